Context: an optimization exercise on an open-source flow, tuned for small area, a short achievable clock period and few clock cycles per item. The choices shown serve that exercise and are no tape-out recipe.
At most, simulation tests tie the RTL to the original design; equivalence was not proved.
Runs are listed by start time; runs that overlapped did not see each other's results, and the first one shown may already differ from the original design.
The series may have gaps, and a smaller design here may also do less where the tests do not look.
The RTL of run 2 was laid out without a check of its function.

### flow/design.v
module softmax_4 (
    input wire clk,
    input wire reset,
    input wire start,
    input wire [15:0] in0, in1, in2, in3,     
    output reg [7:0] out0, out1, out2, out3, 
    output reg done
);
    parameter IDLE = 2'd0, EXP = 2'd1, DIVIDE = 2'd2, DONE = 2'd3;
    reg [1:0] state;
    reg [15:0] exp0, exp1, exp2, exp3;
    wire [17:0] sum_exp;
    reg [7:0] result0, result1, result2, result3;
    always @(posedge clk or posedge reset) begin
        if (reset)
            state <= IDLE;
        else begin
            case (state)
                IDLE:    state <= (start) ? EXP : IDLE;
                EXP:     state <= DIVIDE;
                DIVIDE:  state <= DONE;
                DONE:    state <= IDLE;
                default: state <= IDLE;
            endcase
        end
    end
    wire [31:0] x_sq0, x_sq1, x_sq2, x_sq3;
    assign x_sq0 = in0 * in0;
    assign x_sq1 = in1 * in1;
    assign x_sq2 = in2 * in2;
    assign x_sq3 = in3 * in3;
    assign sum_exp = exp0 + exp1 + exp2 + exp3;
    always @(posedge clk) begin
        if (reset) begin
            exp0 <= 0; exp1 <= 0; exp2 <= 0; exp3 <= 0;
            done <= 0;
        end else begin
            case (state)
                EXP: begin
                    exp0 <= 16'd256 + in0 + (x_sq0 >> 9);
                    exp1 <= 16'd256 + in1 + (x_sq1 >> 9);
                    exp2 <= 16'd256 + in2 + (x_sq2 >> 9);
                    exp3 <= 16'd256 + in3 + (x_sq3 >> 9);
                end
                DIVIDE: begin
                    if (sum_exp != 0) begin
                        result0 <= ({8'd0, exp0} * 24'd255) / sum_exp;
                        result1 <= ({8'd0, exp1} * 24'd255) / sum_exp;
                        result2 <= ({8'd0, exp2} * 24'd255) / sum_exp;
                        result3 <= ({8'd0, exp3} * 24'd255) / sum_exp;
                    end else begin
                        result0 <= 0;
                        result1 <= 0;
                        result2 <= 0;
                        result3 <= 0;
                    end
                end
                DONE: begin
                    out0 <= result0;
                    out1 <= result1;
                    out2 <= result2;
                    out3 <= result3;
                    done <= 1;
                end
                default: begin
                    done <= 0;
                end
            endcase
        end
    end
endmodule
### flow/run.sh
#!/bin/bash
# synth_recipe.tcl (not shown) runs the flow's synth.tcl, then flattens the netlist and writes it again
# the make line also repeats each setting of config.mk as NAME=value (left out here)
make -C /OpenROAD-flow-scripts/flow DESIGN_CONFIG=/design/flow/config.mk WORK_HOME=/design/flow/orfs CLKGATE_MAP_FILE= SYNTH_SCRIPT=/design/flow/synth_recipe.tcl finish
### flow/config.mk
export PLATFORM = sky130hd
export DESIGN_NAME = softmax_4
export DESIGN_NICKNAME = softmax_4
export VERILOG_FILES = /design/flow/design.v
export SDC_FILE = /design/flow/constraint.sdc
export NUM_CORES = 4
export LEC_CHECK = 0
export CAP_MARGIN = 20
export CORE_MARGIN = 2
export CORE_UTILIZATION = 40
export SLEW_MARGIN = 20
### flow/constraint.sdc
create_clock -name core_clock -period 60.0 [get_ports {clk}]
set_input_delay 12.0000 -clock core_clock [delete_from_list [all_inputs] [get_ports {clk}]]
set_output_delay 12.0000 -clock core_clock [all_outputs]
set_load 0.01 [all_outputs]
==> results of run 1 <==
cells by family after synthesis:
logic type	count (synthesis)
and+or+nand+nor	3675
AOI/OAI and AO/OA	2880
adders and majority gates	2639
buffers and inverters	1800
xor gates and xnor gates	783
muxes	484
DFF	131
registers in the layout, indices dropped and copies added, names as in the netlist, 16 cells and up:
register	cells
exp0	16
exp1	16
exp2	16
exp3	16
worst max-delay path: cells and delay by family (launching register included):
kind                     cells  cell delay [ns]
multiplexers                12             4.08
adder cells (fa/ha/maj)     28             8.62
AND/OR/NAND/NOR             72            12.18
XOR/XNOR                     1             0.17
AO/OA/AOI/OAI              134            29.01
buffers and inverters       14             1.86
flip-flops                   1             0.57
area by class of cell:
class,count,area [µm²],share of cell area
sequential,131,3310,0.0303
tap,3220,4030,0.0370
timing repair buffer,602,4910,0.0450
inverter,1503,5660,0.0520
antenna,4,10.0,0.0000919
clock inverter,14,163,0.00149
multi-input combinational,10464,90500,0.830
clock buffer,18,429,0.00394
synthesized netlist by cell type, drive strengths merged, types with 18 or more instances:
cell        n
xor2      269
mux2i     122
nor4       62
buf        72
or4        24
nor2b     142
or2        82
and3       76
o31ai     132
dfxtp      65
o21bai    101
mux2      362
nand3     217
a2111oi    21
nand2b    102
a21o      298
nor3      452
ha       1721
a21boi     54
and2      265
a21oi     711
fa        916
o31a       32
edfxtp     64
a211oi     98
or3        98
o21a      372
clkbuf    225
inv      1502
o2111ai    18
nand2     867
a31oi      72
nand4     100
xnor2     514
nor2     1124
o211ai     89
o21ai     544
o22ai      23
a211o      28
per-layer routing:
metal | track usage | vias up | share of wire
li1 | - | 44151 | -
met1 | 0.330 | 42097 | 0.48
met2 | 0.388 | 2015 | 0.45
met3 | 0.0192 | 346 | 0.046
met4 | 0.0538 | 4 | 0.026
met5 | 0 | - | 0.000090
how the worst max path moves through the flow:
stage	from	to	slack (ns)
after floorplan	exp1[1]	result2[0]	0.006
after global placement	exp2[4]	result2[0]	-1.26
after detailed placement	exp2[4]	result2[0]	-1.95
after CTS	exp2[4]	result2[0]	0.04
after global routing	exp2[9]	result2[0]	-0.27
final	exp2[0]	result2[0]	3.19
timing repair:
action                     CTS  global route
hold endpoints to repair     0             0
cloned                       0             5
setup endpoints to repair    3             8
pin swaps                    2            59
gates resized for setup     26           405
setup buffers                3            63
through the flow:
step | hold WS [ns] | TNS (ns) | std cells | util
2_1_floorplan | 0.400 | 0 | 12392 | -
3_3_place_gp | 0.403 | -1.35 | 15849 | 0.432
3_5_place_dp | 0.405 | -1.98 | 15849 | 0.432
4_1_cts | 0.421 | 0 | 15884 | 0.435
5_1_grt | 0.426 | -0.561 | 15952 | 0.443
6_report | 0.419 | 0 | 15956 | 0.443
==> results.yml, run 1 <==
outcome:
  status: "complete, no violations"
critical_path:
  critical_path.max_fanout: 14
  slowest_delay_ns: 0.57
  startpoint_type: "register"
  r2r_cells: 261
  rrSetupSlack_ns: 3.19
  path_class: "register to register"
  timing.rr.start: "exp2[0]"
  cp-end-kind: "register"
  slowest_stage: "dfxtp_1"
  crit_required_ns: 60.26
  cpMostUsedCell: "ha_1"
  worstReg2RegEnd: "result2[0]"
  timing.critical_path.arrival_ns: 57.07
timing:
  finalSetupViolations: 0
  fin_crit_sh: 0.947
  fin_crit_ns: 56.81
  finalHoldViolCount: 0
  layout_setup_ws_ns: 3.19
  finalMaxSlewViolations: 0
  worst_pin_slew_ns: 1.16
  finClkSkew_ns: 0.0131
  max_freq_mhz: 17.6
  max_slew_margin: 0.223
clock_network:
  cts_buffer_depth: 2
  clockRootBuffer: "clkbuf_16"
  hold_buffers: 0
  cts_tree: "built"
  cts_buffers: 17
  clk_pin_slew_worst_paths_ns: 0.07
  clk_latency_ns: 0.54
  cts_num_sinks: 131
  htree_levels: 4
synth:
  synth_top_family_by_area: "adder cells"
  ys_ff_latch: 131
  synth_warnings: 1
  yosysTopAreaCell: "ha_1"
  synth_xor_area_frac: 0.0694
  syn_inst: 12392
  avgSynthCellArea_um2: 7.98
  seq_area_frac_synth: 0.0331
  synth_flop_cell: "dfxtp_1"
  synth_nets: 15096
  synth_edf_count: 64
  synthAdderAreaFrac: 0.403
  synth_cell_types: 119
  async_flop_share: 0.0153
  synth_area_um2: 98900
  post_synth_and_or_nand_nor_area_fraction: 0.177
  synthMuxAreaShare: 0.0539
  synth.top_cell.area_share: 0.218
  synth_area_leaders: "ha_1, fa_1, inv_1, xnor2_1, nor2_1"
  synth_compound_area_frac: 0.194
die:
  die_x_um: 501
  row_count: 182
  io_pins: 100
  core-area_um2: 246000
  start_util: 0.402
  dieArea_um2: 251000
  die_h_um: 501
finish:
  drive_gt1_frac: 0.107
  area_growth_pct: 10.2
  most-common-layout-cells: "ha_1, inv_1, nor2_1, fa_1, nand2_1"
  nNetsFinal: 15423
  design_area_um2: 109000
  layout_commonest_cell: "ha_1"
  fillers: 24854
global_routing:
  grt_pass1_wl_mm: 475
  grt_start_max_net_pins: 90
  grt_overflow: 0
  gr-usage-all-layers: 0.234
  antenna_found_initial: 11
  grt_pass1_vias: 86300
routing:
  vias: 88613
  drtPass1Iterations: 6
  wl_per_cell_um: 18.7
  vias_per_cell: 5.55
  drt_iter0_drc: 5524
  ant_nets: 0
  drc: 0
  wirelength_mm: 299
place:
  io_buffers: 99
  post-place-ws_ns: -1.95
  place_area_um2: 106000
  hpwlAfterDp_mm: 240
  gp_congestion: 0.946
job:
  cap_violations: 0
worst_hold_path:
  worstHoldStart: "result3[7]"
  hold_class: "register to register"
  hold_end: "out3[7]"
  whs_path_depth: 0
Testbench counts, summed over its fixed seeds: cycles 96,000, items 24,000.
Power of run 1 is not shown: default switching activity piles up to over one toggle a cycle in this logic, so the estimate is an artifact.
==> inputs of run 2 (changes only) <==
==> flow/design.v (replaced) <==
module softmax_4 (
    input wire clk,
    input wire reset,
    input wire start,
    input wire [15:0] in0, in1, in2, in3,
    output reg [7:0] out0, out1, out2, out3,
    output reg done
);
    function [15:0] fexp(input [15:0] x);
        reg [31:0] sq;
        begin
            sq = x * x;
            fexp = 16'd256 + x + sq[24:9];
        end
    endfunction
    function [7:0] fdiv(input [15:0] e, input [17:0] s);
        reg [23:0] n;
        reg [18:0] r;
        reg [18:0] d;
        integer b;
        begin
            n = {e, 8'd0} - {8'd0, e};
            r = {2'd0, n[23:7]};
            for (b = 7; b >= 0; b = b - 1) begin
                d = r - {1'b0, s};
                fdiv[b] = ~d[18] && (s != 0);
                if (!d[18]) r = d;
                if (b > 0) r = {r[17:0], n[b-1]};
            end
        end
    endfunction
    wire [15:0] e0 = fexp(in0);
    wire [15:0] e1 = fexp(in1);
    wire [15:0] e2 = fexp(in2);
    wire [15:0] e3 = fexp(in3);
    wire [17:0] s = e0 + e1 + e2 + e3;
    always @(posedge clk) begin
        out0 <= fdiv(e0, s);
        out1 <= fdiv(e1, s);
        out2 <= fdiv(e2, s);
        out3 <= fdiv(e3, s);
    end
    always @(posedge clk or posedge reset) begin
        if (reset)
            done <= 1'b0;
        else
            done <= start;
    end
endmodule
==> results.yml, run 2 <==
routing:
  ant_nets: 0
  drtPass1Iterations: 6
  wirelength_mm: 168
  routed.top_layer: "met4"
  wl_met2_mm: 81.4
  drt_iter0_drc: 2780
  routed-wl-met3_mm: 5.93
  drt-met1-wl_mm: 76.4
  vias_per_cell: 5.42
  vias: 52456
  drc: 0
  wl_per_cell_um: 17.4
die:
  die_x_um: 392
  io_pins: 100
  dieArea_um2: 154000
  start_util: 0.403
  core-area_um2: 150000
  die_h_um: 392
  row_count: 142
clock_network:
  cts_resized: 0
  clockRootBuffer: "clkbuf_16"
  htree_levels: 2
  cts_buffers: 5
  cts_buffer_depth: 2
  cts_tree: "built"
  post_cts_buffers: 0
  clk_pin_slew_worst_paths_ns: 0.09
  cts_num_sinks: 33
  hold_buffers: 0
timing:
  worst_pin_slew_ns: 1.07
  max_slew_margin: 0.281
  tns_ns: 0
  rsz0062_at_grt: "no"
  finalMaxSlewViolations: 0
  hold_ws_ns: 11.81
  finalSetupViolations: 0
  max_freq_mhz: 19.2
  fin_crit_ns: 52.00
  finalHoldViolCount: 0
  fin_crit_sh: 0.867
synth:
  synth.top_cell.area_share: 0.219
  seq_area_frac_synth: 0.0110
  async_flop_share: 0.0303
  synth_flop_cell: "dfxtp_1"
  ys_ff_latch: 33
  avgSynthCellArea_um2: 7.88
  syn_inst: 7652
  yosysTopAreaCell: "fa_1"
  synth_area_um2: 60300
  synth_most_common_cell: "inv_1"
  synth_area_leaders: "fa_1, ha_1, inv_1, xnor2_1, a21oi_1"
  synth_common_cells: "inv_1, ha_1, fa_1"
  synth_edf_count: 0
  synth_cell_types: 109
  synth_warnings: 1
  synth_nets: 9379
critical_path:
  timing.critical_path.arrival_ns: 52.26
  cpMostUsedCell: "a21oi_1"
  cp-end-kind: "register"
  critical_path.max_fanout: 30
  crit_required_ns: 60.26
  path_class: "primary input to register"
  slowest_delay_ns: 0.89
  slowest_stage: "clkdlybuf4s50_1"
  startpoint_type: "primary input"
outcome:
  status: "complete, no violations"
job:
  cap_violations: 0
finish:
  diodes: 0
  drive_gt1_frac: 0.0423
  most-common-layout-cells: "inv_1, ha_1, fa_1, nand2_1, nor2_1"
  layout_commonest_cell: "inv_1"
  area_growth_pct: 6.33
  nNetsFinal: 9387
  design_area_um2: 64100
worst_hold_path:
  hold_class: "primary input to asynchronous set/reset pin"
place:
  gp_congestion: 0.944
  place_area_um2: 63900
  io_buffers: 99
  hpwlAfterDp_mm: 138
global_routing:
  grt_start_max_net_pins: 55
  grt_pass1_wl_mm: 277
  grt_pass1_vias: 53244
  grt_overflow: 0
  antenna_found_initial: 0
  gr-usage-all-layers: 0.221
-- run 2: changes by cell type after synthesis, moves of 84 or more --
| cell | delta |
|---|---|
| ha_1 | -719 |
| mux2_2 | -248 |
| nor2_1 | -596 |
| fa_1 | -258 |
| nor3_1 | -355 |
| o21a_1 | -287 |
| o21ai_0 | -158 |
| nand3_1 | -145 |
| nand2_1 | -252 |
| xor2_1 | -84 |
| inv_1 | -349 |
| a21oi_1 | -195 |
-- run 2: logic make-up after synthesis --
kind of cell,count (synthesis),synth area share
xor+xnor,636,0.0929
fa+ha+maj,1692,0.432
mux,173,0.0309
buf+inv,1333,0.0834
compound gates,1749,0.187
flops,33,0.0110
simple gates,2036,0.163
-- run 2: worst max-delay path, delay by kind of cell --
family / cells / cell delay (ns)
compound gates: 89 / 17.88
xor+xnor: 5 / 1.01
mux: 7 / 2.14
simple gates: 40 / 7.06
buf+inv: 16 / 3.36
fa+ha+maj: 22 / 8.69
-- run 2: final cells by class --
class,count,area (µm²)
fill,15198,85700
multi-input combinational,6286,54800
inverter,1152,4330
tap,2016,2520
timing repair buffer,182,1610
sequential,33,666
clock buffer,6,129
clock inverter,2,10.0
-- run 2: routing by layer --
| layer | vias up | track usage |
|---|---|---|
| met4 | 0 | 0.0550 |
| met5 | - | 0 |
| met3 | 238 | 0.0113 |
| met2 | 1047 | 0.393 |
| met1 | 25374 | 0.291 |
| li1 | 25797 | - |
-- run 2: per-stage QoR --
step	cells	utilization	worst slack (ns)
after floorplan	7652	-	10.07
after global placement	9668	0.427	8.33
after detailed placement	9668	0.427	8.10
after CTS	9676	0.428	8.30
after global routing	9677	0.428	5.01
final	9677	0.428	8.00
-- run 2: worst paths after layout --
| kind | end | start | slack, ns | cells past startpoint |
|---|---|---|---|---|
| setup / recovery | out0[0] | in0[1] | 8.00 | 179 |
| hold / removal | done | reset | 11.81 | 2 |
| max in group asynchronous | done | reset | 48.11 | 2 |
| min in group core_clock | done | start | 12.12 | 1 |
Power of run 2 is left out for the same reason.
==> inputs of run 3 (changes only) <==
==> flow/design.v (replaced) <==
module softmax_4 (
    input wire clk,
    input wire reset,
    input wire start,
    input wire [15:0] in0, in1, in2, in3,
    output reg [7:0] out0, out1, out2, out3,
    output reg done
);
    wire [15:0] e0, e1, e2, e3;
    sm_exp x0 (.x(in0), .e(e0));
    sm_exp x1 (.x(in1), .e(e1));
    sm_exp x2 (.x(in2), .e(e2));
    sm_exp x3 (.x(in3), .e(e3));
    wire [17:0] s = e0 + e1 + e2 + e3;
    wire nz = |s;
    wire b4 = ~|s[17:2];
    wire [17:0] s1 = b4 ? {s[1:0], 16'd0} : s;
    wire b3 = ~|s1[17:10];
    wire [17:0] s2 = b3 ? {s1[9:0], 8'd0} : s1;
    wire b2 = ~|s2[17:14];
    wire [17:0] s3 = b2 ? {s2[13:0], 4'd0} : s2;
    wire b1 = ~|s3[17:16];
    wire [17:0] s4 = b1 ? {s3[15:0], 2'd0} : s3;
    wire b0 = ~s4[17];
    wire [17:0] d = b0 ? {s4[16:0], 1'b0} : s4;
    function [17:0] nrm(input [15:0] e, input c4, input c3, input c2, input c1, input c0);
        reg [17:0] t;
        begin
            t = {2'b00, e};
            if (c4) t = {t[1:0], 16'd0};
            if (c3) t = {t[9:0], 8'd0};
            if (c2) t = {t[13:0], 4'd0};
            if (c1) t = {t[15:0], 2'd0};
            if (c0) t = {t[16:0], 1'b0};
            nrm = t;
        end
    endfunction
    wire [7:0] q0, q1, q2, q3;
    sm_div d0 (.en(nrm(e0, b4, b3, b2, b1, b0)), .d(d), .q(q0));
    sm_div d1 (.en(nrm(e1, b4, b3, b2, b1, b0)), .d(d), .q(q1));
    sm_div d2 (.en(nrm(e2, b4, b3, b2, b1, b0)), .d(d), .q(q2));
    sm_div d3 (.en(nrm(e3, b4, b3, b2, b1, b0)), .d(d), .q(q3));
    always @(posedge clk) begin
        out0 <= nz ? q0 : 8'd0;
        out1 <= nz ? q1 : 8'd0;
        out2 <= nz ? q2 : 8'd0;
        out3 <= nz ? q3 : 8'd0;
    end
    always @(posedge clk or posedge reset) begin
        if (reset)
            done <= 1'b0;
        else
            done <= start;
    end
endmodule
module sm_exp (input wire [15:0] x, output wire [15:0] e);
    wire t1;
    wire t2;
    wire t3;
    wire t4;
    wire t5;
    wire t6;
    wire t7;
    wire t8;
    wire t9;
    wire t10;
    wire t11;
    wire t12;
    wire t13;
    wire t14;
    wire t15;
    wire t16;
    wire t17;
    wire t18;
    wire t19;
    wire t20;
    wire t21;
    wire t22;
    wire t23;
    wire t24;
    wire t25;
    wire t26;
    wire t27;
    wire t28;
    wire t29;
    wire t30;
    wire t31;
    wire t32;
    wire t33;
    wire t34;
    wire t35;
    wire t36;
    wire t37;
    wire t38;
    wire t39;
    wire t40;
    wire t41;
    wire t42;
    wire t43;
    wire t44;
    wire t45;
    wire t46;
    wire t47;
    wire t48;
    wire t49;
    wire t50;
    wire t51;
    wire t52;
    wire t53;
    wire t54;
    wire t55;
    wire t56;
    wire t57;
    wire t58;
    wire t59;
    wire t60;
    wire t61;
    wire t62;
    wire t63;
    wire t64;
    wire t65;
    wire t66;
    wire t67;
    wire t68;
    wire t69;
    wire t70;
    wire t71;
    wire t72;
    wire t73;
    wire t74;
    wire t75;
    wire t76;
    wire t77;
    wire t78;
    wire t79;
    wire t80;
    wire t81;
    wire t82;
    wire t83;
    wire t84;
    wire t85;
    wire t86;
    wire t87;
    wire t88;
    wire t89;
    wire t90;
    wire t91;
    wire t92;
    wire t93;
    wire t94;
    wire t95;
    wire t96;
    wire t97;
    wire t98;
    wire t99;
    wire t100;
    wire t101;
    wire t102;
    wire t103;
    wire t104;
    wire t105;
    wire t106;
    wire t107;
    wire t108;
    wire t109;
    wire t110;
    wire t111;
    wire t112;
    wire t113;
    wire t114;
    wire t115;
    wire t116;
    wire t117;
    wire t118;
    wire t119;
    wire t120;
    wire t121;
    wire t122;
    wire t123;
    wire t124;
    wire t125;
    wire t126;
    wire t127;
    wire t128;
    wire t129;
    wire t130;
    wire t131;
    wire t132;
    wire t133;
    wire t134;
    wire t135;
    wire t136;
    wire t137;
    wire t138;
    wire t139;
    wire t140;
    wire t141;
    wire t142;
    wire t143;
    wire t144;
    wire t145;
    wire t146;
    wire t147;
    wire t148;
    wire t149;
    wire t150;
    wire t151;
    wire t152;
    wire t153;
    wire t154;
    wire t155;
    wire t156;
    wire t157;
    wire t158;
    wire t159;
    wire t160;
    wire t161;
    wire t162;
    wire t163;
    wire t164;
    wire t165;
    wire t166;
    wire t167;
    wire t168;
    wire t169;
    wire t170;
    wire t171;
    wire t172;
    wire t173;
    wire t174;
    wire t175;
    wire t176;
    wire t177;
    wire t178;
    wire t179;
    wire t180;
    wire t181;
    wire t182;
    wire t183;
    wire t184;
    wire t185;
    wire t186;
    wire t187;
    wire t188;
    wire t189;
    wire t190;
    wire t191;
    wire t192;
    wire t193;
    wire t194;
    wire t195;
    wire t196;
    wire t197;
    wire t198;
    wire t199;
    wire t200;
    wire t201;
    wire t202;
    wire t203;
    wire t204;
    wire t205;
    wire t206;
    wire t207;
    wire t208;
    wire t209;
    wire t210;
    wire t211;
    wire t212;
    wire t213;
    wire t214;
    wire t215;
    wire t216;
    assign t1 = (x[0]&x[15]) ^ (x[1]&x[14]);
    assign t2 = (x[0]&x[15]) & (x[1]&x[14]);
    assign t3 = (x[1]&x[15]) ^ (x[2]&x[14]);
    assign t4 = (x[1]&x[15]) & (x[2]&x[14]);
    assign t5 = (x[2]&x[15]) ^ (x[3]&x[14]);
    assign t6 = (x[2]&x[15]) & (x[3]&x[14]);
    assign t7 = (x[0]&x[9]) ^ (x[1]&x[8]);
    assign t8 = (x[0]&x[9]) & (x[1]&x[8]);
    assign t9 = (x[0]&x[10]) ^ (x[1]&x[9]);
    assign t10 = (x[0]&x[10]) & (x[1]&x[9]);
    assign t11 = (x[0]&x[11]) ^ (x[1]&x[10]) ^ (x[2]&x[9]);
    assign t12 = ((x[0]&x[11]) & (x[1]&x[10])) | ((x[0]&x[11]) & (x[2]&x[9])) | ((x[1]&x[10]) & (x[2]&x[9]));
    assign t13 = (x[3]&x[8]) ^ x[3];
    assign t14 = (x[3]&x[8]) & x[3];
    assign t15 = (x[0]&x[12]) ^ (x[1]&x[11]) ^ (x[2]&x[10]);
    assign t16 = ((x[0]&x[12]) & (x[1]&x[11])) | ((x[0]&x[12]) & (x[2]&x[10])) | ((x[1]&x[11]) & (x[2]&x[10]));
    assign t17 = (x[3]&x[9]) ^ (x[4]&x[8]);
    assign t18 = (x[3]&x[9]) & (x[4]&x[8]);
    assign t19 = (x[0]&x[13]) ^ (x[1]&x[12]) ^ (x[2]&x[11]);
    assign t20 = ((x[0]&x[13]) & (x[1]&x[12])) | ((x[0]&x[13]) & (x[2]&x[11])) | ((x[1]&x[12]) & (x[2]&x[11]));
    assign t21 = (x[3]&x[10]) ^ (x[4]&x[9]) ^ (x[5]&x[8]);
    assign t22 = ((x[3]&x[10]) & (x[4]&x[9])) | ((x[3]&x[10]) & (x[5]&x[8])) | ((x[4]&x[9]) & (x[5]&x[8]));
    assign t23 = x[5] ^ (x[6]&x[7]);
    assign t24 = x[5] & (x[6]&x[7]);
    assign t25 = (x[0]&x[14]) ^ (x[1]&x[13]) ^ (x[2]&x[12]);
    assign t26 = ((x[0]&x[14]) & (x[1]&x[13])) | ((x[0]&x[14]) & (x[2]&x[12])) | ((x[1]&x[13]) & (x[2]&x[12]));
    assign t27 = (x[3]&x[11]) ^ (x[4]&x[10]) ^ (x[5]&x[9]);
    assign t28 = ((x[3]&x[11]) & (x[4]&x[10])) | ((x[3]&x[11]) & (x[5]&x[9])) | ((x[4]&x[10]) & (x[5]&x[9]));
    assign t29 = (x[6]&x[8]) ^ x[6];
    assign t30 = (x[6]&x[8]) & x[6];
    assign t31 = t1 ^ (x[2]&x[13]) ^ (x[3]&x[12]);
    assign t32 = (t1 & (x[2]&x[13])) | (t1 & (x[3]&x[12])) | ((x[2]&x[13]) & (x[3]&x[12]));
    assign t33 = (x[4]&x[11]) ^ (x[5]&x[10]) ^ (x[6]&x[9]);
    assign t34 = ((x[4]&x[11]) & (x[5]&x[10])) | ((x[4]&x[11]) & (x[6]&x[9])) | ((x[5]&x[10]) & (x[6]&x[9]));
    assign t35 = (x[7]&x[8]) ^ x[7] ^ x[8];
    assign t36 = ((x[7]&x[8]) & x[7]) | ((x[7]&x[8]) & x[8]) | (x[7] & x[8]);
    assign t37 = t2 ^ t3 ^ (x[3]&x[13]);
    assign t38 = (t2 & t3) | (t2 & (x[3]&x[13])) | (t3 & (x[3]&x[13]));
    assign t39 = (x[4]&x[12]) ^ (x[5]&x[11]) ^ (x[6]&x[10]);
    assign t40 = ((x[4]&x[12]) & (x[5]&x[11])) | ((x[4]&x[12]) & (x[6]&x[10])) | ((x[5]&x[11]) & (x[6]&x[10]));
    assign t41 = (x[7]&x[9]) ^ x[8] ^ 1'b1;
    assign t42 = ((x[7]&x[9]) & x[8]) | ((x[7]&x[9]) & 1'b1) | (x[8] & 1'b1);
    assign t43 = t4 ^ t5 ^ (x[4]&x[13]);
    assign t44 = (t4 & t5) | (t4 & (x[4]&x[13])) | (t5 & (x[4]&x[13]));
    assign t45 = (x[5]&x[12]) ^ (x[6]&x[11]) ^ (x[7]&x[10]);
    assign t46 = ((x[5]&x[12]) & (x[6]&x[11])) | ((x[5]&x[12]) & (x[7]&x[10])) | ((x[6]&x[11]) & (x[7]&x[10]));
    assign t47 = (x[8]&x[9]) ^ x[9] ^ x[9];
    assign t48 = ((x[8]&x[9]) & x[9]) | ((x[8]&x[9]) & x[9]) | (x[9] & x[9]);
    assign t49 = t6 ^ (x[3]&x[15]) ^ (x[4]&x[14]);
    assign t50 = (t6 & (x[3]&x[15])) | (t6 & (x[4]&x[14])) | ((x[3]&x[15]) & (x[4]&x[14]));
    assign t51 = (x[5]&x[13]) ^ (x[6]&x[12]) ^ (x[7]&x[11]);
    assign t52 = ((x[5]&x[13]) & (x[6]&x[12])) | ((x[5]&x[13]) & (x[7]&x[11])) | ((x[6]&x[12]) & (x[7]&x[11]));
    assign t53 = (x[8]&x[10]) ^ x[10];
    assign t54 = (x[8]&x[10]) & x[10];
    assign t55 = (x[4]&x[15]) ^ (x[5]&x[14]) ^ (x[6]&x[13]);
    assign t56 = ((x[4]&x[15]) & (x[5]&x[14])) | ((x[4]&x[15]) & (x[6]&x[13])) | ((x[5]&x[14]) & (x[6]&x[13]));
    assign t57 = (x[7]&x[12]) ^ (x[8]&x[11]) ^ (x[9]&x[10]);
    assign t58 = ((x[7]&x[12]) & (x[8]&x[11])) | ((x[7]&x[12]) & (x[9]&x[10])) | ((x[8]&x[11]) & (x[9]&x[10]));
    assign t59 = x[10] ^ x[11];
    assign t60 = x[10] & x[11];
    assign t61 = (x[5]&x[15]) ^ (x[6]&x[14]) ^ (x[7]&x[13]);
    assign t62 = ((x[5]&x[15]) & (x[6]&x[14])) | ((x[5]&x[15]) & (x[7]&x[13])) | ((x[6]&x[14]) & (x[7]&x[13]));
    assign t63 = (x[8]&x[12]) ^ (x[9]&x[11]);
    assign t64 = (x[8]&x[12]) & (x[9]&x[11]);
    assign t65 = (x[6]&x[15]) ^ (x[7]&x[14]) ^ (x[8]&x[13]);
    assign t66 = ((x[6]&x[15]) & (x[7]&x[14])) | ((x[6]&x[15]) & (x[8]&x[13])) | ((x[7]&x[14]) & (x[8]&x[13]));
    assign t67 = (x[9]&x[12]) ^ (x[10]&x[11]);
    assign t68 = (x[9]&x[12]) & (x[10]&x[11]);
    assign t69 = (x[7]&x[15]) ^ (x[8]&x[14]);
    assign t70 = (x[7]&x[15]) & (x[8]&x[14]);
    assign t71 = (x[8]&x[15]) ^ (x[9]&x[14]);
    assign t72 = (x[8]&x[15]) & (x[9]&x[14]);
    assign t73 = (x[0]&x[7]) ^ (x[1]&x[6]);
    assign t74 = (x[0]&x[7]) & (x[1]&x[6]);
    assign t75 = (x[0]&x[8]) ^ x[0] ^ (x[1]&x[7]);
    assign t76 = ((x[0]&x[8]) & x[0]) | ((x[0]&x[8]) & (x[1]&x[7])) | (x[0] & (x[1]&x[7]));
    assign t77 = t7 ^ x[1] ^ (x[2]&x[7]);
    assign t78 = (t7 & x[1]) | (t7 & (x[2]&x[7])) | (x[1] & (x[2]&x[7]));
    assign t79 = (x[3]&x[6]) ^ (x[4]&x[5]);
    assign t80 = (x[3]&x[6]) & (x[4]&x[5]);
    assign t81 = t8 ^ t9 ^ (x[2]&x[8]);
    assign t82 = (t8 & t9) | (t8 & (x[2]&x[8])) | (t9 & (x[2]&x[8]));
    assign t83 = x[2] ^ (x[3]&x[7]) ^ (x[4]&x[6]);
    assign t84 = (x[2] & (x[3]&x[7])) | (x[2] & (x[4]&x[6])) | ((x[3]&x[7]) & (x[4]&x[6]));
    assign t85 = t10 ^ t11 ^ t13;
    assign t86 = (t10 & t11) | (t10 & t13) | (t11 & t13);
    assign t87 = (x[4]&x[7]) ^ (x[5]&x[6]) ^ x[6];
    assign t88 = ((x[4]&x[7]) & (x[5]&x[6])) | ((x[4]&x[7]) & x[6]) | ((x[5]&x[6]) & x[6]);
    assign t89 = t12 ^ t14 ^ t15;
    assign t90 = (t12 & t14) | (t12 & t15) | (t14 & t15);
    assign t91 = t17 ^ x[4] ^ (x[5]&x[7]);
    assign t92 = (t17 & x[4]) | (t17 & (x[5]&x[7])) | (x[4] & (x[5]&x[7]));
    assign t93 = t16 ^ t18 ^ t19;
    assign t94 = (t16 & t18) | (t16 & t19) | (t18 & t19);
    assign t95 = t21 ^ t23 ^ x[7];
    assign t96 = (t21 & t23) | (t21 & x[7]) | (t23 & x[7]);
    assign t97 = t20 ^ t22 ^ t24;
    assign t98 = (t20 & t22) | (t20 & t24) | (t22 & t24);
    assign t99 = t25 ^ t27 ^ t29;
    assign t100 = (t25 & t27) | (t25 & t29) | (t27 & t29);
    assign t101 = t26 ^ t28 ^ t30;
    assign t102 = (t26 & t28) | (t26 & t30) | (t28 & t30);
    assign t103 = t31 ^ t33 ^ t35;
    assign t104 = (t31 & t33) | (t31 & t35) | (t33 & t35);
    assign t105 = t32 ^ t34 ^ t36;
    assign t106 = (t32 & t34) | (t32 & t36) | (t34 & t36);
    assign t107 = t37 ^ t39 ^ t41;
    assign t108 = (t37 & t39) | (t37 & t41) | (t39 & t41);
    assign t109 = t38 ^ t40 ^ t42;
    assign t110 = (t38 & t40) | (t38 & t42) | (t40 & t42);
    assign t111 = t43 ^ t45 ^ t47;
    assign t112 = (t43 & t45) | (t43 & t47) | (t45 & t47);
    assign t113 = t44 ^ t46 ^ t48;
    assign t114 = (t44 & t46) | (t44 & t48) | (t46 & t48);
    assign t115 = t49 ^ t51 ^ t53;
    assign t116 = (t49 & t51) | (t49 & t53) | (t51 & t53);
    assign t117 = t50 ^ t52 ^ t54;
    assign t118 = (t50 & t52) | (t50 & t54) | (t52 & t54);
    assign t119 = t55 ^ t57 ^ t59;
    assign t120 = (t55 & t57) | (t55 & t59) | (t57 & t59);
    assign t121 = t56 ^ t58 ^ t60;
    assign t122 = (t56 & t58) | (t56 & t60) | (t58 & t60);
    assign t123 = t61 ^ t63 ^ x[12];
    assign t124 = (t61 & t63) | (t61 & x[12]) | (t63 & x[12]);
    assign t125 = t62 ^ t64 ^ t65;
    assign t126 = (t62 & t64) | (t62 & t65) | (t64 & t65);
    assign t127 = t67 ^ x[11] ^ x[13];
    assign t128 = (t67 & x[11]) | (t67 & x[13]) | (x[11] & x[13]);
    assign t129 = t66 ^ t68 ^ t69;
    assign t130 = (t66 & t68) | (t66 & t69) | (t68 & t69);
    assign t131 = (x[9]&x[13]) ^ (x[10]&x[12]) ^ x[14];
    assign t132 = ((x[9]&x[13]) & (x[10]&x[12])) | ((x[9]&x[13]) & x[14]) | ((x[10]&x[12]) & x[14]);
    assign t133 = t70 ^ t71 ^ (x[10]&x[13]);
    assign t134 = (t70 & t71) | (t70 & (x[10]&x[13])) | (t71 & (x[10]&x[13]));
    assign t135 = (x[11]&x[12]) ^ x[12] ^ x[15];
    assign t136 = ((x[11]&x[12]) & x[12]) | ((x[11]&x[12]) & x[15]) | (x[12] & x[15]);
    assign t137 = (x[0]&x[5]) ^ (x[1]&x[4]);
    assign t138 = (x[0]&x[5]) & (x[1]&x[4]);
    assign t139 = (x[0]&x[6]) ^ (x[1]&x[5]);
    assign t140 = (x[0]&x[6]) & (x[1]&x[5]);
    assign t141 = t73 ^ (x[2]&x[5]) ^ (x[3]&x[4]);
    assign t142 = (t73 & (x[2]&x[5])) | (t73 & (x[3]&x[4])) | ((x[2]&x[5]) & (x[3]&x[4]));
    assign t143 = t74 ^ t75 ^ (x[2]&x[6]);
    assign t144 = (t74 & t75) | (t74 & (x[2]&x[6])) | (t75 & (x[2]&x[6]));
    assign t145 = t76 ^ t77 ^ t79;
    assign t146 = (t76 & t77) | (t76 & t79) | (t77 & t79);
    assign t147 = t78 ^ t80 ^ t81;
    assign t148 = (t78 & t80) | (t78 & t81) | (t80 & t81);
    assign t149 = t82 ^ t84 ^ t85;
    assign t150 = (t82 & t84) | (t82 & t85) | (t84 & t85);
    assign t151 = t86 ^ t88 ^ t89;
    assign t152 = (t86 & t88) | (t86 & t89) | (t88 & t89);
    assign t153 = t90 ^ t92 ^ t93;
    assign t154 = (t90 & t92) | (t90 & t93) | (t92 & t93);
    assign t155 = t94 ^ t96 ^ t97;
    assign t156 = (t94 & t96) | (t94 & t97) | (t96 & t97);
    assign t157 = t98 ^ t100 ^ t101;
    assign t158 = (t98 & t100) | (t98 & t101) | (t100 & t101);
    assign t159 = t102 ^ t104 ^ t105;
    assign t160 = (t102 & t104) | (t102 & t105) | (t104 & t105);
    assign t161 = t106 ^ t108 ^ t109;
    assign t162 = (t106 & t108) | (t106 & t109) | (t108 & t109);
    assign t163 = t110 ^ t112 ^ t113;
    assign t164 = (t110 & t112) | (t110 & t113) | (t112 & t113);
    assign t165 = t114 ^ t116 ^ t117;
    assign t166 = (t114 & t116) | (t114 & t117) | (t116 & t117);
    assign t167 = t118 ^ t120 ^ t121;
    assign t168 = (t118 & t120) | (t118 & t121) | (t120 & t121);
    assign t169 = t122 ^ t124 ^ t125;
    assign t170 = (t122 & t124) | (t122 & t125) | (t124 & t125);
    assign t171 = t126 ^ t128 ^ t129;
    assign t172 = (t126 & t128) | (t126 & t129) | (t128 & t129);
    assign t173 = t130 ^ t132 ^ t133;
    assign t174 = (t130 & t132) | (t130 & t133) | (t132 & t133);
    assign t175 = (x[0]&x[3]) ^ (x[1]&x[2]);
    assign t176 = (x[0]&x[3]) & (x[1]&x[2]);
    assign t177 = (x[0]&x[4]) ^ (x[1]&x[3]);
    assign t178 = (x[0]&x[4]) & (x[1]&x[3]);
    assign t179 = t137 ^ (x[2]&x[3]) ^ x[3];
    assign t180 = (t137 & (x[2]&x[3])) | (t137 & x[3]) | ((x[2]&x[3]) & x[3]);
    assign t181 = t138 ^ t139 ^ (x[2]&x[4]);
    assign t182 = (t138 & t139) | (t138 & (x[2]&x[4])) | (t139 & (x[2]&x[4]));
    assign t183 = t140 ^ t141 ^ x[4];
    assign t184 = (t140 & t141) | (t140 & x[4]) | (t141 & x[4]);
    assign t185 = t142 ^ t143 ^ (x[3]&x[5]);
    assign t186 = (t142 & t143) | (t142 & (x[3]&x[5])) | (t143 & (x[3]&x[5]));
    assign t187 = t144 ^ t145 ^ x[5];
    assign t188 = (t144 & t145) | (t144 & x[5]) | (t145 & x[5]);
    assign t189 = t146 ^ t147 ^ t83;
    assign t190 = (t146 & t147) | (t146 & t83) | (t147 & t83);
    assign t191 = t148 ^ t149 ^ t87;
    assign t192 = (t148 & t149) | (t148 & t87) | (t149 & t87);
    assign t193 = t150 ^ t151 ^ t91;
    assign t194 = (t150 & t151) | (t150 & t91) | (t151 & t91);
    assign t195 = t152 ^ t153 ^ t95;
    assign t196 = (t152 & t153) | (t152 & t95) | (t153 & t95);
    assign t197 = t154 ^ t155 ^ t99;
    assign t198 = (t154 & t155) | (t154 & t99) | (t155 & t99);
    assign t199 = t156 ^ t157 ^ t103;
    assign t200 = (t156 & t157) | (t156 & t103) | (t157 & t103);
    assign t201 = t158 ^ t159 ^ t107;
    assign t202 = (t158 & t159) | (t158 & t107) | (t159 & t107);
    assign t203 = t160 ^ t161 ^ t111;
    assign t204 = (t160 & t161) | (t160 & t111) | (t161 & t111);
    assign t205 = t162 ^ t163 ^ t115;
    assign t206 = (t162 & t163) | (t162 & t115) | (t163 & t115);
    assign t207 = t164 ^ t165 ^ t119;
    assign t208 = (t164 & t165) | (t164 & t119) | (t165 & t119);
    assign t209 = t166 ^ t167 ^ t123;
    assign t210 = (t166 & t167) | (t166 & t123) | (t167 & t123);
    assign t211 = t168 ^ t169 ^ t127;
    assign t212 = (t168 & t169) | (t168 & t127) | (t169 & t127);
    assign t213 = t170 ^ t171 ^ t131;
    assign t214 = (t170 & t171) | (t170 & t131) | (t171 & t131);
    assign t215 = t172 ^ t173 ^ t135;
    assign t216 = (t172 & t173) | (t172 & t135) | (t173 & t135);
    wire [24:0] ra = {t214, t212, t210, t208, t206, t204, t202, t200, t198, t196, t194, t192, t190, t188, t186, t184, t182, t180, t178, t176, t175, (x[0]&x[2]), (x[0]&x[1]), 1'b0, x[0]};
    wire [24:0] rb = {t215, t213, t211, t209, t207, t205, t203, t201, t199, t197, t195, t193, t191, t189, t187, t185, t183, t181, t179, t177, x[2], 1'b0, x[1], 1'b0, 1'b0};
    wire [24:0] sum = ra + rb;
    assign e = sum[24:9];
endmodule
module sm_div (input wire [17:0] en, input wire [17:0] d, output wire [7:0] q);
    wire [27:0] sv0 = {2'b00, en, 8'b0};
    wire [27:0] cv0 = {10'h3ff, ~en};
    wire [19:0] dp = {2'b00, d};
    wire [19:0] dn = {2'b11, ~d};
    wire p1 = 1'b1; wire n1 = 1'b0;
    wire [27:0] a1 = {sv0[26:0], 1'b0};
    wire [27:0] b1 = {cv0[26:0], 1'b0};
    wire [19:0] t1 = ({20{p1}} & dn) | ({20{n1}} & dp);
    wire [19:0] ai1 = {a1[27:9], p1};
    wire [19:0] fs1 = ai1 ^ b1[27:8] ^ t1;
    wire [19:0] fc1 = (ai1 & b1[27:8]) | (ai1 & t1) | (b1[27:8] & t1);
    wire [27:0] sv1 = {fs1, a1[7:0]};
    wire [27:0] cv1 = {fc1[18:0], 1'b0, b1[7:0]};
    wire [3:0] z2 = sv1[27:24] + cv1[27:24];
    wire p2 = ~z2[3];
    wire n2 = z2[3] & ~&z2[2:0];
    wire [27:0] a2 = {sv1[26:0], 1'b0};
    wire [27:0] b2 = {cv1[26:0], 1'b0};
    wire [19:0] t2 = ({20{p2}} & dn) | ({20{n2}} & dp);
    wire [19:0] ai2 = {a2[27:9], p2};
    wire [19:0] fs2 = ai2 ^ b2[27:8] ^ t2;
    wire [19:0] fc2 = (ai2 & b2[27:8]) | (ai2 & t2) | (b2[27:8] & t2);
    wire [27:0] sv2 = {fs2, a2[7:0]};
    wire [27:0] cv2 = {fc2[18:0], 1'b0, b2[7:0]};
    wire [3:0] z3 = sv2[27:24] + cv2[27:24];
    wire p3 = ~z3[3];
    wire n3 = z3[3] & ~&z3[2:0];
    wire [27:0] a3 = {sv2[26:0], 1'b0};
    wire [27:0] b3 = {cv2[26:0], 1'b0};
    wire [19:0] t3 = ({20{p3}} & dn) | ({20{n3}} & dp);
    wire [19:0] ai3 = {a3[27:9], p3};
    wire [19:0] fs3 = ai3 ^ b3[27:8] ^ t3;
    wire [19:0] fc3 = (ai3 & b3[27:8]) | (ai3 & t3) | (b3[27:8] & t3);
    wire [27:0] sv3 = {fs3, a3[7:0]};
    wire [27:0] cv3 = {fc3[18:0], 1'b0, b3[7:0]};
    wire [3:0] z4 = sv3[27:24] + cv3[27:24];
    wire p4 = ~z4[3];
    wire n4 = z4[3] & ~&z4[2:0];
    wire [27:0] a4 = {sv3[26:0], 1'b0};
    wire [27:0] b4 = {cv3[26:0], 1'b0};
    wire [19:0] t4 = ({20{p4}} & dn) | ({20{n4}} & dp);
    wire [19:0] ai4 = {a4[27:9], p4};
    wire [19:0] fs4 = ai4 ^ b4[27:8] ^ t4;
    wire [19:0] fc4 = (ai4 & b4[27:8]) | (ai4 & t4) | (b4[27:8] & t4);
    wire [27:0] sv4 = {fs4, a4[7:0]};
    wire [27:0] cv4 = {fc4[18:0], 1'b0, b4[7:0]};
    wire [3:0] z5 = sv4[27:24] + cv4[27:24];
    wire p5 = ~z5[3];
    wire n5 = z5[3] & ~&z5[2:0];
    wire [27:0] a5 = {sv4[26:0], 1'b0};
    wire [27:0] b5 = {cv4[26:0], 1'b0};
    wire [19:0] t5 = ({20{p5}} & dn) | ({20{n5}} & dp);
    wire [19:0] ai5 = {a5[27:9], p5};
    wire [19:0] fs5 = ai5 ^ b5[27:8] ^ t5;
    wire [19:0] fc5 = (ai5 & b5[27:8]) | (ai5 & t5) | (b5[27:8] & t5);
    wire [27:0] sv5 = {fs5, a5[7:0]};
    wire [27:0] cv5 = {fc5[18:0], 1'b0, b5[7:0]};
    wire [3:0] z6 = sv5[27:24] + cv5[27:24];
    wire p6 = ~z6[3];
    wire n6 = z6[3] & ~&z6[2:0];
    wire [27:0] a6 = {sv5[26:0], 1'b0};
    wire [27:0] b6 = {cv5[26:0], 1'b0};
    wire [19:0] t6 = ({20{p6}} & dn) | ({20{n6}} & dp);
    wire [19:0] ai6 = {a6[27:9], p6};
    wire [19:0] fs6 = ai6 ^ b6[27:8] ^ t6;
    wire [19:0] fc6 = (ai6 & b6[27:8]) | (ai6 & t6) | (b6[27:8] & t6);
    wire [27:0] sv6 = {fs6, a6[7:0]};
    wire [27:0] cv6 = {fc6[18:0], 1'b0, b6[7:0]};
    wire [3:0] z7 = sv6[27:24] + cv6[27:24];
    wire p7 = ~z7[3];
    wire n7 = z7[3] & ~&z7[2:0];
    wire [27:0] a7 = {sv6[26:0], 1'b0};
    wire [27:0] b7 = {cv6[26:0], 1'b0};
    wire [19:0] t7 = ({20{p7}} & dn) | ({20{n7}} & dp);
    wire [19:0] ai7 = {a7[27:9], p7};
    wire [19:0] fs7 = ai7 ^ b7[27:8] ^ t7;
    wire [19:0] fc7 = (ai7 & b7[27:8]) | (ai7 & t7) | (b7[27:8] & t7);
    wire [27:0] sv7 = {fs7, a7[7:0]};
    wire [27:0] cv7 = {fc7[18:0], 1'b0, b7[7:0]};
    wire [3:0] z8 = sv7[27:24] + cv7[27:24];
    wire p8 = ~z8[3];
    wire n8 = z8[3] & ~&z8[2:0];
    wire [27:0] a8 = {sv7[26:0], 1'b0};
    wire [27:0] b8 = {cv7[26:0], 1'b0};
    wire [19:0] t8 = ({20{p8}} & dn) | ({20{n8}} & dp);
    wire [19:0] ai8 = {a8[27:9], p8};
    wire [19:0] fs8 = ai8 ^ b8[27:8] ^ t8;
    wire [19:0] fc8 = (ai8 & b8[27:8]) | (ai8 & t8) | (b8[27:8] & t8);
    wire [27:0] sv8 = {fs8, a8[7:0]};
    wire [27:0] cv8 = {fc8[18:0], 1'b0, b8[7:0]};
    wire [18:0] r = sv8[26:8] + cv8[26:8] + 19'd1;
    wire neg = r[18];
    wire [7:0] P = {p1,p2,p3,p4,p5,p6,p7,p8};
    wire [7:0] N = {n1,n2,n3,n4,n5,n6,n7,n8};
    assign q = P + ~N + {7'd0, ~neg};
endmodule
==> results.yml, run 3 <==
worst_hold_path:
  hold_class: "primary input to asynchronous set/reset pin"
finish:
  layout_commonest_cell: "fa_1"
  fillers: 11441
  area_growth_pct: 5.15
  regArea_um2: 666
  drive_gt1_frac: 0.0386
  most-common-layout-cells: "fa_1, inv_1, nand2_1, ha_1, mux2i_1"
  multi_input_comb_area_um2: 40500
  design_area_um2: 48100
  post-route-util: 0.422
  diodes: 0
  nNetsFinal: 6437
global_routing:
  grt_start_max_net_pins: 74
  grt_overflow: 0
  grt_pass1_wl_mm: 210
  antenna_found_initial: 1
  gr-usage-all-layers: 0.225
  grt_pass1_vias: 36850
routing:
  wl_per_cell_um: 19.8
  vias: 35475
  ant_nets: 0
  vias_per_cell: 5.39
  drt_iter0_drc: 2586
  drc: 0
  drtPass1Iterations: 8
  wirelength_mm: 130
synth:
  yosysTopAreaCell: "fa_1"
  async_flop_share: 0.0303
  seq_area_frac_synth: 0.0146
  ys_ff_latch: 33
  synth.top_cell.area_share: 0.386
  synth_nets: 6552
  synth_most_common_cell: "fa_1"
  synth_flop_cell: "dfxtp_1"
  synth_common_cells: "fa_1, inv_1, nand2_1"
  syn_inst: 5189
  avgSynthCellArea_um2: 8.82
  synth_cell_types: 101
  synth_area_leaders: "fa_1, ha_1, mux2i_1, inv_1, nand2_1"
  synth_edf_count: 0
  synth_area_um2: 45700
  synth_warnings: 1
timing:
  finalMaxSlewViolations: 0
  finalHoldViolCount: 0
  max_slew_margin: 0.285
  max_freq_mhz: 21.1
  rsz0062_at_grt: "no"
  fin_crit_sh: 0.790
  tns_ns: 0
  finalSetupViolations: 0
  worst_pin_slew_ns: 1.06
  fin_crit_ns: 47.40
clock_network:
  clk_pin_slew_worst_paths_ns: 0.08
  htree_levels: 2
  hold_buffers: 0
  cts_resized: 0
  cts_buffers: 5
  clockRootBuffer: "clkbuf_16"
  cts_num_sinks: 33
  cts_tree: "built"
  post_cts_buffers: 0
  cts_buffer_depth: 2
die:
  io_pins: 100
  die_h_um: 342
  die_x_um: 342
  start_util: 0.402
  core-area_um2: 114000
  dieArea_um2: 117000
  row_count: 124
critical_path:
  path_class: "primary input to register"
  timing.critical_path.arrival_ns: 47.65
  critical_path.max_fanout: 73
  crit_required_ns: 60.24
  slowest_delay_ns: 0.97
  slowest_stage: "nor2_1"
  cp-end-kind: "register"
  startpoint_type: "primary input"
place:
  gp_congestion: 0.973
  io_buffers: 99
  hpwlAfterDp_mm: 105
  place_area_um2: 47900
job:
  cap_violations: 0
outcome:
  status: "complete, no violations"
## run 3: changes by cell type after synthesis, moves of 68 or more
cell	change
nand2b_1	-108
mux2i_1	+309
nor2b_1	-83
o21ai_0	-179
nand2_1	-200
o31ai_1	-68
a21oi_1	-274
nor2_1	-248
inv_1	-271
ha_1	-589
fa_1	+225
xor2_1	-110
a21o_1	-216
xnor2_1	-275
## run 3: kinds of logic after synthesis
| logic type | Yosys count | share of synthesized area |
|---|---|---|
| adder cells (fa/ha/maj) | 1297 | 0.500 |
| AND/OR/NAND/NOR | 1195 | 0.124 |
| buffers and inverters | 1183 | 0.103 |
| AO/OA/AOI/OAI | 786 | 0.109 |
| multiplexers | 432 | 0.0964 |
| XOR/XNOR | 263 | 0.0539 |
| flip-flops | 33 | 0.0146 |
## run 3: through the flow
step | setup slack (ns) | std cells | hold WS (ns)
finish | 12.60 | 6587 | 11.80
global route | 9.68 | 6587 | 11.81
CTS | 12.52 | 6586 | 11.78
detailed placement | 12.19 | 6578 | 12.14
global placement | 13.12 | 6578 | 12.14
floorplan | 18.72 | 5189 | 11.73
## run 3: final cells by class
class	instances	area share
timing repair buffer	171	0.0319
clock buffer	8	0.00284
tap	1512	0.0393
multi-input combinational	3973	0.843
sequential	33	0.0138
inverter	890	0.0695
## run 3: worst paths after layout
path                       cells after the start       to  slack, ns    from
worst max-delay path                         120  out3[5]      12.60  in3[2]
worst min-delay path                           2     done      11.80   reset
max in group asynchronous                      2     done      48.11   reset
min in group core_clock                        1     done      12.12   start
## run 3: worst max-delay path: cells and delay by family
family / cells / cell delay (ns)
AOI/OAI and AO/OA: 45 / 10.53
xor gates and xnor gates: 14 / 4.03
adders and majority gates: 24 / 10.03
buffers and inverters: 16 / 4.40
muxes: 2 / 0.47
and+or+nand+nor: 19 / 6.06
## run 3: layer usage
metal / vias up / GRT usage / part of all wire / wire length [µm]
met5: - / 0 / 0.000084 / 11
met4: 2 / 0.0759 / 0.037 / 4760
met3: 222 / 0.0185 / 0.052 / 6830
met2: 1137 / 0.368 / 0.46 / 60400
met1: 17711 / 0.315 / 0.45 / 58300
li1: 16403 / - / - / -
Testbench counts for the RTL of run 3, summed over its fixed seeds: cycles 24,000, items 24,000.
Power of run 3 is left out for the same reason.
==> inputs of run 4 (changes only) <==
--- a/flow/design.v
+++ b/flow/design.v
@@ -38,6 +38,7 @@
     wire [7:0] q0, q1, q2, q3;
-    sm_div d0 (.en(nrm(e0, b4, b3, b2, b1, b0)), .d(d), .q(q0));
-    sm_div d1 (.en(nrm(e1, b4, b3, b2, b1, b0)), .d(d), .q(q1));
-    sm_div d2 (.en(nrm(e2, b4, b3, b2, b1, b0)), .d(d), .q(q2));
-    sm_div d3 (.en(nrm(e3, b4, b3, b2, b1, b0)), .d(d), .q(q3));
+    wire [19:0] d3 = {2'b00, d} + {1'b0, d, 1'b0};
+    sm_div dv0 (.en(nrm(e0, b4, b3, b2, b1, b0)), .d(d), .d3(d3), .q(q0));
+    sm_div dv1 (.en(nrm(e1, b4, b3, b2, b1, b0)), .d(d), .d3(d3), .q(q1));
+    sm_div dv2 (.en(nrm(e2, b4, b3, b2, b1, b0)), .d(d), .d3(d3), .q(q2));
+    sm_div dv3 (.en(nrm(e3, b4, b3, b2, b1, b0)), .d(d), .d3(d3), .q(q3));
     always @(posedge clk) begin
@@ -493,11 +494,278 @@
 endmodule
-module sm_div (input wire [17:0] en, input wire [17:0] d, output wire [7:0] q);
+module sm_qsl (input wire [5:0] z, input wire [1:0] di, output reg p, output reg n,
+               output reg m1, output reg m2, output reg m3);
+    always @(*) begin
+        case ({di, z})
+            8'd32: {p, n, m1, m2, m3} = 5'b01001;
+            8'd33: {p, n, m1, m2, m3} = 5'b01001;
+            8'd34: {p, n, m1, m2, m3} = 5'b01001;
+            8'd35: {p, n, m1, m2, m3} = 5'b01001;
+            8'd36: {p, n, m1, m2, m3} = 5'b01001;
+            8'd37: {p, n, m1, m2, m3} = 5'b01001;
+            8'd38: {p, n, m1, m2, m3} = 5'b01001;
+            8'd39: {p, n, m1, m2, m3} = 5'b01001;
+            8'd40: {p, n, m1, m2, m3} = 5'b01001;
+            8'd41: {p, n, m1, m2, m3} = 5'b01001;
+            8'd42: {p, n, m1, m2, m3} = 5'b01001;
+            8'd43: {p, n, m1, m2, m3} = 5'b01001;
+            8'd44: {p, n, m1, m2, m3} = 5'b01001;
+            8'd45: {p, n, m1, m2, m3} = 5'b01001;
+            8'd46: {p, n, m1, m2, m3} = 5'b01001;
+            8'd47: {p, n, m1, m2, m3} = 5'b01001;
+            8'd48: {p, n, m1, m2, m3} = 5'b01001;
+            8'd49: {p, n, m1, m2, m3} = 5'b01001;
+            8'd50: {p, n, m1, m2, m3} = 5'b01001;
+            8'd51: {p, n, m1, m2, m3} = 5'b01001;
+            8'd52: {p, n, m1, m2, m3} = 5'b01001;
+            8'd53: {p, n, m1, m2, m3} = 5'b01001;
+            8'd54: {p, n, m1, m2, m3} = 5'b01001;
+            8'd55: {p, n, m1, m2, m3} = 5'b01001;
+            8'd56: {p, n, m1, m2, m3} = 5'b01001;
+            8'd57: {p, n, m1, m2, m3} = 5'b01001;
+            8'd58: {p, n, m1, m2, m3} = 5'b01010;
+            8'd59: {p, n, m1, m2, m3} = 5'b01010;
+            8'd60: {p, n, m1, m2, m3} = 5'b01100;
+            8'd61: {p, n, m1, m2, m3} = 5'b01100;
+            8'd62: {p, n, m1, m2, m3} = 5'b00000;
+            8'd63: {p, n, m1, m2, m3} = 5'b00000;
+            8'd0: {p, n, m1, m2, m3} = 5'b00000;
+            8'd1: {p, n, m1, m2, m3} = 5'b10100;
+            8'd2: {p, n, m1, m2, m3} = 5'b10100;
+            8'd3: {p, n, m1, m2, m3} = 5'b10010;
+            8'd4: {p, n, m1, m2, m3} = 5'b10010;
+            8'd5: {p, n, m1, m2, m3} = 5'b10001;
+            8'd6: {p, n, m1, m2, m3} = 5'b10001;
+            8'd7: {p, n, m1, m2, m3} = 5'b10001;
+            8'd8: {p, n, m1, m2, m3} = 5'b10001;
+            8'd9: {p, n, m1, m2, m3} = 5'b10001;
+            8'd10: {p, n, m1, m2, m3} = 5'b10001;
+            8'd11: {p, n, m1, m2, m3} = 5'b10001;
+            8'd12: {p, n, m1, m2, m3} = 5'b10001;
+            8'd13: {p, n, m1, m2, m3} = 5'b10001;
+            8'd14: {p, n, m1, m2, m3} = 5'b10001;
+            8'd15: {p, n, m1, m2, m3} = 5'b10001;
+            8'd16: {p, n, m1, m2, m3} = 5'b10001;
+            8'd17: {p, n, m1, m2, m3} = 5'b10001;
+            8'd18: {p, n, m1, m2, m3} = 5'b10001;
+            8'd19: {p, n, m1, m2, m3} = 5'b10001;
+            8'd20: {p, n, m1, m2, m3} = 5'b10001;
+            8'd21: {p, n, m1, m2, m3} = 5'b10001;
+            8'd22: {p, n, m1, m2, m3} = 5'b10001;
+            8'd23: {p, n, m1, m2, m3} = 5'b10001;
+            8'd24: {p, n, m1, m2, m3} = 5'b10001;
+            8'd25: {p, n, m1, m2, m3} = 5'b10001;
+            8'd26: {p, n, m1, m2, m3} = 5'b10001;
+            8'd27: {p, n, m1, m2, m3} = 5'b10001;
+            8'd28: {p, n, m1, m2, m3} = 5'b10001;
+            8'd29: {p, n, m1, m2, m3} = 5'b10001;
+            8'd30: {p, n, m1, m2, m3} = 5'b10001;
+            8'd31: {p, n, m1, m2, m3} = 5'b10001;
+            8'd96: {p, n, m1, m2, m3} = 5'b01001;
+            8'd97: {p, n, m1, m2, m3} = 5'b01001;
+            8'd98: {p, n, m1, m2, m3} = 5'b01001;
+            8'd99: {p, n, m1, m2, m3} = 5'b01001;
+            8'd100: {p, n, m1, m2, m3} = 5'b01001;
+            8'd101: {p, n, m1, m2, m3} = 5'b01001;
+            8'd102: {p, n, m1, m2, m3} = 5'b01001;
+            8'd103: {p, n, m1, m2, m3} = 5'b01001;
+            8'd104: {p, n, m1, m2, m3} = 5'b01001;
+            8'd105: {p, n, m1, m2, m3} = 5'b01001;
+            8'd106: {p, n, m1, m2, m3} = 5'b01001;
+            8'd107: {p, n, m1, m2, m3} = 5'b01001;
+            8'd108: {p, n, m1, m2, m3} = 5'b01001;
+            8'd109: {p, n, m1, m2, m3} = 5'b01001;
+            8'd110: {p, n, m1, m2, m3} = 5'b01001;
+            8'd111: {p, n, m1, m2, m3} = 5'b01001;
+            8'd112: {p, n, m1, m2, m3} = 5'b01001;
+            8'd113: {p, n, m1, m2, m3} = 5'b01001;
+            8'd114: {p, n, m1, m2, m3} = 5'b01001;
+            8'd115: {p, n, m1, m2, m3} = 5'b01001;
+            8'd116: {p, n, m1, m2, m3} = 5'b01001;
+            8'd117: {p, n, m1, m2, m3} = 5'b01001;
+            8'd118: {p, n, m1, m2, m3} = 5'b01001;
+            8'd119: {p, n, m1, m2, m3} = 5'b01001;
+            8'd120: {p, n, m1, m2, m3} = 5'b01001;
+            8'd121: {p, n, m1, m2, m3} = 5'b01010;
+            8'd122: {p, n, m1, m2, m3} = 5'b01010;
+            8'd123: {p, n, m1, m2, m3} = 5'b01100;
+            8'd124: {p, n, m1, m2, m3} = 5'b01100;
+            8'd125: {p, n, m1, m2, m3} = 5'b01100;
+            8'd126: {p, n, m1, m2, m3} = 5'b00000;
+            8'd127: {p, n, m1, m2, m3} = 5'b00000;
+            8'd64: {p, n, m1, m2, m3} = 5'b00000;
+            8'd65: {p, n, m1, m2, m3} = 5'b10100;
+            8'd66: {p, n, m1, m2, m3} = 5'b10100;
+            8'd67: {p, n, m1, m2, m3} = 5'b10100;
+            8'd68: {p, n, m1, m2, m3} = 5'b10010;
+            8'd69: {p, n, m1, m2, m3} = 5'b10010;
+            8'd70: {p, n, m1, m2, m3} = 5'b10001;
+            8'd71: {p, n, m1, m2, m3} = 5'b10001;
+            8'd72: {p, n, m1, m2, m3} = 5'b10001;
+            8'd73: {p, n, m1, m2, m3} = 5'b10001;
+            8'd74: {p, n, m1, m2, m3} = 5'b10001;
+            8'd75: {p, n, m1, m2, m3} = 5'b10001;
+            8'd76: {p, n, m1, m2, m3} = 5'b10001;
+            8'd77: {p, n, m1, m2, m3} = 5'b10001;
+            8'd78: {p, n, m1, m2, m3} = 5'b10001;
+            8'd79: {p, n, m1, m2, m3} = 5'b10001;
+            8'd80: {p, n, m1, m2, m3} = 5'b10001;
+            8'd81: {p, n, m1, m2, m3} = 5'b10001;
+            8'd82: {p, n, m1, m2, m3} = 5'b10001;
+            8'd83: {p, n, m1, m2, m3} = 5'b10001;
+            8'd84: {p, n, m1, m2, m3} = 5'b10001;
+            8'd85: {p, n, m1, m2, m3} = 5'b10001;
+            8'd86: {p, n, m1, m2, m3} = 5'b10001;
+            8'd87: {p, n, m1, m2, m3} = 5'b10001;
+            8'd88: {p, n, m1, m2, m3} = 5'b10001;
+            8'd89: {p, n, m1, m2, m3} = 5'b10001;
+            8'd90: {p, n, m1, m2, m3} = 5'b10001;
+            8'd91: {p, n, m1, m2, m3} = 5'b10001;
+            8'd92: {p, n, m1, m2, m3} = 5'b10001;
+            8'd93: {p, n, m1, m2, m3} = 5'b10001;
+            8'd94: {p, n, m1, m2, m3} = 5'b10001;
+            8'd95: {p, n, m1, m2, m3} = 5'b10001;
+            8'd160: {p, n, m1, m2, m3} = 5'b01001;
+            8'd161: {p, n, m1, m2, m3} = 5'b01001;
+            8'd162: {p, n, m1, m2, m3} = 5'b01001;
+            8'd163: {p, n, m1, m2, m3} = 5'b01001;
+            8'd164: {p, n, m1, m2, m3} = 5'b01001;
+            8'd165: {p, n, m1, m2, m3} = 5'b01001;
+            8'd166: {p, n, m1, m2, m3} = 5'b01001;
+            8'd167: {p, n, m1, m2, m3} = 5'b01001;
+            8'd168: {p, n, m1, m2, m3} = 5'b01001;
+            8'd169: {p, n, m1, m2, m3} = 5'b01001;
+            8'd170: {p, n, m1, m2, m3} = 5'b01001;
+            8'd171: {p, n, m1, m2, m3} = 5'b01001;
+            8'd172: {p, n, m1, m2, m3} = 5'b01001;
+            8'd173: {p, n, m1, m2, m3} = 5'b01001;
+            8'd174: {p, n, m1, m2, m3} = 5'b01001;
+            8'd175: {p, n, m1, m2, m3} = 5'b01001;
+            8'd176: {p, n, m1, m2, m3} = 5'b01001;
+            8'd177: {p, n, m1, m2, m3} = 5'b01001;
+            8'd178: {p, n, m1, m2, m3} = 5'b01001;
+            8'd179: {p, n, m1, m2, m3} = 5'b01001;
+            8'd180: {p, n, m1, m2, m3} = 5'b01001;
+            8'd181: {p, n, m1, m2, m3} = 5'b01001;
+            8'd182: {p, n, m1, m2, m3} = 5'b01001;
+            8'd183: {p, n, m1, m2, m3} = 5'b01010;
+            8'd184: {p, n, m1, m2, m3} = 5'b01010;
+            8'd185: {p, n, m1, m2, m3} = 5'b01010;
+            8'd186: {p, n, m1, m2, m3} = 5'b01010;
+            8'd187: {p, n, m1, m2, m3} = 5'b01100;
+            8'd188: {p, n, m1, m2, m3} = 5'b01100;
+            8'd189: {p, n, m1, m2, m3} = 5'b01100;
+            8'd190: {p, n, m1, m2, m3} = 5'b00000;
+            8'd191: {p, n, m1, m2, m3} = 5'b00000;
+            8'd128: {p, n, m1, m2, m3} = 5'b00000;
+            8'd129: {p, n, m1, m2, m3} = 5'b10100;
+            8'd130: {p, n, m1, m2, m3} = 5'b10100;
+            8'd131: {p, n, m1, m2, m3} = 5'b10100;
+            8'd132: {p, n, m1, m2, m3} = 5'b10010;
+            8'd133: {p, n, m1, m2, m3} = 5'b10010;
+            8'd134: {p, n, m1, m2, m3} = 5'b10010;
+            8'd135: {p, n, m1, m2, m3} = 5'b10010;
+            8'd136: {p, n, m1, m2, m3} = 5'b10001;
+            8'd137: {p, n, m1, m2, m3} = 5'b10001;
+            8'd138: {p, n, m1, m2, m3} = 5'b10001;
+            8'd139: {p, n, m1, m2, m3} = 5'b10001;
+            8'd140: {p, n, m1, m2, m3} = 5'b10001;
+            8'd141: {p, n, m1, m2, m3} = 5'b10001;
+            8'd142: {p, n, m1, m2, m3} = 5'b10001;
+            8'd143: {p, n, m1, m2, m3} = 5'b10001;
+            8'd144: {p, n, m1, m2, m3} = 5'b10001;
+            8'd145: {p, n, m1, m2, m3} = 5'b10001;
+            8'd146: {p, n, m1, m2, m3} = 5'b10001;
+            8'd147: {p, n, m1, m2, m3} = 5'b10001;
+            8'd148: {p, n, m1, m2, m3} = 5'b10001;
+            8'd149: {p, n, m1, m2, m3} = 5'b10001;
+            8'd150: {p, n, m1, m2, m3} = 5'b10001;
+            8'd151: {p, n, m1, m2, m3} = 5'b10001;
+            8'd152: {p, n, m1, m2, m3} = 5'b10001;
+            8'd153: {p, n, m1, m2, m3} = 5'b10001;
+            8'd154: {p, n, m1, m2, m3} = 5'b10001;
+            8'd155: {p, n, m1, m2, m3} = 5'b10001;
+            8'd156: {p, n, m1, m2, m3} = 5'b10001;
+            8'd157: {p, n, m1, m2, m3} = 5'b10001;
+            8'd158: {p, n, m1, m2, m3} = 5'b10001;
+            8'd159: {p, n, m1, m2, m3} = 5'b10001;
+            8'd224: {p, n, m1, m2, m3} = 5'b01001;
+            8'd225: {p, n, m1, m2, m3} = 5'b01001;
+            8'd226: {p, n, m1, m2, m3} = 5'b01001;
+            8'd227: {p, n, m1, m2, m3} = 5'b01001;
+            8'd228: {p, n, m1, m2, m3} = 5'b01001;
+            8'd229: {p, n, m1, m2, m3} = 5'b01001;
+            8'd230: {p, n, m1, m2, m3} = 5'b01001;
+            8'd231: {p, n, m1, m2, m3} = 5'b01001;
+            8'd232: {p, n, m1, m2, m3} = 5'b01001;
+            8'd233: {p, n, m1, m2, m3} = 5'b01001;
+            8'd234: {p, n, m1, m2, m3} = 5'b01001;
+            8'd235: {p, n, m1, m2, m3} = 5'b01001;
+            8'd236: {p, n, m1, m2, m3} = 5'b01001;
+            8'd237: {p, n, m1, m2, m3} = 5'b01001;
+            8'd238: {p, n, m1, m2, m3} = 5'b01001;
+            8'd239: {p, n, m1, m2, m3} = 5'b01001;
+            8'd240: {p, n, m1, m2, m3} = 5'b01001;
+            8'd241: {p, n, m1, m2, m3} = 5'b01001;
+            8'd242: {p, n, m1, m2, m3} = 5'b01001;
+            8'd243: {p, n, m1, m2, m3} = 5'b01001;
+            8'd244: {p, n, m1, m2, m3} = 5'b01001;
+            8'd245: {p, n, m1, m2, m3} = 5'b01001;
+            8'd246: {p, n, m1, m2, m3} = 5'b01001;
+            8'd247: {p, n, m1, m2, m3} = 5'b01010;
+            8'd248: {p, n, m1, m2, m3} = 5'b01010;
+            8'd249: {p, n, m1, m2, m3} = 5'b01100;
+            8'd250: {p, n, m1, m2, m3} = 5'b01010;
+            8'd251: {p, n, m1, m2, m3} = 5'b01100;
+            8'd252: {p, n, m1, m2, m3} = 5'b01100;
+            8'd253: {p, n, m1, m2, m3} = 5'b01100;
+            8'd254: {p, n, m1, m2, m3} = 5'b00000;
+            8'd255: {p, n, m1, m2, m3} = 5'b00000;
+            8'd192: {p, n, m1, m2, m3} = 5'b00000;
+            8'd193: {p, n, m1, m2, m3} = 5'b10100;
+            8'd194: {p, n, m1, m2, m3} = 5'b10100;
+            8'd195: {p, n, m1, m2, m3} = 5'b10100;
+            8'd196: {p, n, m1, m2, m3} = 5'b10010;
+            8'd197: {p, n, m1, m2, m3} = 5'b10100;
+            8'd198: {p, n, m1, m2, m3} = 5'b10010;
+            8'd199: {p, n, m1, m2, m3} = 5'b10010;
+            8'd200: {p, n, m1, m2, m3} = 5'b10001;
+            8'd201: {p, n, m1, m2, m3} = 5'b10001;
+            8'd202: {p, n, m1, m2, m3} = 5'b10001;
+            8'd203: {p, n, m1, m2, m3} = 5'b10001;
+            8'd204: {p, n, m1, m2, m3} = 5'b10001;
+            8'd205: {p, n, m1, m2, m3} = 5'b10001;
+            8'd206: {p, n, m1, m2, m3} = 5'b10001;
+            8'd207: {p, n, m1, m2, m3} = 5'b10001;
+            8'd208: {p, n, m1, m2, m3} = 5'b10001;
+            8'd209: {p, n, m1, m2, m3} = 5'b10001;
+            8'd210: {p, n, m1, m2, m3} = 5'b10001;
+            8'd211: {p, n, m1, m2, m3} = 5'b10001;
+            8'd212: {p, n, m1, m2, m3} = 5'b10001;
+            8'd213: {p, n, m1, m2, m3} = 5'b10001;
+            8'd214: {p, n, m1, m2, m3} = 5'b10001;
+            8'd215: {p, n, m1, m2, m3} = 5'b10001;
+            8'd216: {p, n, m1, m2, m3} = 5'b10001;
+            8'd217: {p, n, m1, m2, m3} = 5'b10001;
+            8'd218: {p, n, m1, m2, m3} = 5'b10001;
+            8'd219: {p, n, m1, m2, m3} = 5'b10001;
+            8'd220: {p, n, m1, m2, m3} = 5'b10001;
+            8'd221: {p, n, m1, m2, m3} = 5'b10001;
+            8'd222: {p, n, m1, m2, m3} = 5'b10001;
+            8'd223: {p, n, m1, m2, m3} = 5'b10001;
+            default: {p, n, m1, m2, m3} = 5'b00000;
+        endcase
+    end
+endmodule
+module sm_div (input wire [17:0] en, input wire [17:0] d, input wire [19:0] d3, output wire [7:0] q);
     wire [27:0] sv0 = {2'b00, en, 8'b0};
     wire [27:0] cv0 = {10'h3ff, ~en};
-    wire [19:0] dp = {2'b00, d};
-    wire [19:0] dn = {2'b11, ~d};
-    wire p1 = 1'b1; wire n1 = 1'b0;
-    wire [27:0] a1 = {sv0[26:0], 1'b0};
-    wire [27:0] b1 = {cv0[26:0], 1'b0};
-    wire [19:0] t1 = ({20{p1}} & dn) | ({20{n1}} & dp);
+    wire [19:0] d1 = {2'b00, d};
+    wire [19:0] d2 = {1'b0, d, 1'b0};
+    wire [5:0] z1 = {2'b00, en[17:14]} - 6'd1;
+    wire p1, n1, ma1, mb1, mc1;
+    sm_qsl qs1 (.z(z1), .di(d[16:15]), .p(p1), .n(n1), .m1(ma1), .m2(mb1), .m3(mc1));
+    wire [27:0] a1 = {sv0[25:0], 2'b0};
+    wire [27:0] b1 = {cv0[25:0], 2'b0};
+    wire [19:0] g1 = ({20{ma1}} & d1) | ({20{mb1}} & d2) | ({20{mc1}} & d3);
+    wire [19:0] t1 = g1 ^ {20{p1}};
     wire [19:0] ai1 = {a1[27:9], p1};
@@ -507,8 +775,9 @@
     wire [27:0] cv1 = {fc1[18:0], 1'b0, b1[7:0]};
-    wire [3:0] z2 = sv1[27:24] + cv1[27:24];
-    wire p2 = ~z2[3];
-    wire n2 = z2[3] & ~&z2[2:0];
-    wire [27:0] a2 = {sv1[26:0], 1'b0};
-    wire [27:0] b2 = {cv1[26:0], 1'b0};
-    wire [19:0] t2 = ({20{p2}} & dn) | ({20{n2}} & dp);
+    wire [5:0] z2 = sv1[27:22] + cv1[27:22];
+    wire p2, n2, ma2, mb2, mc2;
+    sm_qsl qs2 (.z(z2), .di(d[16:15]), .p(p2), .n(n2), .m1(ma2), .m2(mb2), .m3(mc2));
+    wire [27:0] a2 = {sv1[25:0], 2'b0};
+    wire [27:0] b2 = {cv1[25:0], 2'b0};
+    wire [19:0] g2 = ({20{ma2}} & d1) | ({20{mb2}} & d2) | ({20{mc2}} & d3);
+    wire [19:0] t2 = g2 ^ {20{p2}};
     wire [19:0] ai2 = {a2[27:9], p2};
@@ -518,8 +787,9 @@
     wire [27:0] cv2 = {fc2[18:0], 1'b0, b2[7:0]};
-    wire [3:0] z3 = sv2[27:24] + cv2[27:24];
-    wire p3 = ~z3[3];
-    wire n3 = z3[3] & ~&z3[2:0];
-    wire [27:0] a3 = {sv2[26:0], 1'b0};
-    wire [27:0] b3 = {cv2[26:0], 1'b0};
-    wire [19:0] t3 = ({20{p3}} & dn) | ({20{n3}} & dp);
+    wire [5:0] z3 = sv2[27:22] + cv2[27:22];
+    wire p3, n3, ma3, mb3, mc3;
+    sm_qsl qs3 (.z(z3), .di(d[16:15]), .p(p3), .n(n3), .m1(ma3), .m2(mb3), .m3(mc3));
+    wire [27:0] a3 = {sv2[25:0], 2'b0};
+    wire [27:0] b3 = {cv2[25:0], 2'b0};
+    wire [19:0] g3 = ({20{ma3}} & d1) | ({20{mb3}} & d2) | ({20{mc3}} & d3);
+    wire [19:0] t3 = g3 ^ {20{p3}};
     wire [19:0] ai3 = {a3[27:9], p3};
@@ -529,8 +799,9 @@
     wire [27:0] cv3 = {fc3[18:0], 1'b0, b3[7:0]};
-    wire [3:0] z4 = sv3[27:24] + cv3[27:24];
-    wire p4 = ~z4[3];
-    wire n4 = z4[3] & ~&z4[2:0];
-    wire [27:0] a4 = {sv3[26:0], 1'b0};
-    wire [27:0] b4 = {cv3[26:0], 1'b0};
-    wire [19:0] t4 = ({20{p4}} & dn) | ({20{n4}} & dp);
+    wire [5:0] z4 = sv3[27:22] + cv3[27:22];
+    wire p4, n4, ma4, mb4, mc4;
+    sm_qsl qs4 (.z(z4), .di(d[16:15]), .p(p4), .n(n4), .m1(ma4), .m2(mb4), .m3(mc4));
+    wire [27:0] a4 = {sv3[25:0], 2'b0};
+    wire [27:0] b4 = {cv3[25:0], 2'b0};
+    wire [19:0] g4 = ({20{ma4}} & d1) | ({20{mb4}} & d2) | ({20{mc4}} & d3);
+    wire [19:0] t4 = g4 ^ {20{p4}};
     wire [19:0] ai4 = {a4[27:9], p4};
@@ -540,51 +811,11 @@
     wire [27:0] cv4 = {fc4[18:0], 1'b0, b4[7:0]};
-    wire [3:0] z5 = sv4[27:24] + cv4[27:24];
-    wire p5 = ~z5[3];
-    wire n5 = z5[3] & ~&z5[2:0];
-    wire [27:0] a5 = {sv4[26:0], 1'b0};
-    wire [27:0] b5 = {cv4[26:0], 1'b0};
-    wire [19:0] t5 = ({20{p5}} & dn) | ({20{n5}} & dp);
-    wire [19:0] ai5 = {a5[27:9], p5};
-    wire [19:0] fs5 = ai5 ^ b5[27:8] ^ t5;
-    wire [19:0] fc5 = (ai5 & b5[27:8]) | (ai5 & t5) | (b5[27:8] & t5);
-    wire [27:0] sv5 = {fs5, a5[7:0]};
-    wire [27:0] cv5 = {fc5[18:0], 1'b0, b5[7:0]};
-    wire [3:0] z6 = sv5[27:24] + cv5[27:24];
-    wire p6 = ~z6[3];
-    wire n6 = z6[3] & ~&z6[2:0];
-    wire [27:0] a6 = {sv5[26:0], 1'b0};
-    wire [27:0] b6 = {cv5[26:0], 1'b0};
-    wire [19:0] t6 = ({20{p6}} & dn) | ({20{n6}} & dp);
-    wire [19:0] ai6 = {a6[27:9], p6};
-    wire [19:0] fs6 = ai6 ^ b6[27:8] ^ t6;
-    wire [19:0] fc6 = (ai6 & b6[27:8]) | (ai6 & t6) | (b6[27:8] & t6);
-    wire [27:0] sv6 = {fs6, a6[7:0]};
-    wire [27:0] cv6 = {fc6[18:0], 1'b0, b6[7:0]};
-    wire [3:0] z7 = sv6[27:24] + cv6[27:24];
-    wire p7 = ~z7[3];
-    wire n7 = z7[3] & ~&z7[2:0];
-    wire [27:0] a7 = {sv6[26:0], 1'b0};
-    wire [27:0] b7 = {cv6[26:0], 1'b0};
-    wire [19:0] t7 = ({20{p7}} & dn) | ({20{n7}} & dp);
-    wire [19:0] ai7 = {a7[27:9], p7};
-    wire [19:0] fs7 = ai7 ^ b7[27:8] ^ t7;
-    wire [19:0] fc7 = (ai7 & b7[27:8]) | (ai7 & t7) | (b7[27:8] & t7);
-    wire [27:0] sv7 = {fs7, a7[7:0]};
-    wire [27:0] cv7 = {fc7[18:0], 1'b0, b7[7:0]};
-    wire [3:0] z8 = sv7[27:24] + cv7[27:24];
-    wire p8 = ~z8[3];
-    wire n8 = z8[3] & ~&z8[2:0];
-    wire [27:0] a8 = {sv7[26:0], 1'b0};
-    wire [27:0] b8 = {cv7[26:0], 1'b0};
-    wire [19:0] t8 = ({20{p8}} & dn) | ({20{n8}} & dp);
-    wire [19:0] ai8 = {a8[27:9], p8};
-    wire [19:0] fs8 = ai8 ^ b8[27:8] ^ t8;
-    wire [19:0] fc8 = (ai8 & b8[27:8]) | (ai8 & t8) | (b8[27:8] & t8);
-    wire [27:0] sv8 = {fs8, a8[7:0]};
-    wire [27:0] cv8 = {fc8[18:0], 1'b0, b8[7:0]};
-    wire [18:0] r = sv8[26:8] + cv8[26:8] + 19'd1;
+    wire [18:0] r = sv4[26:8] + cv4[26:8] + 19'd1;
     wire neg = r[18];
-    wire [7:0] P = {p1,p2,p3,p4,p5,p6,p7,p8};
-    wire [7:0] N = {n1,n2,n3,n4,n5,n6,n7,n8};
-    assign q = P + ~N + {7'd0, ~neg};
+    wire [7:0] P = {p1 ? {mb1|mc1, ma1|mc1} : 2'b00, p2 ? {mb2|mc2, ma2|mc2} : 2'b00,
+                    p3 ? {mb3|mc3, ma3|mc3} : 2'b00, p4 ? {mb4|mc4, ma4|mc4} : 2'b00};
+    wire [7:0] N = {n1 ? {mb1|mc1, ma1|mc1} : 2'b00, n2 ? {mb2|mc2, ma2|mc2} : 2'b00,
+                    n3 ? {mb3|mc3, ma3|mc3} : 2'b00, n4 ? {mb4|mc4, ma4|mc4} : 2'b00};
+    wire [7:0] qa = P + ~N;
+    wire [7:0] qb = P + ~N + 8'd1;
+    assign q = neg ? qa : qb;
 endmodule
--- a/flow/config.mk
+++ b/flow/config.mk
@@ -7,5 +7,6 @@
 export LEC_CHECK = 0
+export ABC_AREA = 1
 export CAP_MARGIN = 20
 export CORE_MARGIN = 2
-export CORE_UTILIZATION = 40
+export CORE_UTILIZATION = 70
 export SLEW_MARGIN = 20
==> results.yml, run 4 <==
global_routing:
  grt_util_met2: 0.699
  grt_overflow: 0
  use_met1: 0.556
  grt_pass1_vias: 50400
  antenna_found_initial: 5
  busiest_layer: "met2"
  grt_use_met3: 0.0851
  gr-usage-all-layers: 0.440
  grt_pass1_wl_mm: 264
  grt_start_max_net_pins: 98
clock_network:
  cts_buffers: 5
  hold_buffers: 0
  cts_buffer_depth: 2
  cts_resized: 0
  clockRootBuffer: "clkbuf_16"
  cts_num_sinks: 33
  cts_tree: "built"
  htree_levels: 2
  post_cts_buffers: 0
  clk_pin_slew_worst_paths_ns: 0.06
synth:
  synth.top_cell.area_share: 0.229
  synth_edf_count: 0
  synth_warnings: 2
  ys_ff_latch: 33
  synth_common_cells: "nand2_1, inv_1, fa_1"
  yosysTopAreaCell: "fa_1"
  avgSynthCellArea_um2: 6.42
  seq_area_frac_synth: 0.0132
  synth_area_leaders: "fa_1, nand2_1, inv_1, ha_1, xor2_1"
  synth_flop_cell: "dfxtp_1"
  async_flop_share: 0.0303
  synth_area_um2: 50600
  synth_nets: 8988
  syn_inst: 7880
  synth_cell_types: 71
  synth_most_common_cell: "nand2_1"
routing:
  wl_per_cell_um: 19.2
  vias: 52617
  drtPass1Iterations: 19
  drt_iter0_drc: 6113
  wirelength_mm: 166
  drc: 0
  ant_nets: 0
  vias_per_cell: 6.06
die:
  start_util: 0.707
  row_count: 98
  io_pins: 100
  dieArea_um2: 74400
  core-area_um2: 71500
  die_h_um: 273
  die_x_um: 273
timing:
  finalHoldViolCount: 0
  tns_ns: 0
  fin_crit_ns: 42.04
  fin_crit_sh: 0.701
  worst_pin_slew_ns: 1.24
  rsz0062_at_grt: "no"
  max_freq_mhz: 23.8
  max_slew_margin: 0.170
  layout_setup_ws_ns: 17.96
  finalSetupViolations: 0
  finalMaxSlewViolations: 0
critical_path:
  critical_path.max_fanout: 97
  slowest_delay_ns: 0.99
  startpoint_type: "primary input"
  slowest_stage: "xor2_2"
  cp-end-kind: "register"
  path_class: "primary input to register"
  crit_required_ns: 60.21
  crit_buf_inv: 23
  timing.critical_path.arrival_ns: 42.24
  critPathTopFamily: "simple AND/OR/NAND/NOR gates"
  cpMostUsedCell: "nand2_1"
place:
  post-place-ws_ns: 18.74
  hpwlAfterDp_mm: 129
  io_buffers: 99
  place_area_um2: 52000
  dp.cells: 8669
  gp_congestion: 1.06
finish:
  layout_commonest_cell: "nand2_1"
  area_growth_pct: 3.10
  nNetsFinal: 8834
  drive_gt1_frac: 0.0444
  most-common-layout-cells: "nand2_1, inv_1, fa_1, ha_1, xor2_1"
  design_area_um2: 52100
  final_cells: 8682
job:
  cap_violations: 0
worst_hold_path:
  hold_class: "primary input to asynchronous set/reset pin"
outcome:
  status: "complete, no violations"
run 4: cell types whose count changed after synthesis, sizes merged, moves of 89 or more:
cell / change
nand2: +1698
inv: +795
nand3: +403
mux2i: -382
xor2: +352
fa: -306
and2: -223
o21ai: +203
nor2: +110
xnor2: -104
a21oi: +100
o221ai: +89
run 4: metal layers:
layer  vias up  wire [µm]
met5         -         16
met4         2      12300
met3       886      19800
met2      3450      73000
met1     24143      61200
li1      24136          -
run 4: layout make-up:
cell class / instances / area [µm²]
multi-input combinational: 5828 / 42300
fill: 6107 / 19400
inverter: 1691 / 6350
timing repair buffer: 167 / 1500
tap: 950 / 1190
sequential: 33 / 666
clock buffer: 8 / 136
antenna: 5 / 12.5
run 4: path summary, 6_finish.rpt:
check | from | endpoint | slack, ns | cells after the start
setup / recovery | in2[3] | out2[0] | 17.96 | 134
hold / removal | reset | done | 11.83 | 2
max in group asynchronous | reset | done | 48.09 | 2
min in group core_clock | start | done | 12.13 | 1
run 4: per-stage QoR:
step / util / hold slack [ns]
2_1_floorplan: - / 11.73
3_3_place_gp: 0.727 / 12.14
3_5_place_dp: 0.727 / 12.15
4_1_cts: 0.729 / 11.83
5_1_grt: 0.729 / 11.85
6_report: 0.729 / 11.83
run 4: kinds of logic (layout without fill, tap and decap cells):
kind of cell / Yosys count / in the layout / synth area share
flip-flops: 33 / 33 / 0.0132
buffers and inverters: 2019 / 1866 / 0.153
other: 0 / 5 / 0
XOR/XNOR: 506 / 506 / 0.0881
AND/OR/NAND/NOR: 3177 / 3177 / 0.273
AO/OA/AOI/OAI: 1100 / 1100 / 0.129
adder cells (fa/ha/maj): 1041 / 1041 / 0.343
multiplexers: 4 / 4 / 0.000792
Testbench counts for the RTL of run 4, summed over its fixed seeds: cycles 24,000, items 24,000.
Power of run 4 is left out for the same reason.
==> inputs of run 5 (changes only) <==
--- a/flow/config.mk
+++ b/flow/config.mk
@@ -10,3 +10,3 @@
 export CORE_MARGIN = 2
-export CORE_UTILIZATION = 70
+export CORE_UTILIZATION = 55
 export SLEW_MARGIN = 20
==> results.yml, run 5 <==
synth:
  synth_area_um2: 50600
  yosysTopAreaCell: "fa_1"
  synth_cell_types: 71
  synth_warnings: 2
  synth_edf_count: 0
  seq_area_frac_synth: 0.0132
  synth_area_leaders: "fa_1, nand2_1, inv_1, ha_1, xor2_1"
  synth.top_cell.area_share: 0.229
  avgSynthCellArea_um2: 6.42
  async_flop_share: 0.0303
  synth_flop_cell: "dfxtp_1"
  synth_nets: 8988
  synth_most_common_cell: "nand2_1"
  syn_inst: 7880
  synth_common_cells: "nand2_1, inv_1, fa_1"
  ys_ff_latch: 33
outcome:
  status: "complete, no violations"
clock_network:
  htree_levels: 2
  cts_buffers: 5
  post_cts_buffers: 0
  cts_resized: 0
  hold_buffers: 0
  clk_pin_slew_worst_paths_ns: 0.06
  clockRootBuffer: "clkbuf_16"
  cts_num_sinks: 33
  cts_buffer_depth: 2
  cts_tree: "built"
die:
  die_h_um: 307
  row_count: 111
  io_pins: 100
  core-area_um2: 91400
  die_x_um: 307
  dieArea_um2: 94400
  start_util: 0.553
timing:
  max_freq_mhz: 23.7
  max_slew_margin: 0.189
  tns_ns: 0
  worst_pin_slew_ns: 1.20
  fin_crit_sh: 0.704
  rsz0062_at_grt: "no"
  layout_setup_ws_ns: 17.77
  fin_crit_ns: 42.23
  finalMaxSlewViolations: 0
  finalSetupViolations: 0
  finalHoldViolCount: 0
worst_hold_path:
  hold_class: "primary input to asynchronous set/reset pin"
routing:
  drtPass1Iterations: 7
  drc: 0
  wl_per_cell_um: 19.0
  vias: 50405
  drt_iter0_drc: 4780
  wirelength_mm: 170
  vias_per_cell: 5.65
  ant_nets: 0
critical_path:
  slowest_delay_ns: 0.76
  critical_path.max_fanout: 94
  slowest_stage: "clkdlybuf4s50_1"
  timing.critical_path.arrival_ns: 42.47
  path_class: "primary input to register"
  cp-end-kind: "register"
  crit_required_ns: 60.24
  cpMostUsedCell: "nand2_1"
  startpoint_type: "primary input"
finish:
  most-common-layout-cells: "nand2_1, inv_1, fa_1, ha_1, xor2_1"
  nNetsFinal: 8844
  drive_gt1_frac: 0.0463
  area_growth_pct: 3.92
  layout_commonest_cell: "nand2_1"
  fillers: 9195
global_routing:
  grt_overflow: 0
  grt_util_met2: 0.583
  grt_pass1_vias: 48269
  gr-usage-all-layers: 0.359
  grt_use_met3: 0.0478
  grt_start_max_net_pins: 97
  use_met1: 0.479
  busiest_layer: "met2"
  antenna_found_initial: 4
  grt_pass1_wl_mm: 269
place:
  gp_congestion: 1.02
  hpwlAfterDp_mm: 134
  post-place-ws_ns: 18.05
  io_buffers: 99
job:
  cap_violations: 0
## run 5: stage by stage
stage	hold WS [ns]	std cells	utilization	area (µm²)
2_1_floorplan	11.73	7880	-	50600
3_3_place_gp	12.14	8915	0.573	52400
3_5_place_dp	12.15	8915	0.573	52400
4_1_cts	11.81	8923	0.575	52500
5_1_grt	11.82	8924	0.575	52500
6_report	11.81	8925	0.575	52500
## run 5: logic make-up after synthesis
logic type                 Yosys count  synth area share
muxes                                4          0.000792
AOI/OAI and AO/OA                 1100             0.129
xor gates and xnor gates           506            0.0881
DFF                                 33            0.0132
buffers and inverters             2019             0.153
and+or+nand+nor                   3177             0.273
adders and majority gates         1041             0.343
## run 5: critical path, delay by kind of cell
kind | cells | cell delay [ns]
buffers and inverters | 25 | 5.78
AND/OR/NAND/NOR | 63 | 10.09
adder cells (fa/ha/maj) | 16 | 6.99
AO/OA/AOI/OAI | 28 | 4.98
XOR/XNOR | 9 | 2.46
## run 5: area by class of cell
class                           instances  area [µm²]  share of cell area
Multi-Input combinational cell       5828       42300               0.805
Inverter                             1691        6350               0.121
Timing Repair Buffer                  177        1580              0.0300
Tap cell                             1186        1480              0.0282
Sequential cell                        33         666              0.0127
Clock buffer                            7         153             0.00291
Clock inverter                          1        5.00           0.0000953
Antenna cell                            2        5.00           0.0000953
## run 5: how the worst max path moves through the flow
stage	start	to	cells after the start
6_report	in1[2]	out1[7]	141
5_1_grt	in1[1]	out1[7]	143
4_1_cts	in1[2]	out1[7]	141
3_5_place_dp	in1[2]	out1[7]	141
3_3_place_gp	in1[2]	out1[1]	142
2_1_floorplan	in1[10]	out2[1]	143
## run 5: layer usage
layer,routed length (µm),vias up
met3,14400,486
met1,70600,23628
li1,-,24147
met2,76100,2142
met5,13,-
met4,8790,2
Power of run 5 is left out for the same reason.
==> inputs of run 6 (changes only) <==
--- a/flow/design.v
+++ b/flow/design.v
@@ -15,12 +15,11 @@
     wire nz = |s;
-    wire b4 = ~|s[17:2];
-    wire [17:0] s1 = b4 ? {s[1:0], 16'd0} : s;
-    wire b3 = ~|s1[17:10];
-    wire [17:0] s2 = b3 ? {s1[9:0], 8'd0} : s1;
-    wire b2 = ~|s2[17:14];
-    wire [17:0] s3 = b2 ? {s2[13:0], 4'd0} : s2;
-    wire b1 = ~|s3[17:16];
-    wire [17:0] s4 = b1 ? {s3[15:0], 2'd0} : s3;
-    wire b0 = ~s4[17];
-    wire [17:0] d = b0 ? {s4[16:0], 1'b0} : s4;
+    reg [4:0] k;
+    integer i;
+    always @(*) begin
+        k = 5'd0;
+        for (i = 0; i < 18; i = i + 1)
+            if (s[i]) k = 5'd17 - i[4:0];
+    end
+    wire b4 = k[4], b3 = k[3], b2 = k[2], b1 = k[1], b0 = k[0];
+    wire [17:0] d = s << k;
     function [17:0] nrm(input [15:0] e, input c4, input c3, input c2, input c1, input c0);
@@ -494,265 +493,27 @@
 endmodule
-module sm_qsl (input wire [5:0] z, input wire [1:0] di, output reg p, output reg n,
-               output reg m1, output reg m2, output reg m3);
+module sm_qsl (input wire [5:0] z, input wire [1:0] di, output wire p, output wire n,
+               output wire m1, output wire m2, output wire m3);
+    wire s = z[5];
+    wire [4:0] v = z[4:0] ^ {5{s}};
+    assign p = ~s;
+    assign n = s & (|v);
+    wire v3 = v >= 5'd3, v4 = v >= 5'd4, v5 = v >= 5'd5, v6 = v >= 5'd6;
+    wire v7 = v >= 5'd7, v8 = v >= 5'd8, v9 = v >= 5'd9;
+    wire ge2 = s ? (di[1] ? v5 : v4) : (di[1] ? v4 : v3);
+    reg ge3;
     always @(*) begin
-        case ({di, z})
-            8'd32: {p, n, m1, m2, m3} = 5'b01001;
-            8'd33: {p, n, m1, m2, m3} = 5'b01001;
-            8'd34: {p, n, m1, m2, m3} = 5'b01001;
-            8'd35: {p, n, m1, m2, m3} = 5'b01001;
-            8'd36: {p, n, m1, m2, m3} = 5'b01001;
-            8'd37: {p, n, m1, m2, m3} = 5'b01001;
-            8'd38: {p, n, m1, m2, m3} = 5'b01001;
-            8'd39: {p, n, m1, m2, m3} = 5'b01001;
-            8'd40: {p, n, m1, m2, m3} = 5'b01001;
-            8'd41: {p, n, m1, m2, m3} = 5'b01001;
-            8'd42: {p, n, m1, m2, m3} = 5'b01001;
-            8'd43: {p, n, m1, m2, m3} = 5'b01001;
-            8'd44: {p, n, m1, m2, m3} = 5'b01001;
-            8'd45: {p, n, m1, m2, m3} = 5'b01001;
-            8'd46: {p, n, m1, m2, m3} = 5'b01001;
-            8'd47: {p, n, m1, m2, m3} = 5'b01001;
-            8'd48: {p, n, m1, m2, m3} = 5'b01001;
-            8'd49: {p, n, m1, m2, m3} = 5'b01001;
-            8'd50: {p, n, m1, m2, m3} = 5'b01001;
-            8'd51: {p, n, m1, m2, m3} = 5'b01001;
-            8'd52: {p, n, m1, m2, m3} = 5'b01001;
-            8'd53: {p, n, m1, m2, m3} = 5'b01001;
-            8'd54: {p, n, m1, m2, m3} = 5'b01001;
-            8'd55: {p, n, m1, m2, m3} = 5'b01001;
-            8'd56: {p, n, m1, m2, m3} = 5'b01001;
-            8'd57: {p, n, m1, m2, m3} = 5'b01001;
-            8'd58: {p, n, m1, m2, m3} = 5'b01010;
-            8'd59: {p, n, m1, m2, m3} = 5'b01010;
-            8'd60: {p, n, m1, m2, m3} = 5'b01100;
-            8'd61: {p, n, m1, m2, m3} = 5'b01100;
-            8'd62: {p, n, m1, m2, m3} = 5'b00000;
-            8'd63: {p, n, m1, m2, m3} = 5'b00000;
-            8'd0: {p, n, m1, m2, m3} = 5'b00000;
-            8'd1: {p, n, m1, m2, m3} = 5'b10100;
-            8'd2: {p, n, m1, m2, m3} = 5'b10100;
-            8'd3: {p, n, m1, m2, m3} = 5'b10010;
-            8'd4: {p, n, m1, m2, m3} = 5'b10010;
-            8'd5: {p, n, m1, m2, m3} = 5'b10001;
-            8'd6: {p, n, m1, m2, m3} = 5'b10001;
-            8'd7: {p, n, m1, m2, m3} = 5'b10001;
-            8'd8: {p, n, m1, m2, m3} = 5'b10001;
-            8'd9: {p, n, m1, m2, m3} = 5'b10001;
-            8'd10: {p, n, m1, m2, m3} = 5'b10001;
-            8'd11: {p, n, m1, m2, m3} = 5'b10001;
-            8'd12: {p, n, m1, m2, m3} = 5'b10001;
-            8'd13: {p, n, m1, m2, m3} = 5'b10001;
-            8'd14: {p, n, m1, m2, m3} = 5'b10001;
-            8'd15: {p, n, m1, m2, m3} = 5'b10001;
-            8'd16: {p, n, m1, m2, m3} = 5'b10001;
-            8'd17: {p, n, m1, m2, m3} = 5'b10001;
-            8'd18: {p, n, m1, m2, m3} = 5'b10001;
-            8'd19: {p, n, m1, m2, m3} = 5'b10001;
-            8'd20: {p, n, m1, m2, m3} = 5'b10001;
-            8'd21: {p, n, m1, m2, m3} = 5'b10001;
-            8'd22: {p, n, m1, m2, m3} = 5'b10001;
-            8'd23: {p, n, m1, m2, m3} = 5'b10001;
-            8'd24: {p, n, m1, m2, m3} = 5'b10001;
-            8'd25: {p, n, m1, m2, m3} = 5'b10001;
-            8'd26: {p, n, m1, m2, m3} = 5'b10001;
-            8'd27: {p, n, m1, m2, m3} = 5'b10001;
-            8'd28: {p, n, m1, m2, m3} = 5'b10001;
-            8'd29: {p, n, m1, m2, m3} = 5'b10001;
-            8'd30: {p, n, m1, m2, m3} = 5'b10001;
-            8'd31: {p, n, m1, m2, m3} = 5'b10001;
-            8'd96: {p, n, m1, m2, m3} = 5'b01001;
-            8'd97: {p, n, m1, m2, m3} = 5'b01001;
-            8'd98: {p, n, m1, m2, m3} = 5'b01001;
-            8'd99: {p, n, m1, m2, m3} = 5'b01001;
-            8'd100: {p, n, m1, m2, m3} = 5'b01001;
-            8'd101: {p, n, m1, m2, m3} = 5'b01001;
-            8'd102: {p, n, m1, m2, m3} = 5'b01001;
-            8'd103: {p, n, m1, m2, m3} = 5'b01001;
-            8'd104: {p, n, m1, m2, m3} = 5'b01001;
-            8'd105: {p, n, m1, m2, m3} = 5'b01001;
-            8'd106: {p, n, m1, m2, m3} = 5'b01001;
-            8'd107: {p, n, m1, m2, m3} = 5'b01001;
-            8'd108: {p, n, m1, m2, m3} = 5'b01001;
-            8'd109: {p, n, m1, m2, m3} = 5'b01001;
-            8'd110: {p, n, m1, m2, m3} = 5'b01001;
-            8'd111: {p, n, m1, m2, m3} = 5'b01001;
-            8'd112: {p, n, m1, m2, m3} = 5'b01001;
-            8'd113: {p, n, m1, m2, m3} = 5'b01001;
-            8'd114: {p, n, m1, m2, m3} = 5'b01001;
-            8'd115: {p, n, m1, m2, m3} = 5'b01001;
-            8'd116: {p, n, m1, m2, m3} = 5'b01001;
-            8'd117: {p, n, m1, m2, m3} = 5'b01001;
-            8'd118: {p, n, m1, m2, m3} = 5'b01001;
-            8'd119: {p, n, m1, m2, m3} = 5'b01001;
-            8'd120: {p, n, m1, m2, m3} = 5'b01001;
-            8'd121: {p, n, m1, m2, m3} = 5'b01010;
-            8'd122: {p, n, m1, m2, m3} = 5'b01010;
-            8'd123: {p, n, m1, m2, m3} = 5'b01100;
-            8'd124: {p, n, m1, m2, m3} = 5'b01100;
-            8'd125: {p, n, m1, m2, m3} = 5'b01100;
-            8'd126: {p, n, m1, m2, m3} = 5'b00000;
-            8'd127: {p, n, m1, m2, m3} = 5'b00000;
-            8'd64: {p, n, m1, m2, m3} = 5'b00000;
-            8'd65: {p, n, m1, m2, m3} = 5'b10100;
-            8'd66: {p, n, m1, m2, m3} = 5'b10100;
-            8'd67: {p, n, m1, m2, m3} = 5'b10100;
-            8'd68: {p, n, m1, m2, m3} = 5'b10010;
-            8'd69: {p, n, m1, m2, m3} = 5'b10010;
-            8'd70: {p, n, m1, m2, m3} = 5'b10001;
-            8'd71: {p, n, m1, m2, m3} = 5'b10001;
-            8'd72: {p, n, m1, m2, m3} = 5'b10001;
-            8'd73: {p, n, m1, m2, m3} = 5'b10001;
-            8'd74: {p, n, m1, m2, m3} = 5'b10001;
-            8'd75: {p, n, m1, m2, m3} = 5'b10001;
-            8'd76: {p, n, m1, m2, m3} = 5'b10001;
-            8'd77: {p, n, m1, m2, m3} = 5'b10001;
-            8'd78: {p, n, m1, m2, m3} = 5'b10001;
-            8'd79: {p, n, m1, m2, m3} = 5'b10001;
-            8'd80: {p, n, m1, m2, m3} = 5'b10001;
-            8'd81: {p, n, m1, m2, m3} = 5'b10001;
-            8'd82: {p, n, m1, m2, m3} = 5'b10001;
-            8'd83: {p, n, m1, m2, m3} = 5'b10001;
-            8'd84: {p, n, m1, m2, m3} = 5'b10001;
-            8'd85: {p, n, m1, m2, m3} = 5'b10001;
-            8'd86: {p, n, m1, m2, m3} = 5'b10001;
-            8'd87: {p, n, m1, m2, m3} = 5'b10001;
-            8'd88: {p, n, m1, m2, m3} = 5'b10001;
-            8'd89: {p, n, m1, m2, m3} = 5'b10001;
-            8'd90: {p, n, m1, m2, m3} = 5'b10001;
-            8'd91: {p, n, m1, m2, m3} = 5'b10001;
-            8'd92: {p, n, m1, m2, m3} = 5'b10001;
-            8'd93: {p, n, m1, m2, m3} = 5'b10001;
-            8'd94: {p, n, m1, m2, m3} = 5'b10001;
-            8'd95: {p, n, m1, m2, m3} = 5'b10001;
-            8'd160: {p, n, m1, m2, m3} = 5'b01001;
-            8'd161: {p, n, m1, m2, m3} = 5'b01001;
-            8'd162: {p, n, m1, m2, m3} = 5'b01001;
-            8'd163: {p, n, m1, m2, m3} = 5'b01001;
-            8'd164: {p, n, m1, m2, m3} = 5'b01001;
-            8'd165: {p, n, m1, m2, m3} = 5'b01001;
-            8'd166: {p, n, m1, m2, m3} = 5'b01001;
-            8'd167: {p, n, m1, m2, m3} = 5'b01001;
-            8'd168: {p, n, m1, m2, m3} = 5'b01001;
-            8'd169: {p, n, m1, m2, m3} = 5'b01001;
-            8'd170: {p, n, m1, m2, m3} = 5'b01001;
-            8'd171: {p, n, m1, m2, m3} = 5'b01001;
-            8'd172: {p, n, m1, m2, m3} = 5'b01001;
-            8'd173: {p, n, m1, m2, m3} = 5'b01001;
-            8'd174: {p, n, m1, m2, m3} = 5'b01001;
-            8'd175: {p, n, m1, m2, m3} = 5'b01001;
-            8'd176: {p, n, m1, m2, m3} = 5'b01001;
-            8'd177: {p, n, m1, m2, m3} = 5'b01001;
-            8'd178: {p, n, m1, m2, m3} = 5'b01001;
-            8'd179: {p, n, m1, m2, m3} = 5'b01001;
-            8'd180: {p, n, m1, m2, m3} = 5'b01001;
-            8'd181: {p, n, m1, m2, m3} = 5'b01001;
-            8'd182: {p, n, m1, m2, m3} = 5'b01001;
-            8'd183: {p, n, m1, m2, m3} = 5'b01010;
-            8'd184: {p, n, m1, m2, m3} = 5'b01010;
-            8'd185: {p, n, m1, m2, m3} = 5'b01010;
-            8'd186: {p, n, m1, m2, m3} = 5'b01010;
-            8'd187: {p, n, m1, m2, m3} = 5'b01100;
-            8'd188: {p, n, m1, m2, m3} = 5'b01100;
-            8'd189: {p, n, m1, m2, m3} = 5'b01100;
-            8'd190: {p, n, m1, m2, m3} = 5'b00000;
-            8'd191: {p, n, m1, m2, m3} = 5'b00000;
-            8'd128: {p, n, m1, m2, m3} = 5'b00000;
-            8'd129: {p, n, m1, m2, m3} = 5'b10100;
-            8'd130: {p, n, m1, m2, m3} = 5'b10100;
-            8'd131: {p, n, m1, m2, m3} = 5'b10100;
-            8'd132: {p, n, m1, m2, m3} = 5'b10010;
-            8'd133: {p, n, m1, m2, m3} = 5'b10010;
-            8'd134: {p, n, m1, m2, m3} = 5'b10010;
-            8'd135: {p, n, m1, m2, m3} = 5'b10010;
-            8'd136: {p, n, m1, m2, m3} = 5'b10001;
-            8'd137: {p, n, m1, m2, m3} = 5'b10001;
-            8'd138: {p, n, m1, m2, m3} = 5'b10001;
-            8'd139: {p, n, m1, m2, m3} = 5'b10001;
-            8'd140: {p, n, m1, m2, m3} = 5'b10001;
-            8'd141: {p, n, m1, m2, m3} = 5'b10001;
-            8'd142: {p, n, m1, m2, m3} = 5'b10001;
-            8'd143: {p, n, m1, m2, m3} = 5'b10001;
-            8'd144: {p, n, m1, m2, m3} = 5'b10001;
-            8'd145: {p, n, m1, m2, m3} = 5'b10001;
-            8'd146: {p, n, m1, m2, m3} = 5'b10001;
-            8'd147: {p, n, m1, m2, m3} = 5'b10001;
-            8'd148: {p, n, m1, m2, m3} = 5'b10001;
-            8'd149: {p, n, m1, m2, m3} = 5'b10001;
-            8'd150: {p, n, m1, m2, m3} = 5'b10001;
-            8'd151: {p, n, m1, m2, m3} = 5'b10001;
-            8'd152: {p, n, m1, m2, m3} = 5'b10001;
-            8'd153: {p, n, m1, m2, m3} = 5'b10001;
-            8'd154: {p, n, m1, m2, m3} = 5'b10001;
-            8'd155: {p, n, m1, m2, m3} = 5'b10001;
-            8'd156: {p, n, m1, m2, m3} = 5'b10001;
-            8'd157: {p, n, m1, m2, m3} = 5'b10001;
-            8'd158: {p, n, m1, m2, m3} = 5'b10001;
-            8'd159: {p, n, m1, m2, m3} = 5'b10001;
-            8'd224: {p, n, m1, m2, m3} = 5'b01001;
-            8'd225: {p, n, m1, m2, m3} = 5'b01001;
-            8'd226: {p, n, m1, m2, m3} = 5'b01001;
-            8'd227: {p, n, m1, m2, m3} = 5'b01001;
-            8'd228: {p, n, m1, m2, m3} = 5'b01001;
-            8'd229: {p, n, m1, m2, m3} = 5'b01001;
-            8'd230: {p, n, m1, m2, m3} = 5'b01001;
-            8'd231: {p, n, m1, m2, m3} = 5'b01001;
-            8'd232: {p, n, m1, m2, m3} = 5'b01001;
-            8'd233: {p, n, m1, m2, m3} = 5'b01001;
-            8'd234: {p, n, m1, m2, m3} = 5'b01001;
-            8'd235: {p, n, m1, m2, m3} = 5'b01001;
-            8'd236: {p, n, m1, m2, m3} = 5'b01001;
-            8'd237: {p, n, m1, m2, m3} = 5'b01001;
-            8'd238: {p, n, m1, m2, m3} = 5'b01001;
-            8'd239: {p, n, m1, m2, m3} = 5'b01001;
-            8'd240: {p, n, m1, m2, m3} = 5'b01001;
-            8'd241: {p, n, m1, m2, m3} = 5'b01001;
-            8'd242: {p, n, m1, m2, m3} = 5'b01001;
-            8'd243: {p, n, m1, m2, m3} = 5'b01001;
-            8'd244: {p, n, m1, m2, m3} = 5'b01001;
-            8'd245: {p, n, m1, m2, m3} = 5'b01001;
-            8'd246: {p, n, m1, m2, m3} = 5'b01001;
-            8'd247: {p, n, m1, m2, m3} = 5'b01010;
-            8'd248: {p, n, m1, m2, m3} = 5'b01010;
-            8'd249: {p, n, m1, m2, m3} = 5'b01100;
-            8'd250: {p, n, m1, m2, m3} = 5'b01010;
-            8'd251: {p, n, m1, m2, m3} = 5'b01100;
-            8'd252: {p, n, m1, m2, m3} = 5'b01100;
-            8'd253: {p, n, m1, m2, m3} = 5'b01100;
-            8'd254: {p, n, m1, m2, m3} = 5'b00000;
-            8'd255: {p, n, m1, m2, m3} = 5'b00000;
-            8'd192: {p, n, m1, m2, m3} = 5'b00000;
-            8'd193: {p, n, m1, m2, m3} = 5'b10100;
-            8'd194: {p, n, m1, m2, m3} = 5'b10100;
-            8'd195: {p, n, m1, m2, m3} = 5'b10100;
-            8'd196: {p, n, m1, m2, m3} = 5'b10010;
-            8'd197: {p, n, m1, m2, m3} = 5'b10100;
-            8'd198: {p, n, m1, m2, m3} = 5'b10010;
-            8'd199: {p, n, m1, m2, m3} = 5'b10010;
-            8'd200: {p, n, m1, m2, m3} = 5'b10001;
-            8'd201: {p, n, m1, m2, m3} = 5'b10001;
-            8'd202: {p, n, m1, m2, m3} = 5'b10001;
-            8'd203: {p, n, m1, m2, m3} = 5'b10001;
-            8'd204: {p, n, m1, m2, m3} = 5'b10001;
-            8'd205: {p, n, m1, m2, m3} = 5'b10001;
-            8'd206: {p, n, m1, m2, m3} = 5'b10001;
-            8'd207: {p, n, m1, m2, m3} = 5'b10001;
-            8'd208: {p, n, m1, m2, m3} = 5'b10001;
-            8'd209: {p, n, m1, m2, m3} = 5'b10001;
-            8'd210: {p, n, m1, m2, m3} = 5'b10001;
-            8'd211: {p, n, m1, m2, m3} = 5'b10001;
-            8'd212: {p, n, m1, m2, m3} = 5'b10001;
-            8'd213: {p, n, m1, m2, m3} = 5'b10001;
-            8'd214: {p, n, m1, m2, m3} = 5'b10001;
-            8'd215: {p, n, m1, m2, m3} = 5'b10001;
-            8'd216: {p, n, m1, m2, m3} = 5'b10001;
-            8'd217: {p, n, m1, m2, m3} = 5'b10001;
-            8'd218: {p, n, m1, m2, m3} = 5'b10001;
-            8'd219: {p, n, m1, m2, m3} = 5'b10001;
-            8'd220: {p, n, m1, m2, m3} = 5'b10001;
-            8'd221: {p, n, m1, m2, m3} = 5'b10001;
-            8'd222: {p, n, m1, m2, m3} = 5'b10001;
-            8'd223: {p, n, m1, m2, m3} = 5'b10001;
-            default: {p, n, m1, m2, m3} = 5'b00000;
+        case ({s, di})
+            3'b000: ge3 = v5;
+            3'b001: ge3 = v6;
+            3'b010: ge3 = v7;
+            3'b011: ge3 = v8;
+            3'b100: ge3 = v6;
+            3'b101: ge3 = v7;
+            3'b110: ge3 = v8;
+            default: ge3 = v9;
         endcase
     end
+    assign m3 = ge3;
+    assign m2 = ge2 & ~ge3;
+    assign m1 = ~ge2 & (p | n);
 endmodule
--- a/flow/config.mk
+++ b/flow/config.mk
@@ -10,3 +10,3 @@
 export CORE_MARGIN = 2
-export CORE_UTILIZATION = 55
+export CORE_UTILIZATION = 70
 export SLEW_MARGIN = 20
==> results.yml, run 6 <==
synth:
  seq_area_frac_synth: 0.0135
  ys_ff_latch: 33
  synthMuxAreaShare: 0.000610
  synth_nets: 8660
  synth_cell_types: 79
  synthAdderAreaFrac: 0.339
  synth_xor_area_frac: 0.0890
  synth_area_leaders: "fa_1, nand2_1, inv_1, ha_1, xor2_1"
  yosysTopAreaCell: "fa_1"
  synth_common_cells: "nand2_1, inv_1, fa_1"
  synth_area_um2: 49200
  syn_inst: 7608
  synth_compound_area_frac: 0.128
  synth_top_family_by_area: "adder cells"
  synth_most_common_cell: "nand2_1"
  synth_flop_cell: "dfxtp_1"
  synth_edf_count: 0
  synth.top_cell.area_share: 0.236
  synth_warnings: 2
  avgSynthCellArea_um2: 6.47
  post_synth_and_or_nand_nor_area_fraction: 0.266
  async_flop_share: 0.0303
clock_network:
  htree_levels: 2
  cts_resized: 0
  hold_buffers: 0
  clockRootBuffer: "clkbuf_16"
  cts_num_sinks: 33
  cts_buffer_depth: 2
  post_cts_buffers: 0
  cts_tree: "built"
  cts_buffers: 5
  clk_pin_slew_worst_paths_ns: 0.06
global_routing:
  antenna_found_initial: 6
  grt_pass1_wl_mm: 260
  gr-usage-all-layers: 0.457
  grt_start_max_net_pins: 98
  grt_pass1_vias: 48509
  grt_overflow: 0
die:
  core-area_um2: 69800
  io_pins: 100
  dieArea_um2: 72400
  die_h_um: 269
  die_x_um: 269
  start_util: 0.705
  row_count: 97
timing:
  finalHoldViolCount: 0
  finalMaxSlewViolations: 0
  fin_crit_sh: 0.735
  tns_ns: 0
  finalSetupViolations: 0
  max_freq_mhz: 22.7
  max_slew_margin: 0.113
  rsz0062_at_grt: "no"
  worst_pin_slew_ns: 1.32
  fin_crit_ns: 44.09
routing:
  vias_per_cell: 6.05
  wirelength_mm: 166
  drc: 0
  drtPass1Iterations: 10
  vias: 50782
  drt_iter0_drc: 6663
  wl_per_cell_um: 19.7
  ant_nets: 0
critical_path:
  crit_required_ns: 60.17
  slowest_stage: "xor2_2"
  cp-end-kind: "register"
  slowest_delay_ns: 0.95
  path_class: "primary input to register"
  cpMostUsedCell: "nand2_1"
  timing.critical_path.arrival_ns: 44.26
  startpoint_type: "primary input"
  critical_path.max_fanout: 63
finish:
  nNetsFinal: 8504
  area_growth_pct: 2.69
  most-common-layout-cells: "nand2_1, inv_1, fa_1, nand3_1, xor2_1"
  drive_gt1_frac: 0.0454
  layout_commonest_cell: "nand2_1"
  post-route-util: 0.724
place:
  gp_congestion: 1.05
  io_buffers: 99
  hpwlAfterDp_mm: 127
outcome:
  status: "complete, no violations"
job:
  cap_violations: 0
worst_hold_path:
  hold_class: "primary input to asynchronous set/reset pin"
run 6: cell types whose count changed after synthesis, sizes merged, moves of 14 or more:
cell    change
nor3       -26
o311ai     -14
buf        +20
xor2       -14
ha         -58
o221ai     +28
a22oi      -18
o21ai     -135
o22ai     +103
nand2      -68
clkbuf     -15
nor2       -46
run 6: area by class of cell:
class	instances	area (µm²)
Tap cell	940	1180
Fill cell	6156	19300
Timing Repair Buffer	175	1560
Inverter	1698	6380
Sequential cell	33	666
Multi-Input combinational cell	5539	40600
Clock buffer	8	136
Antenna cell	7	17.5
run 6: worst max-delay path: cells and delay by family:
kind | cells | cell delay (ns)
buffers and inverters | 29 | 5.07
adders and majority gates | 18 | 7.34
xor gates and xnor gates | 12 | 3.48
and+or+nand+nor | 53 | 9.52
AOI/OAI and AO/OA | 33 | 6.73
run 6: metal layers:
metal | track usage | up-vias | part of all wire
met4 | 0.293 | 10 | 0.081
met3 | 0.135 | 941 | 0.13
met2 | 0.704 | 3168 | 0.43
li1 | - | 23244 | -
met1 | 0.560 | 23419 | 0.36
met5 | 0.00541 | - | 0.00049
run 6: worst max-delay path by stage:
stage                      start      end  slack (ns)  cells after the start
after global routing      in0[0]  out0[2]       14.08                    155
after detailed placement  in0[0]  out0[4]       17.17                    151
after floorplan           in0[3]  out3[7]       24.22                    157
after CTS                 in0[0]  out0[4]       17.43                    151
final                     in0[0]  out1[7]       15.91                    145
after global placement    in0[1]  out1[7]       16.91                    145
run 6: metrics by stage:
stage / hold slack, ns / worst slack, ns / instances / area, µm²
finish: 11.84 / 15.91 / 8400 / 50500
global placement: 12.14 / 16.91 / 8384 / 50300
global route: 11.86 / 14.08 / 8394 / 50500
CTS: 11.83 / 17.43 / 8392 / 50500
detailed placement: 12.14 / 17.17 / 8384 / 50400
floorplan: 11.73 / 24.22 / 7608 / 49200
run 6: cell families after synthesis:
logic type,after synthesis
XOR/XNOR,492
multiplexers,3
buffers and inverters,2036
AND/OR/NAND/NOR,3018
other,1
AO/OA/AOI/OAI,1040
flip-flops,33
adder cells (fa/ha/maj),985
Testbench counts for the RTL of run 6, summed over its fixed seeds: cycles 24,000, items 24,000.
Power of run 6 is left out for the same reason.
==> inputs of run 7 (changes only) <==
==> flow/design.v: back to that of run 4 <==
==> flow/flow/run.sh (new file) <==
#!/bin/bash
# Standard ORFS layout (standard.sh) in two parts. Up to clock-tree synthesis,
# repair_timing is asked to over-fix setup by a margin; after it (global route onwards)
# it only fixes violations. Clock period and I/O constraints are unchanged.
set -euo pipefail
cd "$(dirname "${BASH_SOURCE[0]}")/.."
SETUP_SLACK_MARGIN=30 bash standard.sh cts > standard_cts.log 2>&1
SETUP_SLACK_MARGIN=0 bash standard.sh > standard_finish.log 2>&1
==> flow/standard.sh (new file) <==
#!/bin/bash
# synth_recipe.tcl (not shown) runs the flow's synth.tcl, then flattens the netlist and writes it again
# the make line also repeats each setting of config.mk as NAME=value (left out here)
make -C /OpenROAD-flow-scripts/flow DESIGN_CONFIG=/design/flow/config.mk WORK_HOME=/design/flow/orfs CLKGATE_MAP_FILE= SYNTH_SCRIPT=/design/flow/synth_recipe.tcl "${@:-finish}"
removed: flow/run.sh
==> results.yml, run 7 <==
synth:
  avgSynthCellArea_um2: 6.42
  synth_compound_area_frac: 0.129
  synth_warnings: 2
  seq_area_frac_synth: 0.0132
  yosysTopAreaCell: "fa_1"
  synth_flop_cell: "dfxtp_1"
  async_flop_share: 0.0303
  synth.top_cell.area_share: 0.229
  synth_xor_area_frac: 0.0881
  synth_nets: 8988
  synth_cell_types: 71
  synthMuxAreaShare: 0.000792
  synth_common_cells: "nand2_1, inv_1, fa_1"
  ys_ff_latch: 33
  synth_area_leaders: "fa_1, nand2_1, inv_1, ha_1, xor2_1"
  synth_area_um2: 50600
  synthAdderAreaFrac: 0.343
  synth_top_family_by_area: "adder cells"
  synth_edf_count: 0
  syn_inst: 7880
  post_synth_and_or_nand_nor_area_fraction: 0.273
  synth_most_common_cell: "nand2_1"
timing:
  rsz0062_at_grt: "no"
  max_freq_mhz: 28.1
  tns_ns: 0
  fin_crit_ns: 35.57
  finalHoldViolCount: 0
  worst_pin_slew_ns: 1.26
  finalMaxSlewViolations: 0
  finalSetupViolations: 0
  fin_crit_sh: 0.593
  max_slew_margin: 0.148
die:
  start_util: 0.707
  die_h_um: 273
  die_x_um: 273
  dieArea_um2: 74400
  row_count: 98
  io_pins: 100
  core-area_um2: 71500
routing:
  drtPass1Iterations: 14
  vias: 55320
  drc: 0
  ant_nets: 0
  vias_per_cell: 6.22
  drt_iter0_drc: 7543
  wirelength_mm: 184
  wl_per_cell_um: 20.7
finish:
  nNetsFinal: 9045
  area_growth_pct: 12.0
  drive_gt1_frac: 0.127
  most-common-layout-cells: "nand2_1, inv_1, fa_1, ha_1, nand3_1"
  final_cells: 8900
  multi_input_comb_area_um2: 44800
  layout_commonest_cell: "nand2_1"
  regArea_um2: 666
  fillers: 5205
critical_path:
  crit_required_ns: 60.22
  slowest_stage: "fa_1"
  slowest_delay_ns: 0.56
  cpMostUsedCell: "nand2_1"
  path_class: "primary input to register"
  critical_path.max_fanout: 34
  timing.critical_path.arrival_ns: 35.80
  startpoint_type: "primary input"
  cp-end-kind: "register"
clock_network:
  cts_buffers: 5
  clk_pin_slew_worst_paths_ns: 0.06
  cts_buffer_depth: 2
  clockRootBuffer: "clkbuf_16"
  cts_num_sinks: 33
  htree_levels: 2
  hold_buffers: 0
  cts_tree: "built"
global_routing:
  antenna_found_initial: 11
  grt_pass1_vias: 54449
  grt_start_max_net_pins: 49
  grt_overflow: 0
  gr-usage-all-layers: 0.488
  grt_pass1_wl_mm: 289
place:
  io_buffers: 99
  gp_congestion: 1.09
  hpwlAfterDp_mm: 132
  dp.cells: 8660
outcome:
  status: "complete, no violations"
worst_hold_path:
  hold_class: "primary input to asynchronous set/reset pin"
job:
  cap_violations: 0
==> run 7: cell types whose count changed after synthesis, sizes merged, moves of 18 or more <==
| cell | delta |
|---|---|
| nor2 | +46 |
| nand2 | +68 |
| ha | +58 |
| o221ai | -28 |
| buf | -20 |
| nor3 | +26 |
| o22ai | -103 |
| o21ai | +135 |
| a22oi | +18 |
==> run 7: cell families (layout without fill, tap and decap cells) <==
logic type | count (synthesis) | count (layout)
and+or+nand+nor | 3177 | 3193
buffers and inverters | 2019 | 2060
AOI/OAI and AO/OA | 1100 | 1101
adders and majority gates | 1041 | 1041
xor gates and xnor gates | 506 | 506
DFF | 33 | 33
muxes | 4 | 4
other | 0 | 12
==> run 7: critical path: cells and delay by family <==
family | cells | cell delay (ns)
AOI/OAI and AO/OA | 23 | 3.84
xor gates and xnor gates | 10 | 2.05
adders and majority gates | 17 | 7.01
buffers and inverters | 26 | 3.24
and+or+nand+nor | 65 | 7.48
==> run 7: metrics by stage <==
stage                      util  setup slack (ns)  hold slack [ns]  cell area (µm²)
after floorplan               -             26.58            11.73            51900
after global placement    0.741             20.16            12.14            53000
after detailed placement  0.741             19.83            12.14            53000
after CTS                 0.792             25.42            11.83            56600
after global routing      0.792             23.10            11.84            56600
final                     0.792             24.43            11.83            56600
==> run 7: how the worst max path moves through the flow <==
stage               startpoint  endpoint
floorplan               in0[0]   out2[0]
global placement        in2[8]   out2[0]
detailed placement      in2[8]   out2[1]
CTS                     in1[0]   out3[6]
global route           in0[14]   out3[2]
finish                  in1[0]   out3[2]
==> run 7: final cells by class <==
| cell class | instances | area share |
|---|---|---|
| Timing Repair Buffer | 356 | 0.0561 |
| Multi-Input combinational cell | 5845 | 0.792 |
| Tap cell | 950 | 0.0210 |
| Timing Repair inverter | 5 | 0.000663 |
| Inverter | 1691 | 0.116 |
| Sequential cell | 33 | 0.0118 |
| Clock buffer | 8 | 0.00241 |
| Antenna cell | 12 | 0.000530 |
==> run 7: what timing repair did <==
item                                   in CTS  in global routing
setup endpoints to repair                  32                  0
buffers inserted                          190                  0
resized for setup                         695                  0
endpoints found under the hold margin       0                  0
==> run 7: routing by layer <==
metal | part of all wire | global-route usage | vias up
met3 | 0.13 | 0.135 | 1237
met5 | 0.00035 | 0 | -
li1 | - | - | 24573
met1 | 0.35 | 0.589 | 25396
met2 | 0.43 | 0.763 | 4108
met4 | 0.085 | 0.327 | 6
Testbench counts for the RTL of run 7, summed over its fixed seeds: cycles 24,000, items 24,000.
Power of run 7 is left out for the same reason.
==> inputs of run 8 (changes only) <==
==> flow/design.v: back to that of run 6 <==
--- a/flow/config.mk
+++ b/flow/config.mk
@@ -7,3 +7,3 @@
 export LEC_CHECK = 0
-export ABC_AREA = 1
+export ABC_AREA = 0
 export CAP_MARGIN = 20
==> results.yml, run 8 <==
outcome:
  status: "aborted with a tool error"
  haltStage: "global routing (5_1_grt)"
  error_line: "[ERROR GRT-0116] Global routing finished with congestion. Check the congestion regions in the DRC Viewer."
clock_network:
  cts_buffer_depth: 2
  clockRootBuffer: "clkbuf_16"
  cts_num_sinks: 33
  cts_buffers: 5
  hold_buffers: 0
  htree_levels: 2
global_routing:
  grt_pass1_vias: 62148
  gr-usage-all-layers: 0.792
  grt_overflow: 288
  grt_pass1_wl_mm: 410
  grt_start_max_net_pins: 49
synth:
  yosysTopAreaCell: "fa_1"
  seq_area_frac_synth: 0.0143
  avgSynthCellArea_um2: 7.64
  synth_warnings: 2
  synth_most_common_cell: "inv_1"
  synth_flop_cell: "dfxtp_1"
  synth_area_leaders: "fa_1, ha_1, xnor2_1, inv_1, a21oi_1"
  async_flop_share: 0.0303
  synth.top_cell.area_share: 0.249
  ys_ff_latch: 33
  synth_cell_types: 125
  synth_edf_count: 0
  syn_inst: 6089
  synth_nets: 7141
  synth_area_um2: 46500
  synth_common_cells: "inv_1, fa_1, nand2_1"
die:
  die_x_um: 262
  start_util: 0.707
  die_h_um: 262
  io_pins: 100
  row_count: 94
place:
  dp.cells: 6833
  place_area_um2: 49500
  gp_congestion: 1.13
  hpwlAfterDp_mm: 124
  io_buffers: 99
==> run 8: cells by family after synthesis <==
family / share of synthesized area
AOI/OAI and AO/OA: 0.228
xor gates and xnor gates: 0.108
adders and majority gates: 0.359
buffers and inverters: 0.101
DFF: 0.0143
muxes: 0.0174
other: 0.0000806
and+or+nand+nor: 0.173
==> run 8: how the worst min path moves through the flow <==
stage / to / slack [ns]
after detailed placement: done / 12.18
after floorplan: done / 11.73
after CTS: done / 11.87
after global placement: done / 12.14
==> run 8: repair_timing <==
action / 4_1_cts
pin swaps: 308
buffers inserted: 585
setup endpoints to repair: 32
resized for setup: 1025
gates cloned: 42
==> run 8: per-stage QoR <==
step | utilization | setup slack (ns)
floorplan | - | 24.23
global placement | 0.753 | 17.38
detailed placement | 0.753 | 17.20
CTS | 0.888 | 24.18
==> run 8: routing by layer <==
metal	GRT overflow	track usage
met1	34	0.804
met2	124	0.935
met3	37	0.687
met4	88	0.684
met5	5	0.553
Testbench counts for the RTL of run 8, summed over its fixed seeds: cycles 24,000, items 24,000.
==> inputs of run 9 (changes only) <==
==> flow/design.v: back to that of run 4 <==
--- a/flow/config.mk
+++ b/flow/config.mk
@@ -7,6 +7,6 @@
 export LEC_CHECK = 0
-export ABC_AREA = 0
+export ABC_AREA = 1
 export CAP_MARGIN = 20
 export CORE_MARGIN = 2
-export CORE_UTILIZATION = 70
+export CORE_UTILIZATION = 55
 export SLEW_MARGIN = 20
==> results.yml, run 9 <==
die:
  die_x_um: 307
  io_pins: 100
  row_count: 111
  dieArea_um2: 94400
  die_h_um: 307
  start_util: 0.553
  core-area_um2: 91400
critical_path:
  crit_required_ns: 60.23
  slowest_delay_ns: 0.70
  timing.critical_path.arrival_ns: 35.22
  path_class: "primary input to register"
  startpoint_type: "primary input"
  slowest_stage: "fa_1"
  cp-end-kind: "register"
  cpMostUsedCell: "buf_4"
  critical_path.max_fanout: 17
global_routing:
  gr-usage-all-layers: 0.395
  grt_pass1_vias: 53125
  grt_pass1_wl_mm: 296
  antenna_found_initial: 2
  grt_start_max_net_pins: 67
  grt_overflow: 0
clock_network:
  clockRootBuffer: "clkbuf_16"
  clk_pin_slew_worst_paths_ns: 0.06
  cts_num_sinks: 33
  cts_buffers: 5
  cts_buffer_depth: 2
  htree_levels: 2
  cts_tree: "built"
routing:
  vias: 53910
  drc: 0
  drtPass1Iterations: 7
  vias_per_cell: 5.75
  wl_per_cell_um: 20.0
  wirelength_mm: 187
  ant_nets: 0
  drt_iter0_drc: 5853
timing:
  finalSetupViolations: 0
  finalHoldViolCount: 0
  rsz0062_at_grt: "no"
  tns_ns: 0
  max_freq_mhz: 28.6
  fin_crit_ns: 34.99
  worst_pin_slew_ns: 0.975
  fin_crit_sh: 0.583
  finalMaxSlewViolations: 0
  max_slew_margin: 0.350
place:
  gp_congestion: 0.975
  hpwlAfterDp_mm: 134
  io_buffers: 99
  dp.cells: 8903
synth:
  synth_flop_cell: "dfxtp_1"
  synth_xor_area_frac: 0.0881
  synth_most_common_cell: "nand2_1"
  post_synth_and_or_nand_nor_area_fraction: 0.273
  synth_warnings: 2
  synth_area_um2: 50600
  synthMuxAreaShare: 0.000792
  synth_compound_area_frac: 0.129
  synth_nets: 8988
  ys_ff_latch: 33
  avgSynthCellArea_um2: 6.42
  synth_common_cells: "nand2_1, inv_1, fa_1"
  synthAdderAreaFrac: 0.343
  synth_area_leaders: "fa_1, nand2_1, inv_1, ha_1, xor2_1"
  seq_area_frac_synth: 0.0132
  synth.top_cell.area_share: 0.229
  synth_edf_count: 0
  synth_cell_types: 71
  synth_top_family_by_area: "adder cells"
  async_flop_share: 0.0303
  yosysTopAreaCell: "fa_1"
  syn_inst: 7880
finish:
  nNetsFinal: 9293
  most-common-layout-cells: "nand2_1, inv_1, fa_1, buf_4, nand3_1"
  fillers: 8132
  layout_commonest_cell: "nand2_1"
  final_cells: 9375
  regArea_um2: 666
  multi_input_comb_area_um2: 46500
  drive_gt1_frac: 0.184
  area_growth_pct: 20.8
job:
  cap_violations: 0
outcome:
  status: "complete, no violations"
worst_hold_path:
  hold_class: "primary input to asynchronous set/reset pin"
==> run 9: changes by cell type after synthesis, sizes merged, moves of 52 or more <==
cell / delta
a21o: -74
a21oi: -73
a222oi: -85
and2: -267
ha: +58
inv: +803
mux2i: -61
nand2: +1653
nand3: +330
nor2b: -52
o21ai: +129
o22ai: -84
xnor2: -368
xor2: +316
==> run 9: cell type report <==
class,count,share of cell area
inverters,1691,0.107
repair buffers,603,0.0927
repair inverters,4,0.000512
well taps,1186,0.0243
flip-flops and latches,33,0.0109
clock buffers,7,0.00250
clock inverters,1,0.0000819
multi-input cells,5847,0.762
diodes,3,0.000123
==> run 9: worst paths after layout <==
kind,from,to,cells past startpoint
worst max-delay path,in1[5],out0[2],147
max in group asynchronous,reset,done,2
worst min-delay path,reset,done,2
min in group core_clock,start,done,1
==> run 9: worst max-delay path, delay by kind of cell <==
kind / cells / cell delay [ns]
xor gates and xnor gates: 6 / 1.18
and+or+nand+nor: 33 / 3.44
adders and majority gates: 15 / 6.42
buffers and inverters: 69 / 8.56
AOI/OAI and AO/OA: 24 / 3.57
==> run 9: per-layer routing <==
metal / share of wire / up-vias / global-route usage / wire length, µm
met5: 0.000096 / - / 0 / 18
met4: 0.068 / 2 / 0.218 / 12700
met1: 0.38 / 25358 / 0.493 / 72100
li1: - / 25047 / - / -
met2: 0.45 / 2815 / 0.647 / 84800
met3: 0.095 / 688 / 0.0720 / 17800
==> run 9: cells by family after synthesis <==
logic type	after synthesis
AOI/OAI and AO/OA	1100
adders and majority gates	1041
muxes	4
DFF	33
buffers and inverters	2019
and+or+nand+nor	3177
xor gates and xnor gates	506
==> run 9: per-stage QoR <==
stage	setup slack, ns	hold slack [ns]	util	area, µm²
2_1_floorplan	26.58	11.73	-	51900
5_1_grt	23.84	11.82	0.668	61100
3_3_place_gp	19.79	12.14	0.584	53300
3_5_place_dp	19.68	12.14	0.584	53300
4_1_cts	26.17	11.81	0.668	61100
6_report	25.01	11.82	0.668	61100
==> run 9: timing repair <==
| item | 4_1_cts | 5_1_grt |
|---|---|---|
| setup endpoints to repair | 32 | 0 |
| setup buffers | 427 | 0 |
| hold buffers | 0 | 0 |
| gates resized for setup | 1156 | 0 |
Testbench counts for the RTL of run 9, summed over its fixed seeds: cycles 24,000, items 24,000.
Power of run 9 is left out for the same reason.

## separate check: timing with driven ports
Ports are ideal in the flow. The routed layouts listed here were re-timed in OpenROAD.
Step 1 assumes that a clkbuf_16 drives the clock port and a buf_2 every other input.
Step 2 also shifts input and output timing later by t, the mid clock arrival at the registers, as if the neighbouring blocks saw the same clock.
Slacks: no drivers / after step 1 / after step 2; pairs: no drivers / after step 1.
run	t, ns	slack for setup (ns)	hold slack, ns	worst register clock-pin slew, ns
run 1	0.615	3.194 / 3.194 / 3.194	0.419 / 0.419 / 0.419	0.07 / 0.07
run 2	0.376	8.002 / 7.982 / 7.606	11.806 / 11.778 / 12.154	0.09 / 0.09
run 3	0.399	12.595 / 12.627 / 12.227	11.803 / 11.765 / 12.164	0.08 / 0.08
run 4	0.359	17.964 / 17.995 / 17.636	11.826 / 11.796 / 12.155	0.06 / 0.06
run 5	0.377	17.767 / 17.800 / 17.424	11.814 / 11.777 / 12.154	0.06 / 0.06
run 6	0.355	15.910 / 15.944 / 15.588	11.838 / 11.807 / 12.162	0.06 / 0.06
run 7	0.356	24.428 / 24.462 / 24.106	11.827 / 11.792 / 12.148	0.06 / 0.06
run 9	0.372	25.013 / 24.976 / 24.604	11.817 / 11.780 / 12.152	0.06 / 0.06
After both steps setup and hold are still met in every run listed. The setup slack of run 9, which loses most, moves by -0.037 ns with the drivers and by -0.409 ns with both steps.
